Context: an optimization exercise on an open-source flow, tuned for small area. The choices shown serve that exercise and are no tape-out recipe.
In this exercise RTL edits were held to simulation tests only and were not proved equivalent to the original.
Order is by start time. A run may have started before the one above it ended, and the first run may already hold edits.
Some runs may be left out. An edit can pass the tests and still lose a function that they never use.
Power and IR drop assume default switching activity. No driver is modelled on the clock port, so clocking that relies on it looks cheaper here than on a real chip.

--- flow/run.sh ---
#!/bin/bash
# synth_recipe.tcl (not shown) runs the flow's synth.tcl, then flattens the netlist and writes it again
# the make line also repeats each setting of config.mk as NAME=value (left out here)
make -C /OpenROAD-flow-scripts/flow DESIGN_CONFIG=/design/flow/config.mk WORK_HOME=/design/flow/orfs CLKGATE_MAP_FILE= SYNTH_SCRIPT=/design/flow/synth_recipe.tcl finish
--- flow/config.mk ---
export PLATFORM = sky130hd
export DESIGN_NAME = VGA_Controller
export DESIGN_NICKNAME = VGA_Controller
export VERILOG_FILES = /design/flow/design.v
export SDC_FILE = /design/flow/constraint.sdc
export NUM_CORES = 4
export LEC_CHECK = 0
export CAP_MARGIN = 20
export CORE_MARGIN = 2
export CORE_UTILIZATION = 50
export SLEW_MARGIN = 20
--- flow/constraint.sdc ---
create_clock -name core_clock -period 20.0 [get_ports {iCLK}]
set_input_delay 4.0000 -clock core_clock [delete_from_list [all_inputs] [get_ports {iCLK}]]
set_output_delay 4.0000 -clock core_clock [all_outputs]
set_load 0.01 [all_outputs]
--- flow/design.v ---
module	VGA_Controller(
						iRed,
						iGreen,
						iBlue,
						oRequest,
						oVGA_R,
						oVGA_G,
						oVGA_B,
						oVGA_H_SYNC,
						oVGA_V_SYNC,
						oVGA_SYNC,
						oVGA_BLANK,
						iCLK,
						iRST_N,
						iZOOM_MODE_SW,
						oDATA_TO_FLASH,
						oSTART_WRITE,
						oDATA_COUNT,
						pixel_counter,
						iDraw,
						i_key_up,
						i_key_down,
						i_sobel,
						o_vga_test
							);
input		[9:0]	iRed;
input		[9:0]	iGreen;
input		[9:0]	iBlue;
output	reg			oRequest;
output	reg	[9:0]	oVGA_R;
output	reg	[9:0]	oVGA_G;
output	reg	[9:0]	oVGA_B;
output	reg			oVGA_H_SYNC;
output	reg			oVGA_V_SYNC;
output	wire		oVGA_SYNC;
output	reg			oVGA_BLANK;
input				iCLK;
input				iRST_N;
input				iZOOM_MODE_SW;
output	reg	[15:0]	oDATA_TO_FLASH;
output	reg			oSTART_WRITE;
output	reg	[12:0]	oDATA_COUNT;
output	reg	[16:0]	pixel_counter;
input				iDraw;
input				i_key_down;
input				i_key_up;
input				i_sobel;
output	wire [11:0]	o_vga_test;
assign oVGA_SYNC  = 1'b0;
assign o_vga_test = 12'd0;
reg		[9:0]	H_Cont;		 
reg		[9:0]	V_Cont;		 
reg				mVGA_H_SYNC;
reg				mVGA_V_SYNC;
always @(posedge iCLK or negedge iRST_N) begin
	if (!iRST_N) begin
		H_Cont <= 0;
		mVGA_H_SYNC <= 0;
	end else begin
		H_Cont <= (H_Cont < 800) ? H_Cont + 10'd1 : 10'd0;
		mVGA_H_SYNC <= (H_Cont >= 96);
	end
end
always @(posedge iCLK or negedge iRST_N) begin
	if (!iRST_N) begin
		V_Cont <= 0;
		mVGA_V_SYNC <= 0;
	end else if (H_Cont == 0) begin
		V_Cont <= (V_Cont < 527) ? V_Cont + 10'd1 : 10'd0;
		mVGA_V_SYNC <= (V_Cont >= 4);
	end
end
wire h_act = (H_Cont >= 144) && (H_Cont < 784);
wire v_act = (V_Cont >= 35) && (V_Cont < 515);
wire act   = h_act && v_act;
wire c_odd = H_Cont[0];			 
wire c0    = (H_Cont == 144);	 
wire c_hi  = (H_Cont >= 782);	 
wire c_end = (H_Cont == 783);	 
wire v_odd = V_Cont[0];
reg		[1:0]	lc;
always @(posedge iCLK or negedge iRST_N) begin
	if (!iRST_N) lc <= 0;
	else if (act && c_end && !lc[1]) lc <= lc + 2'd1;
end
wire v1 = lc != 0;
wire v2 = lc[1];
reg		[5:0]	k;
always @(posedge iCLK or negedge iRST_N) begin
	if (!iRST_N) k <= 6'd15;
	else if (i_key_up) k <= (k <= 50) ? k + 6'd1 : k;
	else if (i_key_down) k <= (k >= 1) ? k - 6'd1 : k;
end
reg		[9:0]	ring [0:1601];
integer i;
always @(posedge iCLK) begin
	ring[0] <= act ? iGreen : ring[1601];
	for (i = 1; i < 1602; i = i + 1) ring[i] <= ring[i-1];
end
wire	[9:0]	x640  = v1 ? ring[800]  : 10'd0;
wire	[9:0]	x1280 = v2 ? ring[1601] : 10'd0;
reg		[9:0]	p1, p2, x641, x642, x1281, x1282;
always @(posedge iCLK or negedge iRST_N) begin
	if (!iRST_N) begin
		p1 <= 0; p2 <= 0; x641 <= 0; x642 <= 0; x1281 <= 0; x1282 <= 0;
	end else if (act) begin
		p1 <= iGreen;  p2 <= p1;
		x641 <= x640;  x642 <= x641;
		x1281 <= x1280; x1282 <= x1281;
	end
end
function [9:0] abs10;
	input [9:0] d;
	abs10 = d[9] ? (~d + 10'd1) : d;
endfunction
wire	[9:0]	gx = iGreen + {p1[8:0], 1'b0} + p2 - x1280 - {x1281[8:0], 1'b0} - x1282;
wire	[9:0]	gy = p2 + {x642[8:0], 1'b0} + x1282 - iGreen - {x640[8:0], 1'b0} - x1280;
wire	[9:0]	sum = abs10(gx) + abs10(gy);
wire	[10:0]	q11 = ({1'b0, sum} + 11'd19) / 11'd20;
wire	[5:0]	q = q11[5:0];
reg		[5:0]	qring [0:800];
always @(posedge iCLK) begin
	qring[0] <= act ? q : qring[800];
	for (i = 1; i < 801; i = i + 1) qring[i] <= qring[i-1];
end
wire	[5:0]	qd = c_hi ? qring[637] : qring[798];
wire			qv = c_hi | v1;
wire			e  = qv && (qd > k);
reg				eo;		 
always @(posedge iCLK or negedge iRST_N) begin
	if (!iRST_N) eo <= 0;
	else if (act && c_odd) eo <= e;
end
wire pr     = eo | e;						 
wire prow_odd = c0 ? v_odd : ~v_odd;		 
reg		[319:0]	bsr;	 
reg		[319:0]	dsr;	 
wire shift = act && !c_odd;
always @(posedge iCLK) begin
	if (shift) begin
		bsr <= {bsr[318:0], pr};
		dsr <= {dsr[318:0], prow_odd ? dsr[319] : ((v1 & bsr[319]) | pr)};
	end
end
wire fblk = v1 & dsr[318];
reg				Result;
reg		[15:0]	Ave;
reg		[4:0]	P_Cont;
reg				draw;
wire cap = act && draw && c_odd && v_odd;
always @(posedge iCLK or negedge iRST_N) begin
	if (!iRST_N) draw <= 0;
	else if (oDATA_COUNT >= 7500) draw <= 0;
	else if (H_Cont == 0 && V_Cont == 0 && iDraw) draw <= 1;
end
always @(posedge iCLK) begin
	if (cap) Ave <= {Ave[14:0], Result && (H_Cont > 244) && (V_Cont > 85)};
end
always @(posedge iCLK or negedge iRST_N) begin
	if (!iRST_N) begin
		Result <= 0;
		P_Cont <= 0;
		oDATA_TO_FLASH <= 0;
		oDATA_COUNT <= 0;
		oSTART_WRITE <= 0;
		pixel_counter <= 0;
	end else begin
		if (shift) Result <= fblk;
		if (!act) P_Cont <= 0;
		oSTART_WRITE <= 0;
		if (cap) begin
			if (Result && (H_Cont >= 244) && (V_Cont >= 85))
				pixel_counter <= pixel_counter + 17'd1;
			if (P_Cont[4]) begin
				P_Cont <= 1;
				oDATA_TO_FLASH <= Ave;
				oSTART_WRITE <= 1;
				oDATA_COUNT <= oDATA_COUNT + 13'd1;
			end else
				P_Cont <= P_Cont + 5'd1;
		end
	end
end
wire border = (H_Cont == 244 || V_Cont == 85) && (H_Cont >= 244) && (V_Cont >= 85);
wire [9:0] res10 = {10{Result}};
always @(posedge iCLK or negedge iRST_N) begin
	if (!iRST_N) begin
		oVGA_R <= 0;
		oVGA_G <= 0;
		oVGA_B <= 0;
		oVGA_BLANK <= 0;
		oVGA_H_SYNC <= 0;
		oVGA_V_SYNC <= 0;
		oRequest <= 0;
	end else begin
		oVGA_R <= border ? 10'd1023 : act ? (i_sobel ? res10 : iRed)   : 10'd0;
		oVGA_G <= border ? 10'd0    : act ? (i_sobel ? res10 : iGreen) : 10'd0;
		oVGA_B <= border ? 10'd0    : act ? (i_sobel ? res10 : iBlue)  : 10'd0;
		oVGA_BLANK <= mVGA_H_SYNC & mVGA_V_SYNC;
		oVGA_H_SYNC <= mVGA_H_SYNC;
		oVGA_V_SYNC <= mVGA_V_SYNC;
		oRequest <= (H_Cont >= 142) && (H_Cont < 782) && v_act;
	end
end
endmodule
==> results.cfg, run 1 <==
[placed_design]
dp.cells = 34900
dp_hpwl_um = 212000
io_buffers = 116
gp_congestion = 0.677

[detailed_routing]
drc_errors = 0
wl_per_cell_um = 12.3
drt_iter0_drc = 6374
dr.pass1.iters = 5
routed_wl_um = 470000
viasPerCell = 3.92
ant_nets = 0
routed-via-count = 150000

[yosys]
synth_top_area_share_pct = 92.8
synthTopCellsByArea = dfxtp_1 (93%), edfxtp_1 (4.4%), dfrtp_1 (0.96%), fa_1 (0.30%), nand2_1 (0.22%)
synth_seq_cells = 21700
synth_common_cells = dfxtp_1 (20800), edfxtp_1 (656), nand2_1 (262)
muxShareOfSynthArea_pct = 0.0443
synthXorXnorAreaFrac_pct = 0.194
syn_area_mm2 = 0.449
ys_seq_area_share_pct = 98.2
synth_fa_ha_area_share_pct = 0.452
avgSynthCellArea_um2 = 19.6
synth_ff_type = dfxtp_1
yosysWarnings = 3
yosys.area_share.simple_pct = 0.523
async_reset_ff_share_pct = 0.817
synth_top_family_by_area = simple AND/OR/NAND/NOR gates
synth-compound-area-share_pct = 0.398
yosysUniqueCellTypes = 98
yosysMostFrequentCell = dfxtp_1
syn_inst = 22900
synth_edf_count = 656
synth_area_leader_cell = dfxtp_1

[pwr]
pwr-share-comb_pct = 2.6
p_leak_nw = 210
p_clk_share_pct = 44.3
pwr-share-seq_pct = 53.1
p_per_area_mw_per_mm2 = 154
p_sw_mw = 16.3
intPower_mw = 65.4
irDropWorstVdd_v = 0.000114
p_sw_share_pct = 19.9

[hold_path]
hold_path.class = reg -> reg

[layout]
nNetsFinal = 25000
syn_to_final_growth_pct = 18.0
drive_above_1_share_pct = 11.9
finalNonFillerCells = 38300

[timing]
setup_viol = 0
fin_crit_sh_pct = 61.3
hold_violations = 0
tns_ns = 0
layout_min_cycle_time_ns = 12.26
clock_skew_ns = 0.145
rsz0062_at_grt = no
max_freq_ghz = 0.0816
worstMarginPinSlew_ns = 1.05
slew_headroom_pct = 29.8
report.final.slew_viol_count = 0

[clocking]
clkSinkCount = 21700
path_clk_slew_ns = 0.06
post-cts-setup-buffer-count = 0
hold_buffers = 0
clk_latency_ns = 1.20
clk_path_buf_depth = 5
ctsResizeCount = 0
cts_tree = built
htreeDepth = 7
clockRootBuffer = clkbuf_16
cts_buffers = 1877

[global_routing]
track_usage_pct = 10.4
grt_pass1_wl_um = 794000
grt_pass1_vias = 153000
antenna_found_initial = 19
grt_max_degree = 205
overflow = 0

[critical_path]
arrival_ns = 13.28
crit_path_end_kind = flop
critPathLaunchType = input pin
cp_max_fo = 10
crit_required_ns = 21.02
crit_type = in -> reg

[job]
maxCapViolations = 0

[die]
die_w_um = 952
fp.dieArea_mm2 = 0.906
io_pins = 131
die_h_um = 952
initial_core_util_pct = 50.1
coreArea_mm2 = 0.897
num_rows = 348

[status]
status = finished clean
==> flip-flops by register name (all words and copies together), names as in the netlist, 13 cells and up <==
register / flops
oDATA_COUNT: 13
bsr: 320
Ave: 16
dsr: 320
ring: 16020
qring: 4806
pixel_counter: 17
oDATA_TO_FLASH: 16
==> worst max-delay path, stage by stage <==
cell and delay, ns:
clkdlybuf4s50_1 0.49, fa_1 0.58, inv_1 0.07, fa_1 0.54, inv_1 0.06, fa_1 0.54
inv_1 0.07, fa_1 0.50, a211oi_2 0.38, o21ai_1 0.16, a31oi_1 0.22, xnor3_2 0.59
mux2_2 0.37, fa_1 0.52, xnor2_1 0.20, a211oi_1 0.41, nor2_1 0.19, o21ai_1 0.58
nand3_1 0.42, o21ai_0 0.56, a21oi_1 0.11, o221ai_1 0.37, or2_4 0.25, a211oi_2 0.05
o221ai_1 0.56, o21ai_0 0.18, a21oi_1 0.18, a31oi_1 0.11
==> cells in the final DEF, fill, tap and decap left out, types with 11 or more instances in the layout <==
cell	Yosys	routed
dfxtp_1	20800	20800
clkbuf_16	0	1894
edfxtp_1	656	656
clkbuf_8	0	497
clkbuf_1	32	380
clkinv_2	0	362
nand2_1	262	262
dfrtp_1	173	173
inv_1	161	161
bufinv_16	0	160
clkdlybuf4s50_1	0	115
o21ai_0	97	97
fa_1	67	67
xnor2_1	66	66
nor2_1	61	59
ha_1	55	55
a21oi_1	50	50
clkinv_16	0	39
clkinvlp_4	0	38
nand3_1	31	31
clkinv_8	0	26
xor2_1	24	24
nor2b_1	21	21
nor3_1	21	21
nand2b_1	20	20
inv_16	0	19
buf_4	14	17
nand4_1	15	15
mux2_2	15	15
diode_2	0	13
a31oi_1	13	13
conb_1	1	13
or3_1	11	11
a211oi_1	11	11
clkinv_1	0	11
==> per-stage QoR <==
step | utilization [%] | hold slack [ns] | area [um2] | setup slack (ns) | total power [mW]
5_1_grt | 59.1 | 0.195 | 530000 | 7.18 | 84.9
3_5_place_dp | 51.9 | 0.312 | 465000 | 6.37 | 46.5
4_1_cts | 59.1 | 0.191 | 530000 | 7.67 | 83.0
2_1_floorplan | - | 0.310 | 449000 | 0.737 | 45.8
3_3_place_gp | 51.9 | 0.310 | 465000 | 6.09 | 46.6
6_report | 59.1 | 0.206 | 530000 | 7.74 | 81.7
==> power by group through the flow <==
stage	registers [mW]	logic [mW]	clock network [mW]
floorplan	44.3	1.49	0
global placement	44.3	2.30	0
detailed placement	44.3	2.20	0
CTS	43.3	2.21	37.4
global route	43.3	2.41	39.2
finish	43.3	2.14	36.2
==> cell type report <==
class	count	area [um2]
repair buffers	138	1370
inverters	162	608
multi-input cells	1019	7320
well taps	11900	14900
clock inverters	679	9130
clock buffers	2772	55700
flip-flops and latches	21700	441000
diodes	13	32.5
fillers	65400	366000
==> per-layer routing <==
layer  up-vias  track usage [%]  part of all wire, %
met5         -                0               0.0072
met4         4             4.86                  3.9
met3      1432             2.65                  4.6
met2      2180             13.3                   37
met1     70900             16.4                   55
li1      75700                -                    -
==> worst paths after layout <==
kind	from	endpoint	slack, ns	cells after the start
max in group asynchronous	iRST_N	V_Cont[4]$_DFFE_PN0N_	15.61	2
max	iGreen[2]	qring[0][1]$_DFF_P_	7.74	28
min reg2reg	ring[62][6]$_DFF_P_	ring[63][6]$_DFF_P_	0.21	0
min in group asynchronous	iRST_N	pixel_counter[9]$_DFFE_PN0P_	2.99	1
max reg2reg	lc[1]$_DFFE_PN0P_	qring[0][1]$_DFF_P_	9.77	30
min	ring[62][6]$_DFF_P_	ring[63][6]$_DFF_P_	0.21	0
==> cell families after synthesis <==
kind of cell             Yosys count
AND/OR/NAND/NOR                  501
XOR/XNOR                          94
buffers and inverters            216
flip-flops                     21700
other                              1
AO/OA/AOI/OAI                    271
multiplexers                      18
adder cells (fa/ha/maj)          122
==> inputs of run 2 (changes only) <==
--- a/flow/design.v
+++ b/flow/design.v
@@ -91,14 +91,24 @@
 	else if (i_key_up) k <= (k <= 50) ? k + 6'd1 : k;
 	else if (i_key_down) k <= (k >= 1) ? k - 6'd1 : k;
 end
-reg		[9:0]	ring [0:1601];
-integer i;
-always @(posedge iCLK) begin
-	ring[0] <= act ? iGreen : ring[1601];
-	for (i = 1; i < 1602; i = i + 1) ring[i] <= ring[i-1];
-end
-wire	[9:0]	x640  = v1 ? ring[800]  : 10'd0;
-wire	[9:0]	x1280 = v2 ? ring[1601] : 10'd0;
+wire	[1:0]	qtr = (H_Cont < 304) ? 2'd0 : (H_Cont < 464) ? 2'd1 :
+					  (H_Cont < 624) ? 2'd2 : 2'd3;
+wire	[7:0]	t1_lo, t2_lo, t1_hi, t2_hi;
+genvar g;
+generate for (g = 0; g < 8; g = g + 1) begin : PL
+	localparam integer K = 161 + 160 * (g % 4);
+	reg		[1601:0]	r;
+	always @(posedge iCLK) begin
+		r <= {r[1600:0], act ? iGreen[g] : r[1601]};
+		if (act && qtr == (g % 4)) r[K] <= iGreen[8 + g / 4];
+	end
+	assign t1_lo[g] = r[800];
+	assign t2_lo[g] = r[1601];
+	assign t1_hi[g] = r[K + 800];
+	assign t2_hi[g] = r[K - 1];
+end endgenerate
+wire	[9:0]	x640  = v1 ? {t1_hi[4 + qtr], t1_hi[qtr], t1_lo} : 10'd0;
+wire	[9:0]	x1280 = v2 ? {t2_hi[4 + qtr], t2_hi[qtr], t2_lo} : 10'd0;
 reg		[9:0]	p1, p2, x641, x642, x1281, x1282;
 always @(posedge iCLK or negedge iRST_N) begin
 	if (!iRST_N) begin
@@ -118,12 +128,27 @@
 wire	[9:0]	sum = abs10(gx) + abs10(gy);
 wire	[10:0]	q11 = ({1'b0, sum} + 11'd19) / 11'd20;
 wire	[5:0]	q = q11[5:0];
-reg		[5:0]	qring [0:800];
-always @(posedge iCLK) begin
-	qring[0] <= act ? q : qring[800];
-	for (i = 1; i < 801; i = i + 1) qring[i] <= qring[i-1];
-end
-wire	[5:0]	qd = c_hi ? qring[637] : qring[798];
+wire	[2:0]	fw = (H_Cont < 272) ? 3'd0 : (H_Cont < 400) ? 3'd1 :
+					 (H_Cont < 528) ? 3'd2 : (H_Cont < 656) ? 3'd3 : 3'd4;
+wire	[2:0]	fr = (H_Cont < 270) ? 3'd0 : (H_Cont < 398) ? 3'd1 :
+					 (H_Cont < 526) ? 3'd2 : (H_Cont < 654) ? 3'd3 : 3'd4;
+wire	[4:0]	qa_lo, qb_lo, qa_hi;
+wire			qb_hi;
+generate for (g = 0; g < 5; g = g + 1) begin : QL
+	localparam integer K = 161 + 128 * g;
+	reg		[800:0]		r;
+	always @(posedge iCLK) begin
+		r <= {r[799:0], act ? q[g] : r[800]};
+		if (act && fw == g) r[K] <= q[5];
+	end
+	assign qa_lo[g] = r[798];
+	assign qb_lo[g] = r[637];
+	assign qa_hi[g] = r[K - 3];
+	if (g == 0) begin : B0
+		assign qb_hi = r[K + 637];
+	end
+end endgenerate
+wire	[5:0]	qd = c_hi ? {qb_hi, qb_lo} : {qa_hi[fr], qa_lo};
 wire			qv = c_hi | v1;
 wire			e  = qv && (qd > k);
 reg				eo;		 
@@ -131,18 +156,15 @@
 	if (!iRST_N) eo <= 0;
 	else if (act && c_odd) eo <= e;
 end
-wire pr     = eo | e;						 
+wire pr       = eo | e;						 
 wire prow_odd = c0 ? v_odd : ~v_odd;		 
-reg		[319:0]	bsr;	 
-reg		[319:0]	dsr;	 
-wire shift = act && !c_odd;
+wire shift    = act && !c_odd;
+reg		[800:0]	sp;
 always @(posedge iCLK) begin
-	if (shift) begin
-		bsr <= {bsr[318:0], pr};
-		dsr <= {dsr[318:0], prow_odd ? dsr[319] : ((v1 & bsr[319]) | pr)};
-	end
-end
-wire fblk = v1 & dsr[318];
+	sp <= {sp[799:0], shift ? pr : sp[800]};
+	if (shift && !prow_odd) sp[1] <= (v1 & sp[800]) | pr;
+end
+wire fblk = v1 & (c_hi ? sp[638] : sp[799]);
 reg				Result;
 reg		[15:0]	Ave;
 reg		[4:0]	P_Cont;
==> results.cfg, run 2 <==
[status]
status = finished clean

[critical_path]
critPathMaxStageDelay_ns = 0.91
crit_type = in -> reg
arrival_ns = 14.22
cp_slowest_cell = clkdlybuf4s50_1
rrSetupSlack_ns = 9.51
critPathLaunchType = input pin
cp_max_fo = 10
crit_path_end_kind = flop
crit_required_ns = 21.00

[job]
maxCapViolations = 0

[pwr]
finalPower_mw = 68.3
pwr-share-comb_pct = 3.4
intPower_mw = 54.7
p_clk_share_pct = 44.6
p_sw_mw = 13.7
p_leak_nw = 175
irDropWorstVdd_v = 0.000176
pwr-share-seq_pct = 52.0
p_sw_share_pct = 20.0
p_per_area_mw_per_mm2 = 158

[timing]
fin_crit_sh_pct = 66.1
hold_violations = 0
layout_min_cycle_time_ns = 13.22
slew_headroom_pct = 35.3
max_freq_ghz = 0.0756
setup_viol = 0
report.final.slew_viol_count = 0
rsz0062_at_grt = no
worstMarginPinSlew_ns = 0.965
clock_skew_ns = 0.0944
tns_ns = 0

[detailed_routing]
dr.pass1.iters = 5
routed_wl_um = 386000
routed-via-count = 125000
routed.top_layer = met5
drt_iter0_drc = 4662
drc_errors = 0
viasPerCell = 3.94
drt-met1-wl_um = 212000
ant_nets = 0
dr_wl_met3_um = 18900
dr_wl_met2_um = 138000
wl_per_cell_um = 12.2

[yosys]
yosysMostFrequentCell = dfxtp_1
synth_top_area_share_pct = 96.3
avgSynthCellArea_um2 = 19.2
syn_area_mm2 = 0.366
async_reset_ff_share_pct = 0.994
ys_seq_area_share_pct = 97.7
synth_edf_count = 16
synth_ff_type = dfxtp_1
yosysWarnings = 1
yosysUniqueCellTypes = 93
synth_seq_cells = 17800
synthTopCellsByArea = dfxtp_1 (96%), dfrtp_1 (1.2%), fa_1 (0.37%), nand2_1 (0.25%), ha_1 (0.19%)
synth_area_leader_cell = dfxtp_1
synth_common_cells = dfxtp_1 (17600), nand2_1 (241), dfrtp_1 (173)
syn_inst = 19100

[layout]
layout_common_cells = dfxtp_1 (17600), clkbuf_16 (1648), clkbuf_8 (359), clkinv_2 (293), clkbuf_1 (288)
reg_top3 = PL.r x12816, QL.r x4005, sp x801
fillers = 53500
max_flop_register = PL.r
nNetsFinal = 20900
multiInputGateArea_mm2 = 0.00781
final_common_cell = dfxtp_1
seqCellArea_mm2 = 0.358
largest_reg_flops = 12800
drive_above_1_share_pct = 12.1
syn_to_final_growth_pct = 18.4

[global_routing]
grt_max_degree = 72
antenna_found_initial = 23
track_usage_pct = 10.7
grt_pass1_wl_um = 653000
grt_pass1_vias = 127000
overflow = 0

[die]
die_h_um = 860
initial_core_util_pct = 50.1
num_rows = 314
fp.dieArea_mm2 = 0.739
die_w_um = 860
io_pins = 131
coreArea_mm2 = 0.730

[clocking]
ctsResizeCount = 0
hold_buffers = 0
path_clk_slew_ns = 0.06
clk_path_buf_depth = 5
cts_buffers = 1626
clockRootBuffer = clkbuf_16
clk_latency_ns = 1.19
clkSinkCount = 17800
post-cts-setup-buffer-count = 0
cts_tree = built
htreeDepth = 7

[placed_design]
io_buffers = 116
dp_hpwl_um = 178000
gp_congestion = 0.700

[hold_path]
hold_path.class = reg -> reg
run 2: through the flow:
step / cell area (um2) / util (%) / instances / hold slack, ns / worst slack (ns)
5_1_grt: 434000 / 59.4 / 31600 / 0.243 / 6.00
4_1_cts: 434000 / 59.4 / 31600 / 0.232 / 6.65
3_5_place_dp: 379000 / 51.9 / 28800 / 0.312 / 5.39
2_1_floorplan: 366000 / - / 19100 / 0.310 / 8.39
3_3_place_gp: 379000 / 51.9 / 28800 / 0.310 / 5.15
6_report: 434000 / 59.4 / 31700 / 0.257 / 6.78
run 2: final timing paths:
path / startpoint / endpoint / cells past startpoint
max: iGreen[2] / QL[0].r[0]$_DFF_P_ / 32
min: PL[7].r[642]$_DFF_P_ / PL[7].r[643]$_DFF_P_ / 0
max reg2reg: H_Cont[8]$_DFF_PN0_ / QL[0].r[0]$_DFF_P_ / 30
min reg2reg: PL[7].r[642]$_DFF_P_ / PL[7].r[643]$_DFF_P_ / 0
max in group asynchronous: iRST_N / oVGA_G[4]$_DFF_PN0_ / 3
min in group asynchronous: iRST_N / pixel_counter[16]$_DFFE_PN0P_ / 1
run 2: kinds of logic (layout without fill, tap and decap cells):
group,after synthesis,after routing,share of synthesized area [%]
DFF,17800,17800,97.7
and+or+nand+nor,529,529,0.676
AOI/OAI and AO/OA,278,278,0.495
buffers and inverters,174,3103,0.198
adders and majority gates,122,122,0.554
xor gates and xnor gates,97,97,0.252
muxes,45,45,0.137
other,1,28,0.00102
run 2: area by class of cell:
| cell class | instances | area share, % |
|---|---|---|
| antenna | 15 | 0.00866 |
| clock buffer | 2294 | 10.9 |
| clock inverter | 557 | 1.63 |
| inverter | 109 | 0.0943 |
| multi-input combinational | 1084 | 1.80 |
| sequential | 17800 | 82.5 |
| tap | 9638 | 2.78 |
| timing repair buffer | 143 | 0.315 |
run 2: power by group through the flow:
stage,Sequential (mW),Clock [mW],Combinational (mW)
after floorplan,36.3,0,1.54
after global placement,36.3,0,2.52
after detailed placement,36.3,0,2.41
after CTS,35.5,31.5,2.41
after global routing,35.5,32.9,2.60
final,35.5,30.5,2.33
run 2: routing by layer:
layer,GRT usage (%),up-vias
li1,-,62800
met1,16.5,58600
met2,13.4,1975
met3,3.01,1331
met4,6.08,2
met5,0,-
run 2: worst max-delay path: cells and delay by family:
| family | cells | cell delay (ns) |
|---|---|---|
| mux | 2 | 0.59 |
| simple gates | 9 | 2.30 |
| buf+inv | 4 | 1.19 |
| fa+ha+maj | 5 | 2.46 |
| compound gates | 9 | 2.78 |
| xor+xnor | 3 | 0.88 |
==> inputs of run 3 (changes only) <==
--- a/flow/config.mk
+++ b/flow/config.mk
@@ -5,7 +5,10 @@
 export SDC_FILE = /design/flow/constraint.sdc
 export NUM_CORES = 4
 export LEC_CHECK = 0
+export ABC_AREA = 1
 export CAP_MARGIN = 20
 export CORE_MARGIN = 2
-export CORE_UTILIZATION = 50
+export CORE_UTILIZATION = 70
+export CTS_CLUSTER_DIAMETER = 60
+export CTS_CLUSTER_SIZE = 30
 export SLEW_MARGIN = 20
==> results.cfg, run 3 <==
[critical_path]
r2r-start = lc[1]$_DFFE_PN0P_
critPathLaunchType = input pin
critPathMaxStageDelay_ns = 0.68
cp.depth = 52
path_buf_inv = 8
cp_top_family = simple AND/OR/NAND/NOR gates
cp_slowest_cell = clkdlybuf4s50_1
cp_max_fo = 9
setup.worst_path.end = QL[0].r[0]$_DFF_P_
crit_type = in -> reg
crit_path_end_kind = flop
r2r_cells = 54
cp-startpoint = iGreen[2]
rrSetupSlack_ns = 10.71
arrival_ns = 12.10
reg2reg_to = QL[0].r[0]$_DFF_P_
crit_required_ns = 20.99

[clocking]
cts_buffers = 694
path_clk_slew_ns = 0.10
clockRootBuffer = clkbuf_16
cts_tree = built
clkSinkCount = 17800
htreeDepth = 6
ctsResizeCount = 0
clk_path_buf_depth = 4
hold_buffers = 0
clk_latency_ns = 1.06
post-cts-setup-buffer-count = 0

[yosys]
synth_top_area_share_pct = 96.4
avgSynthCellArea_um2 = 19.0
yosysUniqueCellTypes = 56
ys_seq_area_share_pct = 97.8
synth_common_cells = dfxtp_1 (17600), nand2_1 (398), inv_1 (241)
syn_area_mm2 = 0.366
synth_edf_count = 16
yosysMostFrequentCell = dfxtp_1
synth_ff_type = dfxtp_1
synthTopCellsByArea = dfxtp_1 (96%), dfrtp_1 (1.2%), nand2_1 (0.41%), fa_1 (0.37%), inv_1 (0.25%)
async_reset_ff_share_pct = 0.994
yosysWarnings = 1
synth_area_leader_cell = dfxtp_1
syn_inst = 19200
synth_seq_cells = 17800

[layout]
max_flop_register = PL.r
largest_reg_flops = 12800
layout_common_cells = dfxtp_1 (17600), clkbuf_16 (701), nand2_1 (397), inv_1 (240), dfrtp_1 (173)
drive_above_1_share_pct = 4.61
reg_top3 = PL.r x12816, QL.r x4005, sp x801
fin_util_pct = 76.0
fin_area_mm2 = 0.396
final_common_cell = dfxtp_1
syn_to_final_growth_pct = 8.21
finalNonFillerCells = 27200
nNetsFinal = 20200

[pwr]
p_sw_mw = 10.9
p_clk_share_pct = 31.0
pwr-share-seq_pct = 66.0
p_leak_nw = 159
p_per_area_mw_per_mm2 = 136
intPower_mw = 42.8
irDropWorstVdd_v = 0.000246
finalPower_mw = 53.7
p_sw_share_pct = 20.3
pwr-share-comb_pct = 3.0

[detailed_routing]
dr.pass1.iters = 6
routed-via-count = 116000
drt_iter0_drc = 5221
wl_per_cell_um = 13.3
drc_errors = 0
ant_nets = 0
routed_wl_um = 362000
viasPerCell = 4.27

[die]
die_h_um = 727
die_w_um = 727
num_rows = 265
coreArea_mm2 = 0.521
initial_core_util_pct = 70.3
io_pins = 131
fp.dieArea_mm2 = 0.528

[placed_design]
gp_congestion = 0.739
place_area_mm2 = 0.376
io_buffers = 116
dp_hpwl_um = 172000
dp.cells = 26300
pre_cts_slack_ns = 7.76

[timing]
fin_crit_sh_pct = 55.5
clock_skew_ns = 0.0548
max_freq_ghz = 0.0900
slew_headroom_pct = 34.2
setup_viol = 0
tns_ns = 0
report.final.slew_viol_count = 0
holdWs_ns = 0.287
worstMarginPinSlew_ns = 0.986
rsz0062_at_grt = no
worst_slack_ns = 8.89
layout_min_cycle_time_ns = 11.11
hold_violations = 0

[global_routing]
grtUsageMet1_pct = 23.0
use_met3_pct = 2.48
track_usage_pct = 13.7
overflow = 0
grt.busiest_layer = met1
grt_pass1_wl_um = 601000
grt_max_degree = 96
grt_pass1_vias = 114000
antenna_found_initial = 9
met2_usage_pct = 18.2

[hold_path]
holdPathStages = 0
hold_path.class = reg -> reg
min_from = QL[1].r[795]$_DFF_P_

[status]
status = finished clean

[job]
maxCapViolations = 0
[run 3: cell count changes after synthesis, sizes merged, moves of 15 or more]
cell    delta
xnor2     -43
nor2      +17
clkbuf    -15
nand2    +181
nand2b    -33
inv      +136
xor2      +28
mux2      -37
nand3     +63
a21o      -17
[run 3: area by class of cell]
type                       instances  area (um2)
sequential                     17800      358000
multi-input combinational       1129        6990
timing repair buffer             121        1200
tap                             6942        8690
inverter                         249         935
clock buffer                     752       17900
fill                           29300      125000
clock inverter                   152        2380
antenna                           10        25.0
[run 3: cells by family after synthesis]
kind of cell,synth area share (%)
flip-flops,97.8
AND/OR/NAND/NOR,0.839
buffers and inverters,0.319
AO/OA/AOI/OAI,0.312
adder cells (fa/ha/maj),0.555
XOR/XNOR,0.187
other,0.00103
multiplexers,0.00274
[run 3: worst min-delay path by stage]
stage               slack [ns]                     to
floorplan                 0.31  PL[0].r[1000]$_DFF_P_
global placement          0.31   QL[1].r[615]$_DFF_P_
detailed placement        0.31  PL[0].r[1127]$_DFF_P_
CTS                       0.30    QL[3].r[18]$_DFF_P_
global route              0.30  PL[6].r[1598]$_DFF_P_
finish                    0.29   QL[1].r[796]$_DFF_P_
[run 3: power groups by stage]
stage	combinational, mW	sequential (mW)	clock (mW)
finish	1.60	35.5	16.7
global route	1.84	35.5	18.4
CTS	1.61	35.5	17.2
detailed placement	1.60	36.3	0
global placement	1.62	36.3	0
floorplan	1.31	36.3	0
[run 3: layer usage]
layer  vias to the layer above  wire length [um]
met3                       716             13400
met4                         6              9310
met2                      1061            133000
li1                      60100                 -
met1                     54200            206000
met5                         -                35
==> inputs of run 4 (changes only) <==
--- a/flow/design.v
+++ b/flow/design.v
@@ -128,43 +128,63 @@
 wire	[9:0]	sum = abs10(gx) + abs10(gy);
 wire	[10:0]	q11 = ({1'b0, sum} + 11'd19) / 11'd20;
 wire	[5:0]	q = q11[5:0];
-wire	[2:0]	fw = (H_Cont < 272) ? 3'd0 : (H_Cont < 400) ? 3'd1 :
-					 (H_Cont < 528) ? 3'd2 : (H_Cont < 656) ? 3'd3 : 3'd4;
-wire	[2:0]	fr = (H_Cont < 270) ? 3'd0 : (H_Cont < 398) ? 3'd1 :
-					 (H_Cont < 526) ? 3'd2 : (H_Cont < 654) ? 3'd3 : 3'd4;
-wire	[4:0]	qa_lo, qb_lo, qa_hi;
-wire			qb_hi;
-generate for (g = 0; g < 5; g = g + 1) begin : QL
-	localparam integer K = 161 + 128 * g;
+reg		[5:0]	qp;			 
+reg		[5:0]	q1h;		 
+always @(posedge iCLK or negedge iRST_N) begin
+	if (!iRST_N) qp <= 0;
+	else if (act && c_odd) qp <= q;
+end
+always @(posedge iCLK) begin
+	if (act && H_Cont == 145) q1h <= q;
+end
+wire	c2   = (H_Cont == 146);
+wire	[5:0]	pm  = c2 ? q : ((qp >= q) ? qp : q);
+wire	[7:0]	pd  = {c2 | (q >= qp), !c2 && (qp >= q), pm};	 
+wire	[3:0]	pd_h = pd[3:0];
+wire	[3:0]	pd_p = pd[7:4];
+wire	[1:0]	qtr2 = (H_Cont < 302) ? 2'd0 : (H_Cont < 462) ? 2'd1 :
+					   (H_Cont < 622) ? 2'd2 : 2'd3;
+wire shift    = act && !c_odd;
+wire prow_odd = c0 ? v_odd : ~v_odd;		 
+wire pr;									 
+wire	[3:0]	h1n, h1l, h2n, h2l, p1n, p1l, p2n, p2l, bq, dq;
+wire			dl;
+generate for (g = 0; g < 4; g = g + 1) begin : QL
+	localparam integer D = 160 + 160 * g;
 	reg		[800:0]		r;
 	always @(posedge iCLK) begin
-		r <= {r[799:0], act ? q[g] : r[800]};
-		if (act && fw == g) r[K] <= q[5];
-	end
-	assign qa_lo[g] = r[798];
-	assign qb_lo[g] = r[637];
-	assign qa_hi[g] = r[K - 3];
-	if (g == 0) begin : B0
-		assign qb_hi = r[K + 637];
+		r <= {r[799:0], shift ? pd_h[g] : r[800]};
+		if (shift) r[1] <= pd_p[g];
+		if (shift && qtr == g) begin
+			r[D] <= pr;
+			if (!prow_odd) r[D + 1] <= (v1 & bq[qtr]) | pr;
+		end
+	end
+	assign h1n[g] = r[797];  assign h1l[g] = r[636];
+	assign h2n[g] = r[798];  assign h2l[g] = r[637];
+	assign p1n[g] = r[798];  assign p1l[g] = r[637];
+	assign p2n[g] = r[799];  assign p2l[g] = r[638];
+	assign bq[g]  = r[D - 1];
+	assign dq[g]  = r[D - 2];
+	if (g == 0) begin : L0
+		assign dl = r[798];
 	end
 end endgenerate
-wire	[5:0]	qd = c_hi ? {qb_hi, qb_lo} : {qa_hi[fr], qa_lo};
-wire			qv = c_hi | v1;
-wire			e  = qv && (qd > k);
-reg				eo;		 
-always @(posedge iCLK or negedge iRST_N) begin
-	if (!iRST_N) eo <= 0;
-	else if (act && c_odd) eo <= e;
-end
-wire pr       = eo | e;						 
-wire prow_odd = c0 ? v_odd : ~v_odd;		 
-wire shift    = act && !c_odd;
-reg		[800:0]	sp;
-always @(posedge iCLK) begin
-	sp <= {sp[799:0], shift ? pr : sp[800]};
-	if (shift && !prow_odd) sp[1] <= (v1 & sp[800]) | pr;
-end
-wire fblk = v1 & (c_hi ? sp[638] : sp[799]);
+wire	late1 = (H_Cont == 781);		 
+wire	late2 = (H_Cont == 782);		 
+wire	c639  = (H_Cont == 783);
+wire	[3:0]	hh = c_odd ? (late1 ? h1l : h1n) : (late2 ? h2l : h2n);
+wire	[3:0]	pp = c_odd ? (late1 ? p1l : p1n) : (late2 ? p2l : p2n);
+wire	[5:0]	mq = c639 ? q1h : {pp[1:0], hh};
+wire			sq = c639 | (c_odd ? pp[2] : pp[3]);
+wire			hit = (v1 | late1 | late2 | c639) && sq && (mq > k);
+reg				t1;			 
+always @(posedge iCLK or negedge iRST_N) begin
+	if (!iRST_N) t1 <= 0;
+	else if (act && c_odd) t1 <= hit;
+end
+assign pr = t1 | hit;
+wire fblk = v1 & (c_hi ? dl : dq[qtr2]);
 reg				Result;
 reg		[15:0]	Ave;
 reg		[4:0]	P_Cont;
==> results.cfg, run 4 <==
[timing]
hold_violations = 0
report.final.slew_viol_count = 0
slew_headroom_pct = 27.9
setup_viol = 0
clock_skew_ns = 0.0499
fin_crit_sh_pct = 64.7
tns_ns = 0
worstMarginPinSlew_ns = 1.08
layout_min_cycle_time_ns = 12.94
max_freq_ghz = 0.0773
rsz0062_at_grt = no

[critical_path]
critPathLaunchType = input pin
r2r_cells = 64
setup.worst_path.end = QL[1].r[1]$_DFF_P_
cp_max_fo = 9
crit_path_end_kind = flop
rrSetupSlack_ns = 8.89
path_buf_inv = 12
critPathMaxStageDelay_ns = 0.78
reg2reg_to = QL[1].r[1]$_DFF_P_
cp-startpoint = iGreen[2]
r2r-start = lc[1]$_DFFE_PN0P_
cp.depth = 62
cp_slowest_cell = clkdlybuf4s50_1
arrival_ns = 13.88
crit_type = in -> reg
crit_required_ns = 20.94
cp_top_family = simple AND/OR/NAND/NOR gates

[layout]
finalNonFillerCells = 25000
fin_util_pct = 76.1
nNetsFinal = 18600
layout_common_cells = dfxtp_1 (16000), clkbuf_16 (661), nand2_1 (429), inv_1 (247), dfrtp_1 (179)
largest_reg_flops = 12800
fillers = 26900
syn_to_final_growth_pct = 8.12
seqCellArea_mm2 = 0.326
max_flop_register = PL.r
multiInputGateArea_mm2 = 0.00750
drive_above_1_share_pct = 4.56
reg_top3 = PL.r x12816, QL.r x3204, pixel_counter x17
final_common_cell = dfxtp_1

[global_routing]
grt_pass1_wl_um = 569000
track_usage_pct = 14.6
grt_max_degree = 105
grt_pass1_vias = 106000
overflow = 0
antenna_found_initial = 25

[pwr]
finalPower_mw = 50.0
p_per_area_mw_per_mm2 = 138
irDropWorstVdd_v = 0.000336
p_leak_nw = 145

[yosys]
syn_inst = 17700
syn_area_mm2 = 0.335
yosys.area_share.simple_pct = 0.980
synth_common_cells = dfxtp_1 (16000), nand2_1 (430), inv_1 (247)
muxShareOfSynthArea_pct = 0
synthXorXnorAreaFrac_pct = 0.230
synthTopCellsByArea = dfxtp_1 (96%), dfrtp_1 (1.3%), nand2_1 (0.48%), fa_1 (0.40%), inv_1 (0.28%)
yosysWarnings = 1
ys_seq_area_share_pct = 97.4
synth_ff_type = dfxtp_1
synth_area_leader_cell = dfxtp_1
yosysUniqueCellTypes = 55
synth_top_family_by_area = simple AND/OR/NAND/NOR gates
synth_fa_ha_area_share_pct = 0.636
yosysMostFrequentCell = dfxtp_1
synth_seq_cells = 16200
synth_top_area_share_pct = 95.8
async_reset_ff_share_pct = 1.13
synth-compound-area-share_pct = 0.371
synth_edf_count = 22
avgSynthCellArea_um2 = 18.9

[clocking]
ctsResizeCount = 0
hold_buffers = 0
post-cts-setup-buffer-count = 0
clk_latency_ns = 1.07
clockRootBuffer = clkbuf_16
path_clk_slew_ns = 0.10
clkSinkCount = 16200
cts_buffers = 631
cts_tree = built
clk_path_buf_depth = 4
htreeDepth = 6

[placed_design]
gp_congestion = 0.754
dp.cells = 24200
io_buffers = 116
dp_hpwl_um = 180000

[job]
maxCapViolations = 0

[hold_path]
holdPathStages = 0
hold_path.class = reg -> reg

[detailed_routing]
drc_errors = 0
routed_wl_um = 353000
routed-via-count = 107000
viasPerCell = 4.30
dr.pass1.iters = 5
ant_nets = 0
drt_iter0_drc = 5180
wl_per_cell_um = 14.1

[die]
io_pins = 131
die_w_um = 695
die_h_um = 695
fp.dieArea_mm2 = 0.484
coreArea_mm2 = 0.475
num_rows = 253
initial_core_util_pct = 70.4

[status]
status = finished clean
run 4: cell count changes after synthesis, moves of 10 or more:
cell / change
xor2_1: +12
dfxtp_1: -1602
nor3_1: -10
o21ai_0: +12
nand2_1: +32
run 4: cells by family after synthesis:
| group | Yosys count |
|---|---|
| DFF | 16200 |
| and+or+nand+nor | 745 |
| buffers and inverters | 311 |
| AOI/OAI and AO/OA | 222 |
| adders and majority gates | 130 |
| xor gates and xnor gates | 88 |
| other | 1 |
run 4: worst min-delay path by stage:
stage | to | from
2_1_floorplan | PL[0].r[1000]$_DFF_P_ | PL[0].r[999]$_DFF_P_
3_3_place_gp | PL[2].r[471]$_DFF_P_ | PL[2].r[470]$_DFF_P_
3_5_place_dp | PL[0].r[1178]$_DFF_P_ | PL[0].r[1177]$_DFF_P_
4_1_cts | PL[3].r[1509]$_DFF_P_ | PL[3].r[1508]$_DFF_P_
5_1_grt | PL[7].r[1601]$_DFF_P_ | PL[7].r[1600]$_DFF_P_
6_report | QL[3].r[3]$_DFF_P_ | QL[3].r[2]$_DFF_P_
run 4: metal layers:
metal	vias up	share of wire (%)	GRT usage, %
met3	664	3.3	2.23
met2	1111	37	19.5
met1	50300	56	24.3
met4	0	3.1	4.73
met5	-	0	0
li1	55400	-	-
run 4: layout make-up:
class	count	share of cell area (%)
Antenna cell	7	0.00484
Clock buffer	710	4.66
Clock inverter	90	0.326
Inverter	269	0.280
Multi-Input combinational cell	1198	2.07
Sequential cell	16200	90.1
Tap cell	6375	2.20
Timing Repair Buffer	129	0.349
run 4: stage by stage:
step,hold WS (ns),setup slack [ns],area [um2]
after floorplan,0.310,8.24,335000
after global placement,0.310,6.01,344000
after detailed placement,0.312,5.94,344000
after CTS,0.300,7.10,362000
after global routing,0.303,6.08,362000
final,0.303,7.06,362000
run 4: power breakdown:
group,switching [mW],total [mW],internal (mW)
logic,1.72,2.55,0.829
clock network,8.83,15.1,6.25
registers,0.00820,32.4,32.4
==> inputs of run 5 (changes only) <==
--- a/flow/design.v
+++ b/flow/design.v
@@ -109,22 +109,23 @@
 end endgenerate
 wire	[9:0]	x640  = v1 ? {t1_hi[4 + qtr], t1_hi[qtr], t1_lo} : 10'd0;
 wire	[9:0]	x1280 = v2 ? {t2_hi[4 + qtr], t2_hi[qtr], t2_lo} : 10'd0;
-reg		[9:0]	p1, p2, x641, x642, x1281, x1282;
-always @(posedge iCLK or negedge iRST_N) begin
-	if (!iRST_N) begin
-		p1 <= 0; p2 <= 0; x641 <= 0; x642 <= 0; x1281 <= 0; x1282 <= 0;
+wire	[9:0]	u = iGreen - x1280;
+wire	[9:0]	z = iGreen + x1280 + {x640[8:0], 1'b0};
+reg		[9:0]	u1, u2, z1, z2;
+always @(posedge iCLK or negedge iRST_N) begin
+	if (!iRST_N) begin
+		u1 <= 0; u2 <= 0; z1 <= 0; z2 <= 0;
 	end else if (act) begin
-		p1 <= iGreen;  p2 <= p1;
-		x641 <= x640;  x642 <= x641;
-		x1281 <= x1280; x1282 <= x1281;
+		u1 <= u;  u2 <= u1;
+		z1 <= z;  z2 <= z1;
 	end
 end
 function [9:0] abs10;
 	input [9:0] d;
 	abs10 = d[9] ? (~d + 10'd1) : d;
 endfunction
-wire	[9:0]	gx = iGreen + {p1[8:0], 1'b0} + p2 - x1280 - {x1281[8:0], 1'b0} - x1282;
-wire	[9:0]	gy = p2 + {x642[8:0], 1'b0} + x1282 - iGreen - {x640[8:0], 1'b0} - x1280;
+wire	[9:0]	gx = u + {u1[8:0], 1'b0} + u2;
+wire	[9:0]	gy = z2 - z;
 wire	[9:0]	sum = abs10(gx) + abs10(gy);
 wire	[10:0]	q11 = ({1'b0, sum} + 11'd19) / 11'd20;
 wire	[5:0]	q = q11[5:0];
==> results.cfg, run 5 <==
[timing]
layout_min_cycle_time_ns = 13.30
hold_violations = 0
rsz0062_at_grt = no
max_freq_ghz = 0.0752
slew_headroom_pct = 30.8
report.final.slew_viol_count = 0
tns_ns = 0
worstMarginPinSlew_ns = 1.03
fin_crit_sh_pct = 66.5
clock_skew_ns = 0.0473
setup_viol = 0

[detailed_routing]
ant_nets = 0
routed.top_layer = met4
dr_wl_met3_um = 11100
drc_errors = 0
dr_wl_met2_um = 132000
dr.pass1.iters = 5
drt-met1-wl_um = 193000
drt_iter0_drc = 4965
viasPerCell = 4.30
wl_per_cell_um = 13.9
routed-via-count = 107000
routed_wl_um = 344000

[die]
num_rows = 253
initial_core_util_pct = 70.2
coreArea_mm2 = 0.475
die_h_um = 694
io_pins = 131
fp.dieArea_mm2 = 0.482
die_w_um = 694

[yosys]
synth_top_area_share_pct = 96.2
yosysUniqueCellTypes = 59
synth_seq_cells = 16200
async_reset_ff_share_pct = 1.01
syn_inst = 17600
synth_area_leader_cell = dfxtp_1
yosysWarnings = 1
yosysMostFrequentCell = dfxtp_1
synth_common_cells = dfxtp_1 (16000), nand2_1 (395), inv_1 (240)
synth_edf_count = 22
avgSynthCellArea_um2 = 18.9
synthTopCellsByArea = dfxtp_1 (96%), dfrtp_1 (1.2%), nand2_1 (0.44%), ha_1 (0.28%), inv_1 (0.27%)
ys_seq_area_share_pct = 97.6
syn_area_mm2 = 0.333
synth_ff_type = dfxtp_1

[global_routing]
track_usage_pct = 14.3
grt_pass1_wl_um = 564000
antenna_found_initial = 4
grt_max_degree = 66
overflow = 0
grt_pass1_vias = 106000

[layout]
drive_above_1_share_pct = 4.54
reg_top3 = PL.r x12816, QL.r x3204, pixel_counter x17
syn_to_final_growth_pct = 8.12
fin_util_pct = 75.9
largest_reg_flops = 12800
max_flop_register = PL.r
nNetsFinal = 18500
final_common_cell = dfxtp_1
layout_common_cells = dfxtp_1 (16000), clkbuf_16 (660), nand2_1 (395), inv_1 (239), dfrtp_1 (159)

[clocking]
clkSinkCount = 16200
cts_buffers = 636
hold_buffers = 0
htreeDepth = 6
ctsResizeCount = 0
clk_latency_ns = 1.07
path_clk_slew_ns = 0.10
clk_path_buf_depth = 4
cts_tree = built
clockRootBuffer = clkbuf_16
post-cts-setup-buffer-count = 0

[critical_path]
cp_common_cell = nand2_1
cp_max_fo = 6
cp_slowest_cell = clkdlybuf4s50_1
critPathMaxStageDelay_ns = 0.56
arrival_ns = 14.25
crit_path_end_kind = flop
crit_type = in -> reg
critPathLaunchType = input pin
crit_required_ns = 20.95

[job]
maxCapViolations = 0

[placed_design]
io_buffers = 116
gp_congestion = 0.736
dp_hpwl_um = 165000

[hold_path]
hold_path.class = reg -> reg

[pwr]
p_leak_nw = 145
p_per_area_mw_per_mm2 = 136
irDropWorstVdd_v = 0.000244

[status]
status = finished clean
-- run 5: changes by cell type in the layout (fill, tap and decap cells not counted), moves of 6 or more --
cell     previous run  this run
fa_1               67        21
nand2_1           429       395
dfrtp_1           179       159
nand3_1           101       118
ha_1               63        75
o21ai_0           102        93
inv_1             247       239
nor3_1             25        32
inv_16              5        11
nand2_2            20        14
o31ai_1             1         7
-- run 5: metrics by stage --
| step | cells | total power, mW | cell area (um2) | setup slack, ns | hold slack [ns] |
|---|---|---|---|---|---|
| floorplan | 17700 | 34.5 | 333000 | 7.90 | 0.310 |
| global placement | 24000 | 34.9 | 342000 | 5.47 | 0.310 |
| detailed placement | 24000 | 34.9 | 342000 | 5.48 | 0.312 |
| CTS | 24800 | 49.7 | 360000 | 6.64 | 0.293 |
| global route | 24800 | 51.0 | 360000 | 5.29 | 0.302 |
| finish | 24800 | 49.2 | 360000 | 6.70 | 0.291 |
-- run 5: cells by family (layout without fill, tap and decap cells) --
kind of cell	count (synthesis)	count (layout)	synth area share, %
xor gates and xnor gates	87	87	0.229
and+or+nand+nor	728	728	0.967
AOI/OAI and AO/OA	230	230	0.404
buffers and inverters	298	1182	0.352
adders and majority gates	96	96	0.408
DFF	16200	16200	97.6
other	2	19	0.00225
-- run 5: worst max-delay path, delay by kind of cell --
kind / cells / cell delay [ns]
buf+inv: 14 / 1.55
fa+ha+maj: 6 / 1.59
compound gates: 12 / 2.17
xor+xnor: 2 / 0.34
simple gates: 42 / 4.58
-- run 5: area by class of cell --
cell class              count  area, um2
repair buffers            124       1220
multi-input cells        1155       6760
flip-flops and latches  16200     325000
clock buffers             708      16900
well taps                6247       7820
diodes                      5       12.5
fillers                 26400     114000
inverters                 254        955
clock inverters            96       1280
-- run 5: power breakdown --
part           switching, mW  internal (mW)  total (mW)
Sequential           0.00751           32.3        32.3
Clock                   8.88           6.22        15.1
Combinational           1.20          0.563        1.76
-- run 5: final timing paths --
path / start / endpoint / slack (ns) / depth (start not counted)
hold / removal: QL[0].r[359]$_DFF_P_ / QL[0].r[360]$_DFF_P_ / 0.29 / 0
hold reg to reg: QL[0].r[359]$_DFF_P_ / QL[0].r[360]$_DFF_P_ / 0.29 / 0
max in group asynchronous: iRST_N / u2[4]$_DFFE_PN0P_ / 15.07 / 3
setup / recovery: iGreen[0] / QL[1].r[1]$_DFF_P_ / 6.70 / 76
min in group asynchronous: iRST_N / pixel_counter[16]$_DFFE_PN0P_ / 2.93 / 1
setup reg to reg: lc[1]$_DFFE_PN0P_ / QL[1].r[1]$_DFF_P_ / 9.33 / 74
-- run 5: per-layer routing --
layer,GRT usage (%),vias to the layer above
met2,19.6,947
met1,23.6,49800
li1,-,55300
met5,0,-
met4,3.83,0
met3,2.28,681
==> inputs of run 6 (changes only) <==
==> flow/flow/run.sh (new file) <==
#!/bin/bash
set -uo pipefail
export CTS_ARGS="-sink_clustering_enable -repair_clock_nets -sink_clustering_size 28 -sink_clustering_max_diameter 60 -dont_use_dummy_load"
export BUFFER_PORTS_ARGS="-buffer_cell sky130_fd_sc_hd__buf_1"
bash standard.sh > standard.log 2>&1
rc=$?
cp -r orfs/logs flow_logs 2>/dev/null
exit $rc
==> flow/standard.sh (new file) <==
#!/bin/bash
# synth_recipe.tcl (not shown) runs the flow's synth.tcl, then flattens the netlist and writes it again
# the make line also repeats each setting of config.mk as NAME=value (left out here)
make -C /OpenROAD-flow-scripts/flow DESIGN_CONFIG=/design/flow/config.mk WORK_HOME=/design/flow/orfs CLKGATE_MAP_FILE= SYNTH_SCRIPT=/design/flow/synth_recipe.tcl "${@:-finish}"
--- a/flow/config.mk
+++ b/flow/config.mk
@@ -9,6 +9,4 @@
 export CAP_MARGIN = 20
 export CORE_MARGIN = 2
 export CORE_UTILIZATION = 70
-export CTS_CLUSTER_DIAMETER = 60
-export CTS_CLUSTER_SIZE = 30
 export SLEW_MARGIN = 20
removed: flow/run.sh
==> results.cfg, run 6 <==
[clocking]
htreeDepth = 6
clockRootBuffer = clkbuf_16
post-cts-setup-buffer-count = 0
clk_path_buf_depth = 4
clk_latency_ns = 1.07
cts_tree = built
path_clk_slew_ns = 0.09
ctsResizeCount = 0
clkSinkCount = 16200
cts_buffers = 671
hold_buffers = 0

[critical_path]
cp_common_cell = nand2_1
cp_max_fo = 6
reg2reg_to = QL[2].r[0]$_DFF_P_
r2r_cells = 74
cp_slowest_cell = fa_1
arrival_ns = 13.66
critPathMaxStageDelay_ns = 0.50
crit_type = in -> reg
r2r-start = lc[1]$_DFFE_PN0P_
cp-startpoint = iGreen[0]
crit_path_end_kind = flop
setup.worst_path.end = QL[2].r[0]$_DFF_P_
crit_required_ns = 20.92
critPathLaunchType = input pin
rrSetupSlack_ns = 9.61

[timing]
layout_min_cycle_time_ns = 12.74
worst_slack_ns = 7.26
fin_crit_sh_pct = 63.7
max_freq_ghz = 0.0785
holdWs_ns = 0.271
setup_viol = 0
hold_violations = 0
report.final.slew_viol_count = 0
clock_skew_ns = 0.108
worstMarginPinSlew_ns = 0.963
tns_ns = 0
rsz0062_at_grt = no
slew_headroom_pct = 35.5

[yosys]
synth_edf_count = 22
yosysUniqueCellTypes = 59
syn_area_mm2 = 0.333
syn_inst = 17600
avgSynthCellArea_um2 = 18.9
async_reset_ff_share_pct = 1.01
synth_seq_cells = 16200
synthTopCellsByArea = dfxtp_1 (96%), dfrtp_1 (1.2%), nand2_1 (0.44%), ha_1 (0.28%), inv_1 (0.27%)
yosysWarnings = 1
synth_top_area_share_pct = 96.2
synth_common_cells = dfxtp_1 (16000), nand2_1 (395), inv_1 (240)
synth_ff_type = dfxtp_1
ys_seq_area_share_pct = 97.6
synth_area_leader_cell = dfxtp_1
yosysMostFrequentCell = dfxtp_1

[layout]
nNetsFinal = 18500
reg_top3 = PL.r x12816, QL.r x3204, pixel_counter x17
syn_to_final_growth_pct = 7.49
drive_above_1_share_pct = 4.01
largest_reg_flops = 12800
layout_common_cells = dfxtp_1 (16000), clkbuf_16 (671), nand2_1 (395), inv_1 (239), dfrtp_1 (159)
max_flop_register = PL.r
fin_area_mm2 = 0.358
fillers = 26800
final_common_cell = dfxtp_1

[global_routing]
grt_pass1_wl_um = 555000
grt_max_degree = 65
antenna_found_initial = 4
track_usage_pct = 14.0
met2_usage_pct = 19.0
grt.busiest_layer = met1
overflow = 0
use_met3_pct = 2.27
grt_pass1_vias = 105000
grtUsageMet1_pct = 23.3

[placed_design]
pre_cts_slack_ns = 6.09
io_buffers = 116
place_area_mm2 = 0.341
gp_congestion = 0.749
dp_hpwl_um = 163000

[die]
die_w_um = 694
fp.dieArea_mm2 = 0.482
num_rows = 253
coreArea_mm2 = 0.475
initial_core_util_pct = 70.2
io_pins = 131
die_h_um = 694

[detailed_routing]
routed_wl_um = 337000
routed-via-count = 107000
wl_per_cell_um = 13.7
drt_iter0_drc = 4880
dr.pass1.iters = 5
viasPerCell = 4.32
ant_nets = 0
drc_errors = 0

[status]
status = finished clean

[pwr]
p_leak_nw = 144
irDropWorstVdd_v = 0.000253
p_per_area_mw_per_mm2 = 136

[job]
maxCapViolations = 0

[hold_path]
hold_path.class = reg -> reg
## run 6: cell types whose count changed in the layout (fill, tap and decap cells not counted), moves of 5 or more
cell / previous run / this run
clkbuf_1: 31 / 0
inv_12: 7 / 0
clkinv_8: 8 / 0
clkinv_16: 8 / 0
buf_1: 0 / 115
clkbuf_16: 660 / 671
bufinv_16: 5 / 0
clkdlybuf4s50_1: 115 / 0
inv_6: 24 / 0
clkinvlp_4: 8 / 0
inv_16: 11 / 0
clkinv_2: 18 / 1
clkbuf_8: 17 / 0
## run 6: cell type report
class,instances,area [um2],area share (%)
flip-flops and latches,16200,325000,90.8
clock buffers,671,16800,4.69
well taps,6247,7820,2.18
multi-input cells,1155,6760,1.89
inverters,254,955,0.266
repair buffers,123,492,0.137
diodes,4,10.0,0.00279
## run 6: how the worst min path moves through the flow
stage	from	cells past startpoint	endpoint
2_1_floorplan	PL[0].r[999]$_DFF_P_	0	PL[0].r[1000]$_DFF_P_
3_3_place_gp	PL[6].r[780]$_DFF_P_	0	PL[6].r[781]$_DFF_P_
3_5_place_dp	PL[0].r[1120]$_DFF_P_	0	PL[0].r[1121]$_DFF_P_
4_1_cts	PL[3].r[644]$_DFF_P_	0	PL[3].r[645]$_DFF_P_
5_1_grt	PL[3].r[644]$_DFF_P_	0	PL[3].r[645]$_DFF_P_
6_report	PL[3].r[644]$_DFF_P_	0	PL[3].r[645]$_DFF_P_
## run 6: layer usage
metal,vias to the layer above,wire length (um)
met5,-,0
met4,0,8790
met3,656,11100
met2,971,127000
met1,49800,190000
li1,55200,-
## run 6: where the power goes
| group | internal (mW) | switching [mW] |
|---|---|---|
| combinational | 0.556 | 1.21 |
| sequential | 32.3 | 0.00790 |
| clock | 6.02 | 8.58 |
## run 6: logic make-up (layout without fill, tap and decap cells)
| kind of cell | count (synthesis) | after routing | synth area share, % |
|---|---|---|---|
| compound gates | 230 | 230 | 0.404 |
| xor+xnor | 87 | 87 | 0.229 |
| fa+ha+maj | 96 | 96 | 0.408 |
| buf+inv | 298 | 1048 | 0.352 |
| flops | 16200 | 16200 | 97.6 |
| other cells | 2 | 18 | 0.00225 |
| simple gates | 728 | 728 | 0.967 |
## run 6: through the flow
step           total power, mW  std cells  util (%)
4_1_cts                   49.2      24700      75.5
3_3_place_gp              34.9      24000      72.0
5_1_grt                   50.5      24700      75.5
6_report                  48.7      24700      75.5
3_5_place_dp              34.9      24000      72.0
2_1_floorplan             34.5      17700         -
## run 6: worst max-delay path: cells and delay by family
kind,cells,cell delay (ns)
AOI/OAI and AO/OA,12,1.79
adders and majority gates,6,1.87
buffers and inverters,14,1.15
and+or+nand+nor,40,4.47
xor gates and xnor gates,2,0.35
==> inputs of run 7 (changes only) <==
--- a/flow/design.v
+++ b/flow/design.v
@@ -120,13 +120,9 @@
 		z1 <= z;  z2 <= z1;
 	end
 end
-function [9:0] abs10;
-	input [9:0] d;
-	abs10 = d[9] ? (~d + 10'd1) : d;
-endfunction
 wire	[9:0]	gx = u + {u1[8:0], 1'b0} + u2;
 wire	[9:0]	gy = z2 - z;
-wire	[9:0]	sum = abs10(gx) + abs10(gy);
+wire	[9:0]	sum = (gx ^ {10{gx[9]}}) + (gy ^ {10{gy[9]}}) + gx[9] + gy[9];
 wire	[10:0]	q11 = ({1'b0, sum} + 11'd19) / 11'd20;
 wire	[5:0]	q = q11[5:0];
 reg		[5:0]	qp;			 
==> flow/flow/run.sh (replaced) <==
#!/bin/bash
set -uo pipefail
export CTS_ARGS="-sink_clustering_enable -repair_clock_nets -sink_clustering_size 34 -sink_clustering_max_diameter 60 -dont_use_dummy_load"
export BUFFER_PORTS_ARGS="-buffer_cell sky130_fd_sc_hd__buf_1"
bash standard.sh > standard.log 2>&1
rc=$?
cp -r orfs/logs flow_logs 2>/dev/null
exit $rc
==> results.cfg, run 7 <==
[status]
status = finished clean

[placed_design]
gp_congestion = 0.744
pre_cts_slack_ns = 6.36
dp.cells = 23900
dp_hpwl_um = 158000
io_buffers = 116

[die]
die_w_um = 694
io_pins = 131
initial_core_util_pct = 70.2
fp.dieArea_mm2 = 0.482
coreArea_mm2 = 0.475
die_h_um = 694
num_rows = 253

[global_routing]
grt_pass1_vias = 103000
antenna_found_initial = 7
overflow = 0
grt_max_degree = 81
grt_pass1_wl_um = 536000
track_usage_pct = 13.4

[yosys]
synth_ff_type = dfxtp_1
async_reset_ff_share_pct = 1.01
avgSynthCellArea_um2 = 18.9
synth_edf_count = 22
muxShareOfSynthArea_pct = 0
ys_seq_area_share_pct = 97.7
yosysWarnings = 1
yosysMostFrequentCell = dfxtp_1
syn_area_mm2 = 0.333
yosys.area_share.simple_pct = 0.906
synth_common_cells = dfxtp_1 (16000), nand2_1 (383), inv_1 (229)
synth-compound-area-share_pct = 0.395
synth_fa_ha_area_share_pct = 0.430
synth_top_area_share_pct = 96.3
yosysUniqueCellTypes = 63
synth_seq_cells = 16200
syn_inst = 17600
synthXorXnorAreaFrac_pct = 0.249
synth_top_family_by_area = simple AND/OR/NAND/NOR gates
synthTopCellsByArea = dfxtp_1 (96%), dfrtp_1 (1.2%), nand2_1 (0.43%), ha_1 (0.30%), inv_1 (0.26%)
synth_area_leader_cell = dfxtp_1

[clocking]
cts_tree = built
path_clk_slew_ns = 0.11
htreeDepth = 6
post-cts-setup-buffer-count = 0
clk_latency_ns = 1.06
cts_buffers = 574
clk_path_buf_depth = 4
clkSinkCount = 16200
clockRootBuffer = clkbuf_16
ctsResizeCount = 0
hold_buffers = 0

[detailed_routing]
dr_wl_met3_um = 10800
dr_wl_met2_um = 117000
drc_errors = 0
viasPerCell = 4.29
drt_iter0_drc = 5187
dr.pass1.iters = 5
drt-met1-wl_um = 188000
routed_wl_um = 324000
routed-via-count = 105000
routed.top_layer = met4
ant_nets = 0
wl_per_cell_um = 13.2

[layout]
reg_top3 = PL.r x12816, QL.r x3204, pixel_counter x17
syn_to_final_growth_pct = 6.76
seqCellArea_mm2 = 0.325
multiInputGateArea_mm2 = 0.00666
fillers = 27200
layout_common_cells = dfxtp_1 (16000), clkbuf_16 (574), nand2_1 (383), inv_1 (229), dfrtp_1 (159)
drive_above_1_share_pct = 3.59
final_common_cell = dfxtp_1
largest_reg_flops = 12800
nNetsFinal = 18400
max_flop_register = PL.r
finalNonFillerCells = 24500

[critical_path]
cp_common_cell = nand2_1
crit_type = in -> reg
crit_path_end_kind = flop
crit_required_ns = 20.94
cp_max_fo = 10
cp_slowest_cell = fa_1
reg2reg_to = QL[1].r[0]$_DFF_P_
r2r_cells = 62
arrival_ns = 13.53
critPathLaunchType = input pin
critPathMaxStageDelay_ns = 0.53
r2r-start = lc[1]$_DFFE_PN0P_
rrSetupSlack_ns = 9.41

[timing]
layout_min_cycle_time_ns = 12.59
clock_skew_ns = 0.125
tns_ns = 0
report.final.slew_viol_count = 0
setup_viol = 0
rsz0062_at_grt = no
slew_headroom_pct = 23.4
fin_crit_sh_pct = 63.0
worstMarginPinSlew_ns = 1.15
max_freq_ghz = 0.0794
holdWs_ns = 0.252
hold_violations = 0
worst_slack_ns = 7.41

[pwr]
p_leak_nw = 143
p_per_area_mw_per_mm2 = 135
irDropWorstVdd_v = 0.000251
finalPower_mw = 47.9

[hold_path]
hold_path.class = reg -> reg
min_from = PL[6].r[798]$_DFF_P_
min_to = PL[6].r[799]$_DFF_P_
holdPathStages = 0

[job]
maxCapViolations = 0
-- run 7: critical path, delay by kind of cell --
kind	cells	cell delay, ns
fa+ha+maj	8	2.66
xor+xnor	3	0.46
simple gates	31	3.61
compound gates	11	2.05
buf+inv	9	0.73
-- run 7: cell type report --
class	instances	share of cell area, %
well taps	6247	2.20
clock buffers	574	4.04
repair buffers	125	0.142
inverters	245	0.259
flip-flops and latches	16200	91.5
diodes	2	0.00141
multi-input cells	1121	1.87
-- run 7: through the flow --
step / utilization, % / area (um2)
after floorplan: - / 333000
after global routing: 75.0 / 356000
after global placement: 71.9 / 341000
after CTS: 75.0 / 356000
final: 75.0 / 356000
after detailed placement: 71.9 / 341000
-- run 7: cell families after synthesis --
kind of cell	count (synthesis)
fa+ha+maj	102
compound gates	231
flops	16200
buf+inv	288
xor+xnor	94
simple gates	681
other cells	1
-- run 7: worst max path at each step --
stage,from,endpoint,cells after the start
2_1_floorplan,iGreen[0],QL[0].r[1]$_DFF_P_,60
3_3_place_gp,iGreen[0],QL[1].r[1]$_DFF_P_,62
3_5_place_dp,iGreen[0],QL[0].r[1]$_DFF_P_,62
4_1_cts,iGreen[0],QL[1].r[0]$_DFF_P_,62
5_1_grt,iGreen[0],QL[1].r[0]$_DFF_P_,62
6_report,iGreen[0],QL[1].r[0]$_DFF_P_,62
-- run 7: power by group --
part | switching, mW | internal, mW
Clock | 8.35 | 5.21
Combinational | 1.40 | 0.627
Sequential | 0.00725 | 32.3
Total | 9.76 | 38.2
-- run 7: layer usage --
metal,up-vias,track usage [%]
li1,54700,-
met1,49000,22.9
met2,915,17.6
met3,637,2.07
met4,0,3.90
met5,-,0
==> inputs of run 8 (changes only) <==
--- a/flow/design.v
+++ b/flow/design.v
@@ -78,13 +78,11 @@
 wire c_hi  = (H_Cont >= 782);	 
 wire c_end = (H_Cont == 783);	 
 wire v_odd = V_Cont[0];
-reg		[1:0]	lc;
-always @(posedge iCLK or negedge iRST_N) begin
-	if (!iRST_N) lc <= 0;
-	else if (act && c_end && !lc[1]) lc <= lc + 2'd1;
-end
-wire v1 = lc != 0;
-wire v2 = lc[1];
+reg				run;
+always @(posedge iCLK or negedge iRST_N) begin
+	if (!iRST_N) run <= 0;
+	else if (act) run <= 1;
+end
 reg		[5:0]	k;
 always @(posedge iCLK or negedge iRST_N) begin
 	if (!iRST_N) k <= 6'd15;
@@ -99,7 +97,7 @@
 	localparam integer K = 161 + 160 * (g % 4);
 	reg		[1601:0]	r;
 	always @(posedge iCLK) begin
-		r <= {r[1600:0], act ? iGreen[g] : r[1601]};
+		r <= {r[1600:0], act ? iGreen[g] : (run & r[1601])};
 		if (act && qtr == (g % 4)) r[K] <= iGreen[8 + g / 4];
 	end
 	assign t1_lo[g] = r[800];
@@ -107,8 +105,8 @@
 	assign t1_hi[g] = r[K + 800];
 	assign t2_hi[g] = r[K - 1];
 end endgenerate
-wire	[9:0]	x640  = v1 ? {t1_hi[4 + qtr], t1_hi[qtr], t1_lo} : 10'd0;
-wire	[9:0]	x1280 = v2 ? {t2_hi[4 + qtr], t2_hi[qtr], t2_lo} : 10'd0;
+wire	[9:0]	x640  = {t1_hi[4 + qtr], t1_hi[qtr], t1_lo};
+wire	[9:0]	x1280 = {t2_hi[4 + qtr], t2_hi[qtr], t2_lo};
 wire	[9:0]	u = iGreen - x1280;
 wire	[9:0]	z = iGreen + x1280 + {x640[8:0], 1'b0};
 reg		[9:0]	u1, u2, z1, z2;
@@ -150,11 +148,11 @@
 	localparam integer D = 160 + 160 * g;
 	reg		[800:0]		r;
 	always @(posedge iCLK) begin
-		r <= {r[799:0], shift ? pd_h[g] : r[800]};
+		r <= {r[799:0], shift ? pd_h[g] : (run & r[800])};
 		if (shift) r[1] <= pd_p[g];
 		if (shift && qtr == g) begin
 			r[D] <= pr;
-			if (!prow_odd) r[D + 1] <= (v1 & bq[qtr]) | pr;
+			if (!prow_odd) r[D + 1] <= bq[qtr] | pr;
 		end
 	end
 	assign h1n[g] = r[797];  assign h1l[g] = r[636];
@@ -174,14 +172,14 @@
 wire	[3:0]	pp = c_odd ? (late1 ? p1l : p1n) : (late2 ? p2l : p2n);
 wire	[5:0]	mq = c639 ? q1h : {pp[1:0], hh};
 wire			sq = c639 | (c_odd ? pp[2] : pp[3]);
-wire			hit = (v1 | late1 | late2 | c639) && sq && (mq > k);
+wire			hit = sq && (mq > k);
 reg				t1;			 
 always @(posedge iCLK or negedge iRST_N) begin
 	if (!iRST_N) t1 <= 0;
 	else if (act && c_odd) t1 <= hit;
 end
 assign pr = t1 | hit;
-wire fblk = v1 & (c_hi ? dl : dq[qtr2]);
+wire fblk = c_hi ? dl : dq[qtr2];
 reg				Result;
 reg		[15:0]	Ave;
 reg		[4:0]	P_Cont;
==> results.cfg, run 8 <==
[status]
status = finished clean

[hold_path]
min_to = PL[2].r[504]$_DFF_P_
hold_path.class = reg -> reg
min_from = PL[2].r[503]$_DFF_P_
holdPathStages = 0

[critical_path]
crit_path_end_kind = flop
arrival_ns = 13.52
crit_type = in -> reg
reg2reg_to = QL[1].r[1]$_DFF_P_
r2r-start = PL[0].r[1601]$_DFF_P_
cp_common_cell = nand2_2
cp_max_fo = 10
rrSetupSlack_ns = 10.57
crit_required_ns = 20.88
cp-startpoint = iGreen[0]
r2r_cells = 60
cp_top_family = simple AND/OR/NAND/NOR gates
path_buf_inv = 10
critPathLaunchType = input pin
critPathMaxStageDelay_ns = 0.51
cp_slowest_cell = fa_1

[die]
coreArea_mm2 = 0.474
fp.dieArea_mm2 = 0.481
die_h_um = 694
num_rows = 253
initial_core_util_pct = 70.2
io_pins = 131
die_w_um = 694

[job]
maxCapViolations = 0

[detailed_routing]
wl_per_cell_um = 13.6
viasPerCell = 4.29
ant_nets = 0
routed_wl_um = 332000
dr.pass1.iters = 5
routed-via-count = 105000
drc_errors = 0
drt_iter0_drc = 5219

[yosys]
synth_ff_type = dfxtp_1
syn_inst = 17500
synth_top_area_share_pct = 96.3
yosysUniqueCellTypes = 61
yosysWarnings = 1
synth_seq_cells = 16200
avgSynthCellArea_um2 = 19.0
synth_common_cells = dfxtp_1 (16000), nand2_1 (327), inv_1 (228)
syn_area_mm2 = 0.333
async_reset_ff_share_pct = 1.00
yosysMostFrequentCell = dfxtp_1
synthTopCellsByArea = dfxtp_1 (96%), dfrtp_1 (1.2%), nand2_1 (0.37%), ha_1 (0.31%), inv_1 (0.26%)
synth_area_leader_cell = dfxtp_1
ys_seq_area_share_pct = 97.7
synth_edf_count = 22

[timing]
layout_min_cycle_time_ns = 12.64
fin_crit_sh_pct = 63.2
max_freq_ghz = 0.0791
clock_skew_ns = 0.0801
rsz0062_at_grt = no
slew_headroom_pct = 31.1
hold_violations = 0
holdWs_ns = 0.250
report.final.slew_viol_count = 0
setup_viol = 0
worstMarginPinSlew_ns = 1.03
tns_ns = 0

[global_routing]
grt_pass1_wl_um = 542000
grt_pass1_vias = 103000
grt_max_degree = 77
antenna_found_initial = 18
track_usage_pct = 13.7
overflow = 0

[clocking]
hold_buffers = 0
clkSinkCount = 16200
path_clk_slew_ns = 0.11
clockRootBuffer = clkbuf_16
clk_latency_ns = 1.03
clk_path_buf_depth = 4
cts_buffers = 584
ctsResizeCount = 0
post-cts-setup-buffer-count = 0
cts_tree = built
htreeDepth = 6

[placed_design]
dp_hpwl_um = 163000
io_buffers = 116
gp_congestion = 0.732

[layout]
reg_top3 = PL.r x12816, QL.r x3204, pixel_counter x17
syn_to_final_growth_pct = 6.86
final_common_cell = dfxtp_1
nNetsFinal = 18400
layout_common_cells = dfxtp_1 (16000), clkbuf_16 (584), nand2_1 (326), inv_1 (227), dfrtp_1 (158)
max_flop_register = PL.r
drive_above_1_share_pct = 3.71
largest_reg_flops = 12800

[pwr]
irDropWorstVdd_v = 0.000305
p_leak_nw = 143
finalPower_mw = 48.2
p_per_area_mw_per_mm2 = 135
run 8: area by class of cell:
class / count / area, um2
antenna: 8 / 20.0
clock buffer: 584 / 14600
fill: 27200 / 118000
inverter: 243 / 912
multi-input combinational: 1070 / 6560
sequential: 16200 / 325000
tap: 6247 / 7820
timing repair buffer: 126 / 518
run 8: worst max path at each step:
stage / to / slack, ns / cells after the start
after global placement: QL[0].r[1]$_DFF_P_ / 6.21 / 62
after detailed placement: QL[1].r[1]$_DFF_P_ / 6.28 / 62
after floorplan: QL[0].r[1]$_DFF_P_ / 8.07 / 58
final: QL[1].r[1]$_DFF_P_ / 7.36 / 62
after CTS: QL[1].r[1]$_DFF_P_ / 7.34 / 62
after global routing: QL[1].r[1]$_DFF_P_ / 6.38 / 62
run 8: cell families (layout without fill, tap and decap cells):
group                      Yosys count  in the layout  share of synthesized area (%)
AOI/OAI and AO/OA                  223            223                          0.389
xor gates and xnor gates            96             96                          0.257
adders and majority gates          104            104                          0.438
buffers and inverters              282            953                          0.333
DFF                              16200          16200                           97.7
muxes                                5              5                         0.0154
other                                1             21                        0.00113
and+or+nand+nor                    629            629                          0.852
run 8: per-layer routing:
metal | GRT usage (%) | up-vias | share of wire (%)
met3 | 2.21 | 628 | 3.5
met4 | 3.69 | 0 | 2.6
met5 | 0 | - | 0
li1 | - | 54600 | -
met1 | 23.2 | 48800 | 57
met2 | 18.3 | 909 | 37
run 8: per-stage QoR:
step	utilization (%)	setup WS (ns)	instances	instance area, um2
CTS	75.0	7.34	24500	356000
finish	75.0	7.36	24500	356000
global route	75.0	6.38	24500	356000
detailed placement	72.0	6.28	23900	341000
global placement	72.0	6.21	23900	341000
floorplan	-	8.07	17600	333000
run 8: worst reg2reg max path: cells and delay by family, from the launching register on:
family	cells	cell delay (ns)
xor gates and xnor gates	4	0.77
and+or+nand+nor	31	3.22
adders and majority gates	8	2.55
buffers and inverters	8	0.62
DFF	1	0.33
AOI/OAI and AO/OA	9	1.82
run 8: power by group:
group | switching, mW | internal [mW]
clock network | 8.41 | 5.29
registers | 0.00655 | 32.3
logic | 1.43 | 0.686
==> inputs of run 9 (changes only) <==
==> flow/flow/run.sh (replaced) <==
#!/bin/bash
set -uo pipefail
export CTS_ARGS="-sink_clustering_enable -repair_clock_nets -sink_clustering_size 36 -sink_clustering_max_diameter 60 -dont_use_dummy_load"
export BUFFER_PORTS_ARGS="-buffer_cell sky130_fd_sc_hd__buf_1"
bash standard.sh > standard.log 2>&1
rc=$?
cp -r orfs/logs flow_logs 2>/dev/null
exit $rc
==> results.cfg, run 9 <==
[status]
status = finished clean

[yosys]
syn_inst = 17500
async_reset_ff_share_pct = 1.00
syn_area_mm2 = 0.333
yosysMostFrequentCell = dfxtp_1
ys_seq_area_share_pct = 97.7
yosysUniqueCellTypes = 61
synth_top_area_share_pct = 96.3
synth_edf_count = 22
avgSynthCellArea_um2 = 19.0
synth_ff_type = dfxtp_1
synth_area_leader_cell = dfxtp_1
synth_seq_cells = 16200
synthTopCellsByArea = dfxtp_1 (96%), dfrtp_1 (1.2%), nand2_1 (0.37%), ha_1 (0.31%), inv_1 (0.26%)
yosysWarnings = 1
synth_common_cells = dfxtp_1 (16000), nand2_1 (327), inv_1 (228)

[pwr]
p_sw_mw = 9.81
pwr-share-seq_pct = 67.3
p_leak_nw = 143
p_per_area_mw_per_mm2 = 135
intPower_mw = 38.2
irDropWorstVdd_v = 0.000296
pwr-share-comb_pct = 4.4
finalPower_mw = 48.0
p_clk_share_pct = 28.2
p_sw_share_pct = 20.4

[global_routing]
grt_pass1_vias = 102000
overflow = 0
grt_max_degree = 77
grt_pass1_wl_um = 539000
antenna_found_initial = 17
track_usage_pct = 13.6

[detailed_routing]
viasPerCell = 4.29
drt_iter0_drc = 5154
ant_nets = 0
drc_errors = 0
dr.pass1.iters = 5
wl_per_cell_um = 13.5
routed_wl_um = 329000
routed-via-count = 105000

[hold_path]
hold_path.class = reg -> reg

[clocking]
ctsResizeCount = 0
hold_buffers = 0
clk_latency_ns = 1.04
cts_buffers = 571
clkSinkCount = 16200
clockRootBuffer = clkbuf_16
post-cts-setup-buffer-count = 0
htreeDepth = 6
path_clk_slew_ns = 0.11
clk_path_buf_depth = 4
cts_tree = built

[die]
die_h_um = 694
initial_core_util_pct = 70.2
fp.dieArea_mm2 = 0.481
coreArea_mm2 = 0.474
io_pins = 131
num_rows = 253
die_w_um = 694

[timing]
layout_min_cycle_time_ns = 12.62
clock_skew_ns = 0.0843
rsz0062_at_grt = no
hold_violations = 0
setup_viol = 0
fin_crit_sh_pct = 63.1
worstMarginPinSlew_ns = 1.05
max_freq_ghz = 0.0792
holdWs_ns = 0.251
slew_headroom_pct = 29.8
report.final.slew_viol_count = 0
tns_ns = 0

[placed_design]
io_buffers = 116
dp_hpwl_um = 163000
gp_congestion = 0.732

[layout]
largest_reg_flops = 12800
reg_top3 = PL.r x12816, QL.r x3204, pixel_counter x17
layout_common_cells = dfxtp_1 (16000), clkbuf_16 (571), nand2_1 (326), inv_1 (227), dfrtp_1 (158)
syn_to_final_growth_pct = 6.76
drive_above_1_share_pct = 3.64
max_flop_register = PL.r
final_common_cell = dfxtp_1
nNetsFinal = 18400

[job]
maxCapViolations = 0

[critical_path]
crit_type = in -> reg
arrival_ns = 13.50
crit_path_end_kind = flop
cp_max_fo = 10
cp_common_cell = nand2_2
cp_slowest_cell = fa_1
crit_required_ns = 20.88
path_buf_inv = 10
critPathMaxStageDelay_ns = 0.51
cp_top_family = simple AND/OR/NAND/NOR gates
critPathLaunchType = input pin
## run 9: cell counts after synthesis
Identical to the previous run, type by type.
## run 9: worst paths after layout
path                                               to  depth (start not counted)  slack (ns)                  start
max                                QL[1].r[1]$_DFF_P_                         62        7.38              iGreen[0]
min                              PL[2].r[504]$_DFF_P_                          0        0.25   PL[2].r[503]$_DFF_P_
max reg2reg                        QL[1].r[1]$_DFF_P_                         60       10.58  PL[0].r[1601]$_DFF_P_
min reg2reg                      PL[2].r[504]$_DFF_P_                          0        0.25   PL[2].r[503]$_DFF_P_
max in group asynchronous     mVGA_V_SYNC$_DFFE_PN0N_                          2       15.77                 iRST_N
min in group asynchronous  oDATA_COUNT[0]$_DFFE_PN0P_                          1        2.99                 iRST_N
## run 9: cell families after synthesis
kind of cell               Yosys count  synth area share, %
and+or+nand+nor                    629                0.852
xor gates and xnor gates            96                0.257
buffers and inverters              282                0.333
other                                1              0.00113
DFF                              16200                 97.7
muxes                                5               0.0154
AOI/OAI and AO/OA                  223                0.389
adders and majority gates          104                0.438
## run 9: power groups by stage
stage	Combinational (mW)	Sequential, mW	Clock [mW]
floorplan	1.71	33.1	0
global placement	2.18	33.1	0
detailed placement	2.15	33.1	0
CTS	2.17	32.3	14.0
global route	2.45	32.3	15.0
finish	2.12	32.3	13.6
## run 9: cell type report
class                           instances  area, um2
Sequential cell                     16200     325000
Fill cell                           27300     119000
Clock buffer                          571      14300
Tap cell                             6247       7820
Multi-Input combinational cell       1070       6560
Inverter                              243        912
Timing Repair Buffer                  126        518
Antenna cell                            8       20.0
## run 9: metrics by stage
step	utilization [%]	setup WS (ns)	std cells	instance area, um2
floorplan	-	8.07	17600	333000
global placement	72.0	6.21	23900	341000
detailed placement	72.0	6.28	23900	341000
CTS	75.0	7.34	24500	356000
global route	75.0	6.38	24500	356000
finish	75.0	7.38	24500	356000
## run 9: routing by layer
metal | vias to the layer above | GRT usage [%] | share of wire [%]
li1 | 54600 | - | -
met1 | 48800 | 23.1 | 57
met2 | 908 | 18.1 | 36
met3 | 631 | 2.14 | 3.6
met4 | 0 | 3.75 | 2.7
met5 | - | 0 | 0

==> afterwards: timing with drivers on the ports <==
In the flow no input, the clock included, has a driving cell. The finished layouts below were timed again as built, in two steps.
Step 1: set_driving_cell puts a clkbuf_16 on iCLK and a buf_2 on each other input, an assumption about the parent block.
Step 2 times the ports against the registers' clock, not the clock port: input delays grow and output delays shrink by t, the midpoint of the rising clock arrivals with the driver on.
Three values: no drivers, after step 1, after step 2; two values: the first two.
run | t, ns | setup slack, ns | clock arrival spread, ns | worst register clock-pin slew, ns
run 1 | 1.257 | 7.743 / 7.651 / 6.394 | 0.153 / 0.152 | 0.07 / 0.07
run 2 | 1.277 | 6.779 / 6.871 / 5.593 | 0.124 / 0.123 | 0.07 / 0.07
run 3 | 1.171 | 8.891 / 8.653 / 7.482 | 0.091 / 0.091 | 0.11 / 0.11
run 4 | 1.161 | 7.065 / 7.004 / 5.843 | 0.069 / 0.070 | 0.11 / 0.11
run 5 | 1.161 | 6.699 / 6.794 / 5.633 | 0.051 / 0.051 | 0.11 / 0.11
run 6 | 1.137 | 7.256 / 7.351 / 6.214 | 0.125 / 0.125 | 0.10 / 0.10
run 7 | 1.106 | 7.406 / 7.490 / 6.384 | 0.128 / 0.128 | 0.12 / 0.12
run 8 | 1.111 | 7.360 / 7.446 / 6.335 | 0.118 / 0.118 | 0.12 / 0.12
run 9 | 1.121 | 7.380 / 7.466 / 6.346 | 0.121 / 0.121 | 0.12 / 0.12
After both steps every run listed still meets setup and hold. For run 3, which loses most, drivers alone change the setup slack by -0.238 ns; drivers and shift together by -1.409 ns.
